Context: an optimization exercise on an open-source flow, tuned for small area. The choices shown serve that exercise and are no tape-out recipe. In this exercise RTL edits were held to simulation tests only and were not proved equivalent to the original. The runs stand in the order in which they began. Some may have run side by side, so a run need not build on the results above it, and the first need not be the original design. Not every run is shown, and edits may drop behaviour that the tests do not exercise. No driver is modelled on the clock port, so clocking that relies on it looks cheaper here than on a real chip. Power figures rest on the tool's default switching activity, not on a simulated workload.

<file path="flow/design.v">
module debouncer (clk100Mhz, rst, i_sig, o_sig_debounced);
   input clk100Mhz;          
   input rst;      
   input  i_sig;
   output o_sig_debounced;
    reg                isig_rg, isig_sync_rg              ;         
    reg                sig_rg, sig_d_rg, sig_debounced_rg ;         
    reg [3 : 0] counter_rg  ;         
    always @(posedge clk100Mhz)
    begin
       if (rst)
       begin
          sig_rg           <= 0 ;
          sig_d_rg         <= 0 ;
          sig_debounced_rg <= 0 ;
          counter_rg       <=  1;
       end
       else
       begin
          sig_rg   <= isig_sync_rg  ;
          sig_d_rg <= sig_rg        ;
          counter_rg <= (sig_d_rg == sig_rg) ? counter_rg + 1 : 1 ;
          if (counter_rg [3])
          begin
             sig_debounced_rg <= sig_d_rg ;
          end
       end
    end
    always @(posedge clk100Mhz) begin
       if (rst)
       begin
          isig_rg      <= 0 ;
          isig_sync_rg <= 0 ;
       end
       else
       begin
          isig_rg      <= i_sig   ;         
          isig_sync_rg <= isig_rg ;         
       end
    end
    assign o_sig_debounced = sig_debounced_rg ;
endmodule
`timescale 1ns / 1ps
module pulse_generator #(
    parameter CW = 7,            
    parameter WALK_N = 100,      
    parameter JOG_N = 50,        
    parameter RUN_N = 25         
)(
    input [1:0] MODE,
    input START,
    input rst,
    input STOP,
    input clk100Mhz,
    output reg pulse
);
    reg [CW-1:0] count;
    reg generating_checkpoint;
    always@(posedge clk100Mhz) 
    begin
        if(rst) begin
            generating_checkpoint <= 0;
            count <= 0;
            pulse <= 0;
        end
        else 
        begin
            pulse <= 0;
            if(STOP)
                generating_checkpoint <= 0;
            else if(START)
                generating_checkpoint <= 1;
            if(generating_checkpoint) 
            begin
                count <= count + 1;
                case(MODE)
                    2'b00: begin  
                        if(count >= WALK_N) begin
                            count <= 0;
                            pulse <= 1;
                        end
                    end
                    2'b01: begin 
                        if(count >= JOG_N) begin
                            count <= 0;
                            pulse <= 1;
                        end
                    end
                    2'b10: 
                    begin 
                        if(count >= RUN_N) begin
                            count <= 0;
                            pulse <= 1;
                        end
                    end
                    2'b11: 
                    begin  
                        count <= 0;
                        pulse <= 0;
                    end
                endcase
            end
            else 
            begin
                count <= 0;
            end
        end
    end
endmodule
`timescale 1ns / 1ps
`timescale 1ns / 1ps
module fitbitTracker(
input pulseSignal,
input clk100Mhz,
input rst,
output reg [15:0] step,
output reg [15:0] stepdisplay,
output [15:0] distancedisplay,
output reg OFLOW
    );
    always@(posedge clk100Mhz)
        begin
        if(rst) begin
            stepdisplay  <= 0 ;
            stepdisplay <= 0 ;
            OFLOW <= 0 ;
            step<=0;
        end
        else if (pulseSignal) 
        begin
         step <=  step  + 1;
           if(step < 9999)
           begin
            stepdisplay  <=  step;
             end
             else begin
             stepdisplay <= 9999;
             OFLOW  <= 1;
         end
       end
    end
  assign distancedisplay = step >> 11;
    endmodule
module bin2bcd_fsm(clk100Mhz, rst, start, bin, bcd);
    input clk100Mhz, rst, start;
    input [13:0] bin;
    output reg [15:0] bcd;
    reg [13:0] r_bin;  
    reg [15:0] w_bcd;  
    reg [3:0] counter;
    reg [1:0] state;
    localparam START_case = 0, SHIFT = 1, CHECK_ADD = 2, FINISH = 3;
    always @(posedge clk100Mhz)
    begin
        if(rst)
        begin
            counter <= 0;
            state <= START_case;
            bcd <= 0;
            w_bcd <= 0;
			r_bin<=0;
        end
        else
        begin
            case(state)
                START_case:
                begin
                    counter <= 0;
                    if(start)
                    begin
                        state <= SHIFT;
                        w_bcd <= 0;
                        r_bin <= bin;
                    end
                    else
                        state <= START_case;
                end
                SHIFT:
                begin
                    w_bcd <= w_bcd << 1;
                    w_bcd[0] <= r_bin[13];
                    r_bin <= r_bin << 1;
                    counter <= counter + 1;
                    state <= CHECK_ADD;
                end
                CHECK_ADD:
                begin
                    if(w_bcd[3:0] >= 5)
                        w_bcd[3:0] <= w_bcd[3:0] + 3;
                    if(w_bcd[7:4] >= 5)
                        w_bcd[7:4] <= w_bcd[7:4] + 3;
                    if(w_bcd[11:8] >= 5)
                        w_bcd[11:8] <= w_bcd[11:8] + 3;
                    if(w_bcd[15:12] >= 5)
                        w_bcd[15:12] <= w_bcd[15:12] + 3;
                    if(counter < (13))  
                        state <= SHIFT;
                    else
                        state <= FINISH;
                end
                FINISH:
                begin
                    bcd <= {w_bcd[14:0], r_bin[13]};
                    state <= START_case;
                end
            endcase
        end
    end
endmodule
`timescale 1ns / 1ps
module Rotator #(
    parameter CW = 11,           
    parameter PERIOD = 2000      
)(
    input clk100Mhz,          
    input rst,  
    input [15:0] step_count,   
    input [15:0] distance,     
    input [3:0] mode,          
    output reg [15:0] display_value, 
    output reg dp              
);
    parameter STATE_STEPS = 2'b00;
    parameter STATE_DIST = 2'b01;
    parameter STATE_MODE = 2'b10;
    reg [CW-1:0] counter;    
    reg [1:0] display_mode;   
    always @(*)
     begin
        case (display_mode)
            STATE_STEPS:
             begin
                display_value = step_count;  
                dp = 0;              
            end
            STATE_DIST:
             begin
                   display_value = distance;
                dp = 1;              
            end
            STATE_MODE: 
            begin
                   display_value = {12'b0, mode};  
                dp = 0;              
            end
            default: 
            begin
                   display_value = 16'b0;
                dp = 0;
            end
        endcase
    end
    always @(posedge clk100Mhz)
     begin
        if (rst)
         begin
            counter <= 0;
            display_mode <= STATE_STEPS;
        end 
        else 
        begin
            if (counter == PERIOD - 1) 
            begin
               counter <= 0;
                case (display_mode)
                    STATE_STEPS: display_mode <= STATE_DIST;
                    STATE_DIST: display_mode <= STATE_MODE;
                    default: display_mode <= STATE_STEPS;
                endcase
            end 
            else
             begin
                counter <= counter + 1;
            end
        end
    end
endmodule
`timescale 1ns / 1ps
module segment_driver #(
    parameter RW = 7             
)(
    input wire clk100Mhz,           
    input wire rst,               
    input wire [15:0] display_value,    
    input wire display_dp,          
    output reg [7:1] cathodes,      
    output reg [3:0] anodes         
);
    reg [7:0] segment_pattern;  
    reg [RW-1:0] refresh_counter;  
    reg [3:0] digit_to_show;   
    reg decimal_status;   
    wire [1:0] digit_select;
    always @(*) begin
        case (digit_to_show)
            4'h0: segment_pattern[6:0] = 7'b1000000;   
            4'h1: segment_pattern[6:0] = 7'b1111001;   
            4'h2: segment_pattern[6:0] = 7'b0100100;   
            4'h3: segment_pattern[6:0] = 7'b0110000;   
            4'h4: segment_pattern[6:0] = 7'b0011001;   
            4'h5: segment_pattern[6:0] = 7'b0010010;   
            4'h6: segment_pattern[6:0] = 7'b0000010;   
            4'h7: segment_pattern[6:0] = 7'b1111000;   
            4'h8: segment_pattern[6:0] = 7'b0000000;   
            4'h9: segment_pattern[6:0] = 7'b0010000;   
            default: segment_pattern[6:0] = 7'b1111111;
        endcase
        segment_pattern[7] = decimal_status;   
        cathodes = segment_pattern;   
    end
    assign digit_select = refresh_counter[RW-2:RW-3];
    always @(posedge clk100Mhz) begin
        if (rst)
            refresh_counter <= 0;
        else
            refresh_counter <= refresh_counter + 1;
    end
    always @(*) begin
        case (digit_select)
            2'b00: begin   
                anodes = 4'b1110;
                digit_to_show = display_value[3:0];
                decimal_status = 1;   
            end
            2'b01: begin   
                anodes = 4'b1101;
                digit_to_show = display_value[7:4];
                decimal_status = !display_dp;   
            end
            2'b10: begin   
                anodes = 4'b1011;
                digit_to_show = display_value[11:8];
                decimal_status = 1;   
            end
            2'b11: begin   
                anodes = 4'b0111;
                digit_to_show = display_value[15:12];
                decimal_status = 1;   
            end
            default: begin
                anodes = 4'b1111;
                digit_to_show = 4'b0000;
                decimal_status = 1;   
            end
        endcase
    end
endmodule
`timescale 1ns / 1ps
module top(
    input clk100Mhz,
    input [1:0] mode,
    input START,
    input STOP,
    input rst,
    output [7:1] cathode,
    output [3:0] anode,
    output overflow
);
wire start_db, stop_db;
wire pulse;
wire [15:0] step, stepdisplay, distancedisplay;
wire [15:0] bcd_step, bcd_distance;
wire [15:0] display_value;
wire dp;
debouncer db_start (.clk100Mhz(clk100Mhz), .rst(rst), .i_sig(START), .o_sig_debounced(start_db));
debouncer db_stop  (.clk100Mhz(clk100Mhz), .rst(rst), .i_sig(STOP),  .o_sig_debounced(stop_db));
pulse_generator pg (
    .MODE(mode),
    .START(start_db),
    .rst(rst),
    .STOP(stop_db),
    .clk100Mhz(clk100Mhz),
    .pulse(pulse)
);
fitbitTracker tracker (
    .pulseSignal(pulse),
    .clk100Mhz(clk100Mhz),
    .rst(rst),
    .step(step),
    .stepdisplay(stepdisplay),
    .distancedisplay(distancedisplay),
    .OFLOW(overflow)
);
bin2bcd_fsm bin2bcd_step (
    .clk100Mhz(clk100Mhz),
    .rst(rst),
    .start(1'b1),  
    .bin(stepdisplay[13:0]),
    .bcd(bcd_step)
);
bin2bcd_fsm bin2bcd_dist (
    .clk100Mhz(clk100Mhz),
    .rst(rst),
    .start(1'b1),
    .bin(distancedisplay[13:0]),
    .bcd(bcd_distance)
);
Rotator rotator (
    .clk100Mhz(clk100Mhz),
    .rst(rst),
    .step_count(bcd_step),
    .distance(bcd_distance),
    .mode({2'b00, mode}),  
    .display_value(display_value),
    .dp(dp)
);
segment_driver seg_driver (
    .clk100Mhz(clk100Mhz),
    .rst(rst),
    .display_value(display_value),
    .display_dp(dp),
    .cathodes(cathode),
    .anodes(anode)
);
endmodule
</file>
<file path="flow/run.sh">
#!/bin/bash
# synth_recipe.tcl (not shown) runs the flow's synth.tcl, then flattens the netlist and writes it again
# the make line also repeats each setting of config.mk as NAME=value (left out here)
make -C /OpenROAD-flow-scripts/flow DESIGN_CONFIG=/design/flow/config.mk WORK_HOME=/design/flow/orfs CLKGATE_MAP_FILE= SYNTH_SCRIPT=/design/flow/synth_recipe.tcl finish
</file>
<file path="flow/constraint.sdc">
create_clock -name core_clock -period 10.0 [get_ports {clk100Mhz}]
set_input_delay 2.0000 -clock core_clock [delete_from_list [all_inputs] [get_ports {clk100Mhz}]]
set_output_delay 2.0000 -clock core_clock [all_outputs]
set_load 0.01 [all_outputs]
</file>
<file path="flow/config.mk">
export PLATFORM = sky130hd
export DESIGN_NAME = top
export DESIGN_NICKNAME = top
export VERILOG_FILES = /design/flow/design.v
export SDC_FILE = /design/flow/constraint.sdc
export NUM_CORES = 4
export LEC_CHECK = 0
export CAP_MARGIN = 20
export CORE_MARGIN = 2
export CORE_UTILIZATION = 40
export SLEW_MARGIN = 20
</file>
==> results.cfg, run 1 <==
[clock_network]
clkLatencyLatePin_ps = 420
cts_root_buffer = clkbuf_16
cts-resized-gates = 0
cts_hold_buf = 0
numCtsBuffers = 17
cts_tree = built
postCtsSetupBuffers = 0
clockBufferDepth = 2
cts_max_level = 4
cts_sinks = 181
clk_pin_slew_ps = 60

[final_layout]
fin_area_um2 = 9618
drive_gt1_share_pct = 5.545
antenna_cells = 0
nets = 1042
area_growth_pct = 10.60

[global_route]
grt_max_degree = 62
antenna_found_initial = 0
globalRouteOverflowTotal = 0
first_global_vias = 5995
grt_usage_pct = 15.06
grt_first_pass_wirelength_mm = 28.17

[synthesis]
synth_enable_flop_cells = 0
ys_ff_latch = 181
synthCells = 1013
ys_seq_area_share_pct = 41.67
synth_area_leaders = dfxtp_1 42%, mux2i_1 8.7%, nor2_1 6.8%
yosys.area.top_type = dfxtp_1
syn_nets = 1058
yosys_warnings = 6
ys.flop_type = dfxtp_1
synth.avg_cell_area_um2 = 8.584
yosys.area.top_type_share_pct = 41.67
synth_cell_types = 67
synthArstFlopShare_pct = 0
netlist_area_um2 = 8696

[timing]
worstMarginPinSlew_ps = 1002
setup_violations = 0
fin_crit_ps = 6484
period_share_pct = 64.84
fin_ws_ps = 3516
slew_headroom_pct = 33.19
timing.fmax_ghz = 0.1542
hold_ws_ps = 397.9
totalNegativeSetupSlack_ps = 0
skew_ps = 9.329
slew_violations = 0
rsz0062_at_grt = false
hold_viol = 0

[floorplanning]
rows = 53
coreArea_um2 = 21150
dieWidth_um = 151.4
dieArea_um2 = 22940
pin_count = 18
die_h_um = 151.4
start_util_pct = 41.11

[flow_run]
drv_cap = 0

[power]
powerDensity_nw_per_um2 = 163.1
p_leak_nw = 3.421
vdd_ir_drop_max_uv = 120.0

[drt]
dr_total_vias = 6529
first_pass_iters = 4
drtIter0Drc = 323
routed_wl_mm = 16.46
avgRoutedWirePerCell_um = 12.81
avgViaCountPerCell = 5.081
drtAntennaViolNets = 0
route.detailed.drc = 0

[setup_path]
rr_worst_depth = 6
crit_family = buffers and inverters
regToRegSetupSlack_ps = 7530
r2r-end = bin2bcd_step.w_bcd[0]
cpMostUsedCell = clkdlybuf4s50_1
critPathLaunchType = primary input
crit_path_top_delay_cell = clkdlybuf4s50_1
max_stage_delay_ps = 530
cp_num_buf_inv = 3
crit_fanout = 7
cp_cell_sequence = clkdlybuf4s50_1 > o2bb2ai_1 > a211oi_2 > inv_1 > ha_1 > a221o_1 > clkdlybuf4s50_1
end_kind = output port
critPathArrivalTime_ps = 4480
critPathKind = primary input to output port
crit_required_ps = 8000
reg2reg_from = bin2bcd_step.state[1]

[placement]
portBuffers = 17
dp_hpwl_mm = 10.75
preCtsSetupSlack_ps = 3512
placed_area_um2 = 8989
routabilityCongestion = 0.7658

[hold_path]
min_to = db_start.counter_rg[0]
hold_path.class = flop to flop
min_delay_path_depth = 1
min-delay-start = db_start.counter_rg[0]

[outcome]
status = finished clean
==> flip-flops by register name, summed over array words and instances, names as in the netlist, 4 cells and up <==
name,flops
bin2bcd_dist.r_bin,14
bin2bcd_step.counter,4
pg.count,7
bin2bcd_step.w_bcd,16
bin2bcd_dist.bcd,16
rotator.counter,11
bin2bcd_dist.w_bcd,16
seg_driver.refresh_counter,6
bin2bcd_step.bcd,16
bin2bcd_dist.counter,4
db_start.counter_rg,4
tracker.stepdisplay,14
bin2bcd_step.r_bin,14
tracker.step,16
db_stop.counter_rg,4
==> power breakdown <==
| part | total, mW | leakage, nW | internal [mW] | switching [mW] |
|---|---|---|---|---|
| Clock | 0.708 | 0.308 | 0.433 | 0.275 |
| Sequential | 0.741 | 1.46 | 0.732 | 0.00955 |
| Combinational | 0.119 | 1.65 | 0.0410 | 0.0777 |
==> cells by family after synthesis <==
group / share of synthesized area (%)
and+or+nand+nor: 21.12
buffers and inverters: 5.324
muxes: 8.748
DFF: 41.67
AOI/OAI and AO/OA: 12.49
xor gates and xnor gates: 5.036
adders and majority gates: 5.612
==> Yosys cell counts (all sizes together), types with 2 or more instances <==
cell type / count
a31oi: 9
nor2b: 20
a31o: 4
xnor2: 28
or2: 6
nor3: 14
o32ai: 2
ha: 39
clkbuf: 39
inv: 55
nor3b: 10
mux2i: 76
a211oi: 8
nand4: 12
a32o: 4
xor2: 22
nand2b: 38
a21oi: 78
nor4: 2
o21ai: 43
or3: 2
nand3b: 5
and2: 4
nand2: 46
a22o: 4
nor2: 159
a21boi: 2
nand3: 47
and3: 7
o22ai: 2
a22oi: 2
and4: 2
a311oi: 3
dfxtp: 181
a221o: 2
o2bb2ai: 2
buf: 18
==> layout by cell type, fill, tap and decap left out, types with 5 or more instances in the layout <==
cell,instances
buf_4,6
ha_1,39
nor2b_1,20
dfxtp_1,181
a31oi_1,9
inv_1,54
nand2_1,46
nor2_1,158
a21oi_1,76
a211oi_1,6
o21ai_0,41
and3_1,7
clkdlybuf4s50_1,16
nand2b_1,38
nor3b_1,10
nand3_1,47
xnor2_1,28
xor2_1,22
nor3_1,12
or2_2,5
nand3b_1,5
nand4_1,12
clkbuf_16,17
mux2i_1,76
==> metal layers <==
metal / GRT usage (%) / vias to the layer above / wire length (µm)
met1: 19.95 / 3098 / 8281
met5: 0 / - / 0
met3: 3.795 / 7 / 418
met4: 3.505 / 0 / 106
li1: - / 3389 / -
met2: 24.68 / 35 / 7654
==> stage by stage <==
step | total power, mW | std cells | utilization, %
after detailed placement | 0.8776 | 1253 | 42.49
after global placement | 0.8762 | 1253 | 42.49
final | 1.568 | 1285 | 45.47
after CTS | 1.595 | 1285 | 45.47
after global routing | 1.641 | 1285 | 45.47
after floorplan | 0.8500 | 1013 | -
==> area by class of cell <==
class	instances	area (µm²)
clock inverters	11	168.9
flip-flops and latches	181	3623
inverters	55	206.4
clock buffers	21	460.4
fillers	2072	11540
well taps	275	344.1
repair buffers	22	205.2
multi-input cells	720	4609
==> how the worst max path moves through the flow <==
| stage | from | end | slack, ps | depth (start not counted) |
|---|---|---|---|---|
| after detailed placement | mode[1] | cathode[4] | 3510 | 7 |
| final | mode[1] | cathode[4] | 3520 | 7 |
| after floorplan | mode[1] | cathode[4] | 4740 | 5 |
| after global placement | mode[1] | cathode[4] | 3530 | 7 |
| after CTS | mode[1] | cathode[4] | 3500 | 7 |
| after global routing | mode[1] | cathode[4] | 3370 | 7 |
==> run 2: changes to the inputs <==
==> flow/design.v (replaced) <==
module debouncer (clk100Mhz, rst, i_sig, o_sig_debounced);
   input  clk100Mhz;
   input  rst;
   input  i_sig;
   output o_sig_debounced;
   reg       s1, s2, s3, s4, db;
   reg [2:0] cnt;
   always @(posedge clk100Mhz) begin
      if (rst) begin
         s1 <= 0; s2 <= 0; s3 <= 0; s4 <= 0; db <= 0;
         cnt <= 0;
      end else begin
         s1 <= i_sig;
         s2 <= s1;
         s3 <= s2;
         s4 <= s3;
         if (s3 != s4)
            cnt <= 0;
         else if (cnt != 3'd7)
            cnt <= cnt + 1'b1;
         if (cnt == 3'd7)
            db <= s4;
      end
   end
   assign o_sig_debounced = db;
endmodule
module pulse_generator (
    input [1:0] MODE,
    input START,
    input rst,
    input STOP,
    input clk100Mhz,
    output reg pulse
);
    reg [6:0] count;
    reg gen;
    wire ge100 = count[6] & count[5] & count[2];
    wire ge50  = count[6] | (count[5] & count[4] & (count[3] | count[2] | count[1]));
    wire ge25  = count[6] | count[5] | (count[4] & count[3] & (count[2] | count[1] | count[0]));
    wire hit   = (MODE == 2'b00) ? ge100 : (MODE == 2'b01) ? ge50 : ge25;
    always @(posedge clk100Mhz) begin
        if (rst) begin
            gen   <= 0;
            count <= 0;
            pulse <= 0;
        end else begin
            if (STOP)
                gen <= 0;
            else if (START)
                gen <= 1;
            pulse <= gen & (MODE != 2'b11) & hit;
            if (!gen || MODE == 2'b11 || hit)
                count <= 0;
            else
                count <= count + 1'b1;
        end
    end
endmodule
module fitbitTracker (
    input clk100Mhz,
    input rst,
    input pulseSignal,
    input samp,
    input fin,
    output reg [15:0] P,
    output [4:0] dval,
    output reg OFLOW
);
    reg [15:0] s;
    reg [1:0] a, b;
    wire [2:0] pend = a + b;
    wire [2:0] low  = s[1:0] + pend;
    wire at9999 = (s[15:2] == 14'd2499) & (low == 3'd3);
    wire [15:0] sn = s + b;
    wire [4:0] d0 = P[3:0] + b;
    wire c0 = (d0 >= 5'd10);
    wire [3:0] n0 = c0 ? d0 - 5'd10 : d0[3:0];
    wire c1 = c0 & (P[7:4] == 4'd9);
    wire [3:0] n1 = c0 ? (c1 ? 4'd0 : P[7:4] + 1'b1) : P[7:4];
    wire c2 = c1 & (P[11:8] == 4'd9);
    wire [3:0] n2 = c1 ? (c2 ? 4'd0 : P[11:8] + 1'b1) : P[11:8];
    wire c3 = c2 & (P[15:12] == 4'd9);
    wire [3:0] n3 = c2 ? (c3 ? 4'd0 : P[15:12] + 1'b1) : P[15:12];
    wire [15:0] pinc = c3 ? 16'h9999 : {n3, n2, n1, n0};
    wire sn_low = (sn[15:2] == 14'd0) & (sn[1] ^ sn[0]);    
    wire [15:0] pnext = sn_low ? {15'd0, sn[1]} : pinc;
    always @(posedge clk100Mhz) begin
        if (rst) begin
            s <= 0; a <= 0; b <= 0; P <= 0; OFLOW <= 0;
        end else begin
            if (pulseSignal & at9999)
                OFLOW <= 1'b1;
            if (samp) begin
                b <= a;
                a <= {1'b0, pulseSignal};
            end else begin
                a <= a + pulseSignal;
                if (fin) begin
                    b <= 0;
                    if (b != 2'd0) begin
                        s <= sn;
                        P <= pnext;
                    end
                end
            end
        end
    end
    assign dval = s[15:11];
endmodule
module bin2bcd_fsm (bin, tens, ones);
    input [4:0] bin;
    output [1:0] tens;
    output [3:0] ones;
    assign tens = (bin >= 5'd30) ? 2'd3 : (bin >= 5'd20) ? 2'd2 : (bin >= 5'd10) ? 2'd1 : 2'd0;
    assign ones = bin - tens * 4'd10;
endmodule
module Rotator (
    input clk100Mhz,
    input rst,
    output reg [1:0] screen,
    output reg [1:0] sel,
    output samp,             
    output fin               
);
    reg [3:0] c16;
    reg [6:0] q;
    reg [2:0] m7;
    always @(posedge clk100Mhz) begin
        if (rst) begin
            c16 <= 0; q <= 0; screen <= 0; sel <= 0; m7 <= 0;
        end else begin
            c16 <= c16 + 1'b1;
            if (c16 == 4'd15) begin
                sel <= sel + 1'b1;
                if (q == 7'd124) begin
                    q <= 0;
                    screen <= (screen == 2'd2) ? 2'd0 : screen + 1'b1;
                end else
                    q <= q + 1'b1;
            end
            if (c16[1:0] == 2'd3)
                m7 <= (m7 == 3'd6) ? 3'd0 : m7 + 1'b1;
        end
    end
    assign samp = (c16[1:0] == 2'd0) & (m7 == 3'd0);
    assign fin  = (c16[1:0] == 2'd3) & (m7 == 3'd6);
endmodule
module segment_driver (
    input [1:0] screen,
    input [1:0] sel,
    input [15:0] P,
    input [1:0] dtens,
    input [3:0] dones,
    input [1:0] mode,
    output reg [7:1] cathodes,
    output reg [3:0] anodes
);
    reg [3:0] digit;
    always @(*) begin
        case (sel)
            2'd0: anodes = 4'b1110;
            2'd1: anodes = 4'b1101;
            2'd2: anodes = 4'b1011;
            default: anodes = 4'b0111;
        endcase
        case (screen)
            2'd0: digit = P[sel*4 +: 4];
            2'd1: digit = (sel == 2'd0) ? dones : (sel == 2'd1) ? {2'b00, dtens} : 4'd0;
            2'd2: digit = (sel == 2'd0) ? {2'b00, mode} : 4'd0;
            default: digit = 4'd0;
        endcase
        case (digit)
            4'h0: cathodes = 7'b1000000;
            4'h1: cathodes = 7'b1111001;
            4'h2: cathodes = 7'b0100100;
            4'h3: cathodes = 7'b0110000;
            4'h4: cathodes = 7'b0011001;
            4'h5: cathodes = 7'b0010010;
            4'h6: cathodes = 7'b0000010;
            4'h7: cathodes = 7'b1111000;
            4'h8: cathodes = 7'b0000000;
            4'h9: cathodes = 7'b0010000;
            default: cathodes = 7'b1111111;
        endcase
    end
endmodule
module top(
    input clk100Mhz,
    input [1:0] mode,
    input START,
    input STOP,
    input rst,
    output [7:1] cathode,
    output [3:0] anode,
    output overflow
);
    wire start_db, stop_db, pulse, samp, fin;
    wire [1:0] screen, sel;
    wire [15:0] P;
    wire [4:0] dval;
    wire [1:0] dtens;
    wire [3:0] dones;
    debouncer db_start (.clk100Mhz(clk100Mhz), .rst(rst), .i_sig(START), .o_sig_debounced(start_db));
    debouncer db_stop  (.clk100Mhz(clk100Mhz), .rst(rst), .i_sig(STOP),  .o_sig_debounced(stop_db));
    pulse_generator pg (.MODE(mode), .START(start_db), .rst(rst), .STOP(stop_db),
                        .clk100Mhz(clk100Mhz), .pulse(pulse));
    Rotator tb_i (.clk100Mhz(clk100Mhz), .rst(rst), .screen(screen), .sel(sel),
                  .samp(samp), .fin(fin));
    fitbitTracker tracker (.clk100Mhz(clk100Mhz), .rst(rst), .pulseSignal(pulse),
                           .samp(samp), .fin(fin), .P(P), .dval(dval), .OFLOW(overflow));
    bin2bcd_fsm dist_bcd (.bin(dval), .tens(dtens), .ones(dones));
    segment_driver seg_driver (.screen(screen), .sel(sel), .P(P), .dtens(dtens), .dones(dones),
                               .mode(mode), .cathodes(cathode), .anodes(anode));
endmodule
==> results.cfg, run 2 <==
[outcome]
status = finished clean

[clock_network]
cts_hold_buf = 0
postCtsSetupBuffers = 0
cts_max_level = 3
cts_sinks = 80
numCtsBuffers = 9
clkLatencyLatePin_ps = 340
clk_pin_slew_ps = 60
cts_root_buffer = clkbuf_16
clockBufferDepth = 2
cts-resized-gates = 0
cts_tree = built

[timing]
slew_headroom_pct = 44.28
worstMarginPinSlew_ps = 824.2
timing.fmax_ghz = 0.1627
skew_ps = 5.423
totalNegativeSetupSlack_ps = 0
fin_crit_ps = 6145
fin_ws_ps = 3855
hold_ws_ps = 437.5
rsz0062_at_grt = false
period_share_pct = 61.45
setup_violations = 0
hold_viol = 0
slew_violations = 0

[synthesis]
synthArstFlopShare_pct = 0
yosys.area.top_type = dfxtp_1
yosys_warnings = 5
yosys.area.top_type_share_pct = 33.62
synth_area_leaders = dfxtp_1 34%, ha_1 8.7%, nor2_1 6.8%
ys_seq_area_share_pct = 33.62
synth_enable_flop_cells = 0
synth.most_common_cell = nor2_1
netlist_area_um2 = 4763
syn_nets = 611
ys_ff_latch = 80
ys.flop_type = dfxtp_1
synthCells = 567
synthTopCellsByCount = 86 x nor2_1, 80 x dfxtp_1, 35 x nand2_1
synth_cell_types = 62
synth.avg_cell_area_um2 = 8.401

[drt]
dr_total_vias = 3799
first_pass_iters = 15
avgViaCountPerCell = 5.351
routed_wl_mm = 9.867
drtIter0Drc = 185
route.detailed.drc = 0
drtAntennaViolNets = 0
avgRoutedWirePerCell_um = 13.90

[floorplanning]
rows = 39
dieWidth_um = 113.1
coreArea_um2 = 11520
pin_count = 18
start_util_pct = 41.36
die_h_um = 113.1
dieArea_um2 = 12800

[final_layout]
reg_top3 = tracker.P x16, tracker.s x16
drive_gt1_share_pct = 7.231
fin_area_um2 = 5315
multi_input_comb_area_um2 = 2892
fill_cells = 1116
mostFrequentLayoutCell = nor2_1
antenna_cells = 0
area_growth_pct = 11.58
nets = 606
final_cell_mix = 86 x nor2_1, 80 x dfxtp_1, 35 x nand2_1
final-seq-area_um2 = 1602

[placement]
portBuffers = 17
placed_area_um2 = 4976
dp_hpwl_mm = 7.012
preCtsSetupSlack_ps = 3837
routabilityCongestion = 0.8371

[setup_path]
critPathKind = primary input to output port
critPathLaunchType = primary input
regToRegSetupSlack_ps = 6800
max_stage_delay_ps = 570
crit_required_ps = 8000
critPathArrivalTime_ps = 4140
end_kind = output port
crit_fanout = 5
crit_path_top_delay_cell = clkdlybuf4s50_1
cp_cell_sequence = clkdlybuf4s50_1 > nand2_1 > a211o_1 > ha_1 > mux2i_1 > mux2i_1 > clkdlybuf4s50_1

[global_route]
globalRouteOverflowTotal = 0
grt_usage_pct = 16.49
first_global_vias = 3701
grt_max_degree = 65
grt_first_pass_wirelength_mm = 17.34
antenna_found_initial = 0

[flow_run]
drv_cap = 0

[power]
vdd_ir_drop_max_uv = 67.71
p_leak_nw = 2.001
powerDensity_nw_per_um2 = 136.0
power_mw = 0.7227

[hold_path]
hold_path.class = flop to flop
==> run 2: cell types whose count changed in the layout (fill, tap and decap cells not counted), moves of 20 or more <==
cell and delta:
nor2_1 -72, nand2b_1 -30, mux2i_1 -58, o21ai_0 -32, nand3_1 -20, inv_1 -21
dfxtp_1 -101, a21oi_1 -53
==> run 2: through the flow <==
step | std cells | utilization (%)
6_report | 710 | 46.15
5_1_grt | 710 | 46.15
4_1_cts | 710 | 46.15
3_5_place_dp | 694 | 43.21
3_3_place_gp | 694 | 43.21
2_1_floorplan | 567 | -
==> run 2: cell families (layout without fill, tap and decap cells) <==
logic type	Yosys count	in the layout	synth area share (%)
multiplexers	26	26	6.619
adder cells (fa/ha/maj)	40	40	11.19
AO/OA/AOI/OAI	80	80	11.32
flip-flops	80	80	33.62
XOR/XNOR	43	43	7.906
AND/OR/NAND/NOR	230	230	23.67
buffers and inverters	68	68	5.674
==> run 2: layout make-up <==
| class | count | share of cell area, % |
|---|---|---|
| clock buffers | 9 | 4.237 |
| clock inverters | 7 | 2.142 |
| inverters | 33 | 2.331 |
| multi-input cells | 419 | 54.40 |
| flip-flops and latches | 80 | 30.13 |
| well taps | 143 | 3.366 |
| repair buffers | 19 | 3.390 |
==> run 2: layer usage <==
| metal | up-vias | part of all wire [%] | GRT usage, % | wire length, µm |
|---|---|---|---|---|
| li1 | 1936 | - | - | - |
| met1 | 1790 | 50 | 21.90 | 4909 |
| met2 | 59 | 46 | 26.71 | 4547 |
| met3 | 14 | 2.7 | 3.696 | 266 |
| met4 | 0 | 1.5 | 5.285 | 144 |
| met5 | - | 0 | 0 | 0 |
==> run 2: final timing paths <==
kind / to / cells past startpoint / start
setup / recovery: cathode[4] / 7 / mode[0]
hold / removal: pg.gen / 1 / db_stop.db
setup reg to reg: tracker.P[15] / 9 / tracker.b[0]
hold reg to reg: pg.gen / 1 / db_stop.db
==> run 2: worst max-delay path: cells and delay by family <==
| family | cells | cell delay [ps] |
|---|---|---|
| buffers and inverters | 2 | 1120 |
| AOI/OAI and AO/OA | 1 | 370 |
| adders and majority gates | 1 | 330 |
| muxes | 2 | 260 |
| and+or+nand+nor | 1 | 70 |
==> run 2: power breakdown <==
group	switching [mW]	internal, mW
clock	0.145	0.224
combinational	0.0127	0.0103
sequential	0.00538	0.325
==> run 3: changes to the inputs <==
--- a/flow/design.v
+++ b/flow/design.v
@@ -62,31 +62,40 @@
     input pulseSignal,
     input samp,
     input fin,
-    output reg [15:0] P,
+    output reg [15:0] Q,
+    output reg bin,
     output [4:0] dval,
     output reg OFLOW
 );
-    reg [15:0] s;
     reg [1:0] a, b;
+    wire [1:0] bb = fin ? b : 2'd0;
+    wire [4:0] x0 = Q[3:0] + bb;
+    wire dec0 = ~bin & (x0 >= 5'd10);
+    wire c0 = x0[4] | dec0;
+    wire [3:0] r0 = dec0 ? x0[3:0] + 4'd6 : x0[3:0];
+    wire n1_9 = (Q[7:4] == 4'd9), n1_f = (Q[7:4] == 4'd15);
+    wire c1 = c0 & (bin ? n1_f : n1_9);
+    wire [3:0] r1 = (c0 & ~bin & n1_9) ? 4'd0 : Q[7:4] + c0;
+    wire n2_9 = (Q[11:8] == 4'd9), n2_f = (Q[11:8] == 4'd15);
+    wire c2 = c1 & (bin ? n2_f : n2_9);
+    wire [3:0] r2 = (c1 & ~bin & n2_9) ? 4'd0 : Q[11:8] + c1;
+    wire n3_9 = (Q[15:12] == 4'd9), n3_f = (Q[15:12] == 4'd15);
+    wire c3 = c2 & (bin ? n3_f : n3_9);
+    wire [3:0] r3 = (c2 & ~bin & n3_9) ? 4'd0 : Q[15:12] + c2;
+    wire [15:0] r = {r3, r2, r1, r0};
+    wire low12 = (r[15:2] == 14'd0) & (r[1] ^ r[0]);
+    wire [3:0] T = Q[15:12], H = Q[11:8], X = Q[7:4], U = Q[3:0];
+    wire ge2047 = (T > 2) | ((T == 2) & ((H > 0) | (X > 4) | ((X == 4) & (U >= 7))));
+    wire ge4095 = (T > 4) | ((T == 4) & ((H > 0) | ((X == 9) & (U >= 5))));
+    wire ge6143 = (T > 6) | ((T == 6) & ((H > 1) | ((H == 1) & ((X > 4) | ((X == 4) & (U >= 3))))));
+    wire ge8191 = (T > 8) | ((T == 8) & ((H > 1) | ((H == 1) & (X == 9) & (U >= 1))));
+    wire [4:0] dbcd = {2'b00, ge8191, ge4095 & ~ge8191, (ge2047 & ~ge4095) | (ge6143 & ~ge8191)};
+    assign dval = bin ? Q[15:11] : dbcd;
     wire [2:0] pend = a + b;
-    wire [2:0] low  = s[1:0] + pend;
-    wire at9999 = (s[15:2] == 14'd2499) & (low == 3'd3);
-    wire [15:0] sn = s + b;
-    wire [4:0] d0 = P[3:0] + b;
-    wire c0 = (d0 >= 5'd10);
-    wire [3:0] n0 = c0 ? d0 - 5'd10 : d0[3:0];
-    wire c1 = c0 & (P[7:4] == 4'd9);
-    wire [3:0] n1 = c0 ? (c1 ? 4'd0 : P[7:4] + 1'b1) : P[7:4];
-    wire c2 = c1 & (P[11:8] == 4'd9);
-    wire [3:0] n2 = c1 ? (c2 ? 4'd0 : P[11:8] + 1'b1) : P[11:8];
-    wire c3 = c2 & (P[15:12] == 4'd9);
-    wire [3:0] n3 = c2 ? (c3 ? 4'd0 : P[15:12] + 1'b1) : P[15:12];
-    wire [15:0] pinc = c3 ? 16'h9999 : {n3, n2, n1, n0};
-    wire sn_low = (sn[15:2] == 14'd0) & (sn[1] ^ sn[0]);    
-    wire [15:0] pnext = sn_low ? {15'd0, sn[1]} : pinc;
+    wire at9999 = ~bin & (Q[15:4] == 12'h999) & (Q[3:0] + pend == 4'd8);
     always @(posedge clk100Mhz) begin
         if (rst) begin
-            s <= 0; a <= 0; b <= 0; P <= 0; OFLOW <= 0;
+            Q <= 0; bin <= 1'b1; a <= 0; OFLOW <= 0;
         end else begin
             if (pulseSignal & at9999)
                 OFLOW <= 1'b1;
@@ -95,17 +104,24 @@
                 a <= {1'b0, pulseSignal};
             end else begin
                 a <= a + pulseSignal;
-                if (fin) begin
+                if (fin)
                     b <= 0;
-                    if (b != 2'd0) begin
-                        s <= sn;
-                        P <= pnext;
-                    end
-                end
+            end
+            if (bin) begin
+                if (low12) begin
+                    bin <= 1'b0;
+                    Q <= {15'd0, r[1]};
+                end else
+                    Q <= r;
+            end else begin
+                if (c3) begin
+                    bin <= 1'b1;
+                    Q <= {14'h09C4, r[0], ~r[0]};
+                end else
+                    Q <= r;
             end
         end
     end
-    assign dval = s[15:11];
 endmodule
 module bin2bcd_fsm (bin, tens, ones);
     input [4:0] bin;
@@ -149,6 +165,8 @@
     input [1:0] screen,
     input [1:0] sel,
     input [15:0] P,
+    input bin,
+    input oflow,
     input [1:0] dtens,
     input [3:0] dones,
     input [1:0] mode,
@@ -164,7 +182,7 @@
             default: anodes = 4'b0111;
         endcase
         case (screen)
-            2'd0: digit = P[sel*4 +: 4];
+            2'd0: digit = bin ? {oflow, 2'b00, oflow} : P[sel*4 +: 4];
             2'd1: digit = (sel == 2'd0) ? dones : (sel == 2'd1) ? {2'b00, dtens} : 4'd0;
             2'd2: digit = (sel == 2'd0) ? {2'b00, mode} : 4'd0;
             default: digit = 4'd0;
@@ -197,6 +215,7 @@
     wire start_db, stop_db, pulse, samp, fin;
     wire [1:0] screen, sel;
     wire [15:0] P;
+    wire bin;
     wire [4:0] dval;
     wire [1:0] dtens;
     wire [3:0] dones;
@@ -207,8 +226,8 @@
     Rotator tb_i (.clk100Mhz(clk100Mhz), .rst(rst), .screen(screen), .sel(sel),
                   .samp(samp), .fin(fin));
     fitbitTracker tracker (.clk100Mhz(clk100Mhz), .rst(rst), .pulseSignal(pulse),
-                           .samp(samp), .fin(fin), .P(P), .dval(dval), .OFLOW(overflow));
+                           .samp(samp), .fin(fin), .Q(P), .bin(bin), .dval(dval), .OFLOW(overflow));
     bin2bcd_fsm dist_bcd (.bin(dval), .tens(dtens), .ones(dones));
-    segment_driver seg_driver (.screen(screen), .sel(sel), .P(P), .dtens(dtens), .dones(dones),
+    segment_driver seg_driver (.screen(screen), .sel(sel), .P(P), .bin(bin), .oflow(overflow), .dtens(dtens), .dones(dones),
                                .mode(mode), .cathodes(cathode), .anodes(anode));
 endmodule
==> results.cfg, run 3 <==
[synthesis]
synth_enable_flop_cells = 2
netlist_area_um2 = 4352
synthCells = 499
synthTopCellsByCount = 66 x nor2_1, 63 x dfxtp_1, 41 x nand2_1
synth.most_common_cell = nor2_1
synth_compound_area_share_pct = 14.35
ys.flop_type = dfxtp_1
synth.avg_cell_area_um2 = 8.721
synthArstFlopShare_pct = 0
yosys_warnings = 5
syn_nets = 542
yosys.area.top_type_share_pct = 28.98
ys_ff_latch = 65
synth.area.mux_share_pct = 5.405
synth-adder-area-share_pct = 11.50
ys_seq_area_share_pct = 30.36
synth_area_leaders = dfxtp_1 29%, ha_1 9.2%, nor2_1 5.7%
synth_top_family_by_area = simple AND/OR/NAND/NOR gates
synth_simple_gate_area_share_pct = 25.36
synth_cell_types = 74
synthXorXnorAreaFrac_pct = 5.635
yosys.area.top_type = dfxtp_1

[final_layout]
final_cell_mix = 66 x nor2_1, 63 x dfxtp_1, 41 x nand2_1
antenna_cells = 0
mostFrequentLayoutCell = nor2_1
reg_top3 = tracker.Q x16, pg.count x7, tb_i.q x7
drive_gt1_share_pct = 7.874
fill_cells = 1083
nets = 547
largest_register_ffs = 16
fin_area_um2 = 4720
area_growth_pct = 8.453
layout.cells.non_filler = 648
regMostFlops = tracker.Q
utilization_pct = 43.92

[global_route]
antenna_found_initial = 0
first_global_vias = 3357
grt_usage_pct = 16.22
grt_first_pass_wirelength_mm = 15.43
grt_max_degree = 37
globalRouteOverflowTotal = 0

[setup_path]
crit_fanout = 5
rr_worst_depth = 22
crit_required_ps = 8000
critPathKind = primary input to output port
end_kind = output port
critPathArrivalTime_ps = 4510
critPathLaunchType = primary input

[power]
power_mw = 0.5412
powerDensity_nw_per_um2 = 114.7
vdd_ir_drop_max_uv = 79.39
p_leak_nw = 1.861

[placement]
portBuffers = 17
dp_hpwl_mm = 6.425
place_inst = 633
placed_area_um2 = 4492
routabilityCongestion = 0.8328

[clock_network]
cts_max_level = 3
cts_sinks = 65
cts_root_buffer = clkbuf_8
numCtsBuffers = 9
clockBufferDepth = 2
cts-resized-gates = 0
cts_tree = built
cts_hold_buf = 0
clkLatencyLatePin_ps = 330
clk_pin_slew_ps = 70
postCtsSetupBuffers = 0

[timing]
hold_viol = 0
fin_crit_ps = 6509
rsz0062_at_grt = false
slew_headroom_pct = 39.54
worstMarginPinSlew_ps = 895.6
timing.fmax_ghz = 0.1536
slew_violations = 0
period_share_pct = 65.09
setup_violations = 0
skew_ps = 5.903
totalNegativeSetupSlack_ps = 0

[floorplanning]
rows = 38
die_h_um = 108.3
pin_count = 18
start_util_pct = 40.50
coreArea_um2 = 10750
dieArea_um2 = 11730
dieWidth_um = 108.3

[drt]
wl_met1_mm = 4.174
avgViaCountPerCell = 5.400
top_layer = met4
route.detailed.drc = 0
drtAntennaViolNets = 0
dr_total_vias = 3499
routed_wl_mm = 8.918
wl_met3_um = 393
first_pass_iters = 5
wl_met2_mm = 4.265
drtIter0Drc = 295
avgRoutedWirePerCell_um = 13.76

[hold_path]
hold_path.class = flop to flop
min_delay_path_depth = 1

[outcome]
status = finished clean

[flow_run]
drv_cap = 0
-- run 3: cell count changes after synthesis, moves of 5 or more --
cell	previous run	this run
a21oi_1	23	28
clkbuf_1	24	10
nor2b_1	16	11
mux2i_1	18	13
nor2_1	86	66
nand3_1	27	16
nand2_1	35	41
xnor2_1	23	12
dfxtp_1	80	63
inv_1	33	27
and3_1	4	9
buf_2	6	1
buf_6	0	7
clkbuf_8	0	5
-- run 3: layer usage --
layer	vias to the layer above	track usage, %
met2	97	28.03
met1	1633	20.44
met5	-	0
met4	0	3.755
met3	8	3.918
li1	1761	-
-- run 3: area by class of cell --
cell class	count	area [µm²]	area share [%]
Multi-Input combinational cell	382	2709	57.40
Tap cell	140	175.2	3.712
Clock buffer	11	151.4	3.208
Sequential cell	65	1321	28.00
Timing Repair Buffer	19	185.2	3.924
Inverter	27	101.3	2.147
Clock inverter	4	76.32	1.617
-- run 3: report_power, final --
part / leakage (nW) / switching (mW) / internal (mW)
clock network: 0.112 / 0.101 / 0.153
logic: 1.22 / 0.0103 / 0.00871
registers: 0.530 / 0.00317 / 0.265
total: 1.86 / 0.114 / 0.427
-- run 3: kinds of logic after synthesis --
kind of cell | after synthesis
DFF | 65
muxes | 18
xor gates and xnor gates | 28
adders and majority gates | 37
AOI/OAI and AO/OA | 88
and+or+nand+nor | 211
buffers and inverters | 52
-- run 3: worst paths after layout --
check              start  slack (ps)      endpoint
min reg2reg  db_start.s2         440   db_start.s3
min          db_start.s2         440   db_start.s3
max reg2reg  tb_i.c16[0]        4730  tracker.Q[0]
max              mode[1]        3490    cathode[4]
-- run 3: per-stage QoR --
stage | hold slack [ps] | worst slack [ps]
final | 440.5 | 3491
after global routing | 467.7 | 3188
after CTS | 441.6 | 3483
after detailed placement | 424.2 | 3490
after global placement | 416.1 | 3558
after floorplan | 399.3 | 4736
-- run 3: worst max-delay path, cell delays in order --
cell and delay [ps]:
clkdlybuf4s50_1 550, nand2_1 80, o2bb2ai_1 150, nand2_1 60, o311ai_0 240, inv_1 200, ha_1 320, nand2_1 90
o21ai_0 100, a21oi_1 170, clkdlybuf4s50_1 550
==> run 4: changes to the inputs <==
--- a/flow/config.mk
+++ b/flow/config.mk
@@ -8,4 +8,7 @@
 export CAP_MARGIN = 20
 export CORE_MARGIN = 2
 export CORE_UTILIZATION = 40
+export CTS_BUF_LIST = sky130_fd_sc_hd__clkbuf_8
+export CTS_CLUSTER_DIAMETER = 500
+export CTS_CLUSTER_SIZE = 100
 export SLEW_MARGIN = 20
==> results.cfg, run 4 <==
[power]
powerDensity_nw_per_um2 = 114.7
vdd_ir_drop_max_uv = 79.39
clockPowerShare_pct = 46.9
seqPwrFrac_pct = 49.6
p_comb_share_pct = 3.5
power_switching_mw = 0.1142
sw_frac_of_total_pct = 21.11
p_leak_nw = 1.861
p_int_mw = 0.4270

[placement]
dp_hpwl_mm = 6.425
place_inst = 633
portBuffers = 17
routabilityCongestion = 0.8328

[global_route]
grt_max_degree = 37
grt_first_pass_wirelength_mm = 15.43
globalRouteOverflowTotal = 0
first_global_vias = 3357
antenna_found_initial = 0
grt_usage_pct = 16.22

[setup_path]
crit_family = buffers and inverters
path_depth = 11
end_kind = output port
r2r-end = tracker.Q[0]
critPathArrivalTime_ps = 4510
regToRegSetupSlack_ps = 4730
critPathKind = primary input to output port
crit_required_ps = 8000
cp_cell_sequence = clkdlybuf4s50_1 > nand2_1 > o2bb2ai_1 > nand2_1 > o311ai_0 > inv_1 > ha_1 > nand2_1 > o21ai_0 > a21oi_1 > clkdlybuf4s50_1
rr_worst_depth = 22
critPathLaunchType = primary input
cp_num_buf_inv = 3
reg2reg_from = tb_i.c16[0]
cpMostUsedCell = nand2_1
crit_fanout = 5
crit_path_top_delay_cell = clkdlybuf4s50_1
max_stage_delay_ps = 550

[drt]
first_pass_iters = 5
avgRoutedWirePerCell_um = 13.76
route.detailed.drc = 0
routed_wl_mm = 8.918
avgViaCountPerCell = 5.400
drtIter0Drc = 295
dr_total_vias = 3499
drtAntennaViolNets = 0

[final_layout]
nets = 547
layout.cells.non_filler = 648
largest_register_ffs = 16
fill_cells = 1083
area_growth_pct = 8.453
final_cell_mix = 66 x nor2_1, 63 x dfxtp_1, 41 x nand2_1
regMostFlops = tracker.Q
reg_top3 = tracker.Q x16, pg.count x7, tb_i.q x7
antenna_cells = 0
drive_gt1_share_pct = 7.874
mostFrequentLayoutCell = nor2_1

[synthesis]
synthCells = 499
synth_enable_flop_cells = 2
synthTopCellsByCount = 66 x nor2_1, 63 x dfxtp_1, 41 x nand2_1
ys.flop_type = dfxtp_1
synth-adder-area-share_pct = 11.50
synth_simple_gate_area_share_pct = 25.36
yosys_warnings = 5
synth_cell_types = 74
ys_ff_latch = 65
syn_nets = 542
synthXorXnorAreaFrac_pct = 5.635
synth.area.mux_share_pct = 5.405
synth.avg_cell_area_um2 = 8.721
yosys.area.top_type = dfxtp_1
synthArstFlopShare_pct = 0
yosys.area.top_type_share_pct = 28.98
synth_compound_area_share_pct = 14.35
synth_area_leaders = dfxtp_1 29%, ha_1 9.2%, nor2_1 5.7%
synth.most_common_cell = nor2_1
netlist_area_um2 = 4352
ys_seq_area_share_pct = 30.36
synth_top_family_by_area = simple AND/OR/NAND/NOR gates

[clock_network]
cts_sinks = 65
numCtsBuffers = 9
clk_pin_slew_ps = 70
cts-resized-gates = 0
clkLatencyLatePin_ps = 330
cts_hold_buf = 0
cts_max_level = 3
postCtsSetupBuffers = 0
clockBufferDepth = 2
cts_tree = built
cts_root_buffer = clkbuf_8

[hold_path]
min_to = db_start.s3
min_delay_path_depth = 1
min-delay-start = db_start.s2
hold_path.class = flop to flop

[floorplanning]
pin_count = 18
die_h_um = 108.3
dieArea_um2 = 11730
coreArea_um2 = 10750
dieWidth_um = 108.3
start_util_pct = 40.50
rows = 38

[timing]
skew_ps = 5.903
totalNegativeSetupSlack_ps = 0
period_share_pct = 65.09
worstMarginPinSlew_ps = 895.6
fin_crit_ps = 6509
timing.fmax_ghz = 0.1536
setup_violations = 0
slew_headroom_pct = 39.54
rsz0062_at_grt = false
slew_violations = 0
hold_viol = 0

[flow_run]
drv_cap = 0

[outcome]
status = finished clean
[run 4: layout make-up]
class	count	area, µm²	area share, %
Tap cell	140	175.2	3.712
Inverter	27	101.3	2.147
Sequential cell	65	1321	28.00
Timing Repair Buffer	19	185.2	3.924
Clock inverter	4	76.32	1.617
Multi-Input combinational cell	382	2709	57.40
Clock buffer	11	151.4	3.208
[run 4: cells by family after synthesis]
group,count (synthesis)
compound gates,88
mux,18
fa+ha+maj,37
buf+inv,52
flops,65
xor+xnor,28
simple gates,211
[run 4: how the worst max path moves through the flow]
stage | slack, ps | end | start
3_5_place_dp | 3490 | cathode[4] | mode[1]
5_1_grt | 3190 | cathode[3] | tracker.Q[1]
6_report | 3490 | cathode[4] | mode[1]
2_1_floorplan | 4740 | cathode[4] | mode[1]
4_1_cts | 3480 | cathode[4] | mode[1]
3_3_place_gp | 3560 | cathode[4] | mode[1]
[run 4: power by group through the flow]
stage	Combinational (mW)	Clock [mW]	Sequential [mW]
2_1_floorplan	0.0137	0	0.274
3_3_place_gp	0.0184	0	0.274
3_5_place_dp	0.0195	0	0.274
4_1_cts	0.0195	0.261	0.268
5_1_grt	0.0224	0.271	0.269
6_report	0.0190	0.254	0.268
[run 4: layer usage]
layer / vias to the layer above / track usage [%] / share of wire (%)
li1: 1761 / - / -
met1: 1633 / 20.44 / 47
met2: 97 / 28.03 / 48
met3: 8 / 3.918 / 4.4
met4: 0 / 3.755 / 0.94
met5: - / 0 / 0
[run 4: per-stage QoR]
step                utilization, %  total power [mW]  area, µm²  hold slack [ps]  setup WS, ps
finish                       43.92            0.5412       4720            440.5          3491
global route                 43.92            0.5620       4720            467.7          3188
CTS                          43.92            0.5486       4720            441.6          3483
detailed placement           41.80            0.2939       4492            424.2          3490
global placement             41.80            0.2924       4492            416.1          3558
floorplan                        -            0.2873       4352            399.3          4736
==> run 5: changes to the inputs <==
==> flow/config.mk (replaced) <==
export PLATFORM = sky130hd
export DESIGN_NAME = top
export DESIGN_NICKNAME = top
export VERILOG_FILES = /design/flow/design.v
export SDC_FILE = /design/flow/constraint.sdc
export NUM_CORES = 4
export LEC_CHECK = 0
export CAP_MARGIN = 20
export CORE_MARGIN = 2
export CORE_UTILIZATION = 70
export CTS_BUF_LIST = sky130_fd_sc_hd__clkbuf_4 sky130_fd_sc_hd__clkbuf_8
export CTS_CLUSTER_DIAMETER = 200
export CTS_CLUSTER_SIZE = 50
export SLEW_MARGIN = 20
==> results.cfg, run 5 <==
[outcome]
status = finished clean

[synthesis]
synth_cell_types = 74
ys_ff_latch = 65
yosys.area.top_type = dfxtp_1
synth.avg_cell_area_um2 = 8.721
yosys.area.top_type_share_pct = 28.98
netlist_area_um2 = 4352
synthCells = 499
synthTopCellsByCount = 66 x nor2_1, 63 x dfxtp_1, 41 x nand2_1
synth_area_leaders = dfxtp_1 29%, ha_1 9.2%, nor2_1 5.7%
ys.flop_type = dfxtp_1
synthArstFlopShare_pct = 0
synth.most_common_cell = nor2_1
syn_nets = 542
yosys_warnings = 5
synth_enable_flop_cells = 2
ys_seq_area_share_pct = 30.36

[setup_path]
cpMostUsedCell = nand2_1
max_stage_delay_ps = 570
critPathLaunchType = primary input
crit_fanout = 5
crit_path_top_delay_cell = clkdlybuf4s50_1
crit_required_ps = 8000
crit_family = buffers and inverters
critPathKind = primary input to output port
critPathArrivalTime_ps = 4600
cp_cell_sequence = clkdlybuf4s50_1 > nand2_1 > o2bb2ai_1 > nand2_1 > o311ai_0 > inv_1 > ha_1 > nand2_1 > o21ai_0 > a21oi_1 > clkdlybuf4s50_1
cp_num_buf_inv = 3
end_kind = output port

[timing]
skew_ps = 7.009
hold_viol = 0
rsz0062_at_grt = false
fin_crit_ps = 6600
timing.fmax_ghz = 0.1515
period_share_pct = 66.00
slew_headroom_pct = 40.27
hold_ws_ps = 431.0
worstMarginPinSlew_ps = 884.8
setup_violations = 0
totalNegativeSetupSlack_ps = 0
slew_violations = 0

[clock_network]
numCtsBuffers = 9
postCtsSetupBuffers = 0
cts_sinks = 65
clkLatencyLatePin_ps = 330
cts_root_buffer = clkbuf_8
cts-resized-gates = 0
cts_hold_buf = 0
cts_tree = built
clockBufferDepth = 2
clk_pin_slew_ps = 70
cts_max_level = 3

[floorplanning]
coreArea_um2 = 5956
dieArea_um2 = 6863
start_util_pct = 73.07
pin_count = 18
dieWidth_um = 82.85
die_h_um = 82.85
rows = 28

[final_layout]
multi_input_comb_area_um2 = 2709
drive_gt1_share_pct = 8.055
final_cell_mix = 66 x nor2_1, 63 x dfxtp_1, 41 x nand2_1
largest_register_ffs = 16
fill_cells = 440
mostFrequentLayoutCell = nor2_1
final-seq-area_um2 = 1321
nets = 547
reg_top3 = tracker.Q x16, pg.count x7, tb_i.q x7
area_growth_pct = 6.210
antenna_cells = 0
layout.cells.non_filler = 584
regMostFlops = tracker.Q

[flow_run]
drv_cap = 0

[global_route]
grt_first_pass_wirelength_mm = 15.33
use_met3_pct = 4.274
grt_usage_pct = 26.83
use_met2_pct = 46.85
first_global_vias = 3379
globalRouteOverflowTotal = 0
grt_max_degree = 36
grt_busiest_layer = met2
antenna_found_initial = 0
gr-usage-met1_pct = 33.42

[power]
powerDensity_nw_per_um2 = 112.4
p_leak_nw = 1.859
vdd_ir_drop_max_uv = 125.9

[drt]
drtAntennaViolNets = 0
routed_wl_mm = 8.999
drtIter0Drc = 260
first_pass_iters = 4
avgRoutedWirePerCell_um = 15.41
route.detailed.drc = 0
dr_total_vias = 3606
avgViaCountPerCell = 6.175

[placement]
dp_hpwl_mm = 6.472
routabilityCongestion = 0.9609
place_inst = 568
portBuffers = 17

[hold_path]
hold_path.class = flop to flop
==> run 5: cell counts after synthesis <==
No cell type changed its count.
==> run 5: where the power goes <==
part | switching (mW) | internal (mW) | total (mW) | leakage [nW]
Combinational | 0.0107 | 0.00878 | 0.0195 | 1.22
Clock | 0.0996 | 0.132 | 0.232 | 0.110
Sequential | 0.00331 | 0.265 | 0.269 | 0.530
==> run 5: area by class of cell <==
type                            count  share of cell area [%]
Timing Repair Buffer               19                   4.007
Clock inverter                      4                   1.137
Inverter                           27                   2.193
Multi-Input combinational cell    382                   58.61
Clock buffer                       12                   3.438
Tap cell                           75                   2.030
Sequential cell                    65                   28.59
==> run 5: layer usage <==
layer  vias to the layer above  routed length, µm
li1                       1765                  -
met1                      1720               4084
met2                        98               4351
met3                        23                366
met4                         0                197
met5                         -                  0
==> run 5: final timing paths <==
| kind | slack (ps) | from | end | depth (start not counted) |
|---|---|---|---|---|
| max | 3400 | mode[1] | cathode[4] | 11 |
| min | 430 | db_stop.db | pg.gen | 1 |
| max reg2reg | 4780 | tb_i.c16[0] | tracker.Q[0] | 22 |
| min reg2reg | 430 | db_stop.db | pg.gen | 1 |
==> run 5: per-stage QoR <==
step	cell area, µm²	total power [mW]	utilization [%]	setup WS [ps]
after floorplan	4352	0.2873	-	4736
after global placement	4410	0.2923	74.05	3593
after detailed placement	4410	0.2939	74.05	3429
after CTS	4622	0.5236	77.61	3381
after global routing	4622	0.5372	77.61	3171
final	4622	0.5197	77.61	3400
==> run 5: cell families after synthesis <==
| logic type | synth area share, % |
|---|---|
| AND/OR/NAND/NOR | 25.36 |
| AO/OA/AOI/OAI | 14.35 |
| flip-flops | 30.36 |
| buffers and inverters | 7.390 |
| adder cells (fa/ha/maj) | 11.50 |
| XOR/XNOR | 5.635 |
| multiplexers | 5.405 |
==> run 6: changes to the inputs <==
==> flow/config.mk (replaced) <==
export PLATFORM = sky130hd
export DESIGN_NAME = top
export DESIGN_NICKNAME = top
export VERILOG_FILES = /design/flow/design.v
export SDC_FILE = /design/flow/constraint.sdc
export NUM_CORES = 4
export LEC_CHECK = 0
export ABC_AREA = 1
export CAP_MARGIN = 20
export CORE_MARGIN = 2
export CORE_UTILIZATION = 40
export SLEW_MARGIN = 20
==> results.cfg, run 6 <==
[outcome]
status = finished clean

[synthesis]
ys_seq_area_share_pct = 31.77
synth_cell_types = 45
synthArstFlopShare_pct = 0
synthCells = 576
yosys_warnings = 5
ys_ff_latch = 65
netlist_area_um2 = 4159
synth.most_common_cell = nand2_1
yosys.area.top_type_share_pct = 30.32
synth_enable_flop_cells = 2
yosys.area.top_type = dfxtp_1
syn_nets = 619
synthTopCellsByCount = 115 x nand2_1, 90 x inv_1, 71 x nor2_1
synth_area_leaders = dfxtp_1 30%, nand2_1 10%, ha_1 9.6%
ys.flop_type = dfxtp_1
synth.avg_cell_area_um2 = 7.220

[power]
vdd_ir_drop_max_uv = 69.71
p_leak_nw = 2.244
powerDensity_nw_per_um2 = 107.3

[timing]
slew_headroom_pct = 50.38
setup_violations = 0
worstMarginPinSlew_ps = 743.5
rsz0062_at_grt = false
timing.fmax_ghz = 0.1597
totalNegativeSetupSlack_ps = 0
hold_viol = 0
skew_ps = 14.95
fin_ws_ps = 3738
fin_crit_ps = 6262
slew_violations = 0
period_share_pct = 62.62

[flow_run]
drv_cap = 0

[final_layout]
final_cell_mix = 115 x nand2_1, 90 x inv_1, 71 x nor2_1
layout.cells.non_filler = 736
drive_gt1_share_pct = 7.500
mostFrequentLayoutCell = nand2_1
nets = 638
fin_area_um2 = 4634
antenna_cells = 0
reg_top3 = tracker.Q x16, pg.count x7, tb_i.q x7
regMostFlops = tracker.Q
utilization_pct = 45.30
largest_register_ffs = 16
multi_input_comb_area_um2 = 2446
final-seq-area_um2 = 1321
fill_cells = 1025
area_growth_pct = 11.43

[global_route]
globalRouteOverflowTotal = 0
grt_max_degree = 28
grt_first_pass_wirelength_mm = 15.75
grt_usage_pct = 17.33
first_global_vias = 3531
antenna_found_initial = 0

[clock_network]
cts_root_buffer = clkbuf_8
clkLatencyLatePin_ps = 350
cts_hold_buf = 0
clk_pin_slew_ps = 80
cts_max_level = 3
numCtsBuffers = 9
clockBufferDepth = 2
cts_sinks = 65
cts-resized-gates = 0
cts_tree = built
postCtsSetupBuffers = 0

[drt]
drtAntennaViolNets = 0
avgRoutedWirePerCell_um = 12.23
dr_total_vias = 3618
routed_wl_mm = 9.004
drtIter0Drc = 209
route.detailed.drc = 0
avgViaCountPerCell = 4.916
first_pass_iters = 5

[setup_path]
r2r-end = tracker.bin
rr_worst_depth = 25
regToRegSetupSlack_ps = 5810
critPathKind = flop to output port
critPathArrivalTime_ps = 4260
reg2reg_from = tb_i.c16[0]
crit_required_ps = 8000
crit_fanout = 17
critPathLaunchType = flop
end_kind = output port

[placement]
portBuffers = 17
routabilityCongestion = 0.8499
dp_hpwl_mm = 6.851
placed_area_um2 = 4457
preCtsSetupSlack_ps = 3853
place_inst = 720

[floorplanning]
dieWidth_um = 106.0
coreArea_um2 = 10230
rows = 37
pin_count = 18
dieArea_um2 = 11230
die_h_um = 106.0
start_util_pct = 40.65

[hold_path]
min_to = db_stop.s3
min_delay_path_depth = 2
min-delay-start = db_stop.s2
hold_path.class = flop to flop
run 6: logic make-up after synthesis:
logic type                 after synthesis  share of synthesized area [%]
xor gates and xnor gates                19                          4.182
DFF                                     65                          31.77
AOI/OAI and AO/OA                       76                          10.41
adders and majority gates               37                          12.03
and+or+nand+nor                        278                          32.19
buffers and inverters                  101                          9.416
run 6: worst max-delay path by stage:
stage | startpoint | end | slack [ps] | depth (start not counted)
2_1_floorplan | mode[0] | cathode[4] | 5000 | 9
6_report | tracker.bin | cathode[3] | 3740 | 15
4_1_cts | tracker.bin | cathode[3] | 3740 | 15
3_5_place_dp | mode[0] | cathode[4] | 3850 | 11
5_1_grt | tracker.bin | cathode[3] | 3380 | 19
3_3_place_gp | mode[0] | cathode[4] | 3890 | 11
run 6: metal layers:
layer  GRT usage [%]  wire, µm  vias up
li1                -         -     1899
met1           22.17      4316     1644
met2           29.22      4176       57
met3           3.188       327       18
met4           6.297       184        0
met5               0         0        -
run 6: where the power goes:
| group | switching, mW | internal, mW |
|---|---|---|
| logic | 0.0131 | 0.00876 |
| registers | 0.00315 | 0.266 |
| clock network | 0.114 | 0.0926 |
| total | 0.130 | 0.367 |
run 6: critical path: stages, from the launching register on:
cell	delay (ps)
dfxtp_1	730
inv_1	520
nor3_1	470
inv_1	160
nand2_4	110
ha_1	130
inv_1	40
fa_1	360
xor2_1	250
inv_1	70
nand3_1	100
nand3_2	130
nand2_2	150
nand2_4	80
o21ai_1	70
clkdlybuf4s50_1	540
run 6: layout make-up:
type	count	area share, %
clock buffer	9	2.673
timing repair buffer	18	3.834
sequential	65	28.51
tap	136	3.672
inverter	91	7.370
multi-input combinational	410	52.78
clock inverter	7	1.161
run 6: stage by stage:
step / hold slack [ps] / power (mW)
global route: 418.8 / 0.5178
finish: 387.8 / 0.4975
global placement: 392.6 / 0.2962
floorplan: 388.3 / 0.2902
CTS: 393.4 / 0.5060
detailed placement: 397.6 / 0.2974
==> run 7: changes to the inputs <==
==> flow/flow/run.sh (new file) <==
#!/bin/bash
# Own layout flow. Steps:
#   1. the standard synthesis, unchanged (standard.sh synth);
#   2. the combinational logic of that netlist re-mapped for area with ABC
#      (registers, their names and cell types are kept as they are);
#   3. the standard floorplan-to-finish on the re-mapped netlist, with a
#      clock tree built from fewer, smaller buffers and plain port buffers.
# Each tool's full output goes to a log file of its own in this folder.
set -euo pipefail
W=$(pwd)
F=$W/flow
P=${FLOW_PLATFORM:-sky130hd}
R=$W/orfs/results/$P/top/base
FH=${FLOW_HOME:-/OpenROAD-flow-scripts/flow}
YOSYS=$FH/../tools/install/yosys/bin/yosys
[ -x "$YOSYS" ] || YOSYS=$(command -v yosys)
export LIB=$FH/platforms/$P/lib/sky130_fd_sc_hd__tt_025C_1v80.lib

bash standard.sh synth > $W/log_1_standard_synth.log 2>&1
cp $R/1_2_yosys.v $W/standard_1_2_yosys.v

export REMAP_IN=$W/standard_1_2_yosys.v
export REMAP_OUT=$W/remapped.v
"$YOSYS" -c $F/remap.tcl > $W/log_2_remap.log 2>&1
"$YOSYS" -c $F/check.tcl > $W/log_2_remap_check.log 2>&1
cp $W/remapped.v $R/1_2_yosys.v
rm -f $R/1_synth.odb $R/1_synth.sdc
bash standard.sh synth > $W/log_3_synth_odb.log 2>&1

export CTS_ARGS="$(cat $F/cts_args.txt)"
export BUFFER_PORTS_ARGS="-buffer_cell sky130_fd_sc_hd__buf_1"
bash standard.sh finish > $W/log_4_layout.log 2>&1
==> flow/flow/check.tcl (new file) <==
# The re-mapped netlist must be complete: every cell a library cell, no undriven or multiply driven net.
yosys read_liberty -lib -ignore_miss_func $::env(LIB)
yosys read_verilog $::env(REMAP_OUT)
yosys hierarchy -check -top top
yosys check -assert
==> flow/flow/cts_args.txt (new file) <==
-sink_clustering_enable -sink_clustering_size 100 -sink_clustering_max_diameter 1000 -buf_list sky130_fd_sc_hd__clkbuf_8 -root_buf sky130_fd_sc_hd__clkbuf_8 -dont_use_dummy_load -repair_clock_nets
==> flow/flow/remap.tcl (new file) <==
# Re-map the combinational logic of the standard synthesis netlist for area.
# Sequential cells and tie cells are black boxes, so every register keeps its
# instance name and cell type; only the gates between them are re-made.
yosys read_liberty -ignore_miss_func $::env(LIB)
yosys blackbox sky130_fd_sc_hd__*df* sky130_fd_sc_hd__*dl* sky130_fd_sc_hd__conb_1
yosys read_verilog $::env(REMAP_IN)
yosys hierarchy -top top
yosys flatten
yosys opt_clean -purge
yosys stat -liberty $::env(LIB)
set dont_use {-dont_use sky130_fd_sc_hd__probe_p_8 -dont_use sky130_fd_sc_hd__probec_p_8 -dont_use sky130_fd_sc_hd__lpflow_*}
yosys abc -liberty $::env(LIB) {*}$dont_use -script "+strash;&get,-n;&deepsyn,-T,60;&put;dch,-f;amap"
yosys opt_clean -purge
yosys hilomap -singleton -hicell sky130_fd_sc_hd__conb_1 HI -locell sky130_fd_sc_hd__conb_1 LO
yosys splitnets
yosys opt_clean -purge
yosys insbuf -buf sky130_fd_sc_hd__buf_4 A X
yosys stat -liberty $::env(LIB)
yosys write_verilog -noattr -noexpr -nohex -nodec $::env(REMAP_OUT)
==> flow/standard.sh (new file) <==
#!/bin/bash
# synth_recipe.tcl (not shown) runs the flow's synth.tcl, then flattens the netlist and writes it again
# the make line also repeats each setting of config.mk as NAME=value (left out here)
make -C /OpenROAD-flow-scripts/flow DESIGN_CONFIG=/design/flow/config.mk WORK_HOME=/design/flow/orfs CLKGATE_MAP_FILE= SYNTH_SCRIPT=/design/flow/synth_recipe.tcl "${@:-finish}"
--- a/flow/config.mk
+++ b/flow/config.mk
@@ -5,7 +5,6 @@
 export SDC_FILE = /design/flow/constraint.sdc
 export NUM_CORES = 4
 export LEC_CHECK = 0
-export ABC_AREA = 1
 export CAP_MARGIN = 20
 export CORE_MARGIN = 2
 export CORE_UTILIZATION = 40
removed: flow/run.sh
==> results.cfg, run 7 <==
[outcome]
status = finished clean

[setup_path]
setup.worst_path.start = mode[1]
crit_fanout = 4
end_kind = output port
crit_path_top_delay_cell = a31oi_1
critPathArrivalTime_ps = 3690
critPathLaunchType = primary input
regToRegSetupSlack_ps = 5380
crit_family = compound AO/OA/AOI/OAI gates
rr_worst_depth = 25
cp_num_buf_inv = 2
critPathKind = primary input to output port
r2r-end = tracker.Q[15]
path_depth = 11
max_stage_delay_ps = 300
reg2reg_from = tb_i.c16[0]
crit_required_ps = 8000
cp_cell_sequence = buf_1 > nand4_1 > o2111ai_1 > a31oi_1 > nand2_1 > o21ai_0 > o21ai_0 > nor2_1 > nor2_1 > a21oi_1 > buf_1
crit_end = cathode[2]

[hold_path]
hold_path.class = flop to flop
min_delay_path_depth = 2

[synthesis]
synth.avg_cell_area_um2 = 7.357
synthCells = 416
syn_nets = 422
yosys_warnings = 5
netlist_area_um2 = 3060

[clock_network]
numCtsBuffers = 9
cts_max_level = 3
cts_root_buffer = clkbuf_8
clk_pin_slew_ps = 60
clockBufferDepth = 2
cts_tree = built
cts_hold_buf = 0
postCtsSetupBuffers = 0
clkLatencyLatePin_ps = 340
cts-resized-gates = 0
cts_sinks = 65

[final_layout]
regMostFlops = tracker.Q
largest_register_ffs = 16
final_cell_mix = 103 x nor2_1, 63 x dfxtp_1, 45 x clkinv_1
fill_cells = 745
mostFrequentLayoutCell = nor2_1
nets = 450
reg_top3 = tracker.Q x16, pg.count x7, tb_i.q x7
drive_gt1_share_pct = 2.262
layout.cells.non_filler = 541
antenna_cells = 0
area_growth_pct = 10.10

[global_route]
gr-usage-met1_pct = 24.43
grt_first_pass_wirelength_mm = 12.17
grt_busiest_layer = met2
antenna_found_initial = 0
globalRouteOverflowTotal = 0
use_met2_pct = 27.63
first_global_vias = 2659
grt_max_degree = 33
grt_usage_pct = 18.36
use_met3_pct = 6.058

[power]
p_comb_share_pct = 10.6
power_switching_mw = 0.1286
clockPowerShare_pct = 33.1
power_mw = 0.4949
p_int_mw = 0.3663
vdd_ir_drop_max_uv = 79.17
p_leak_nw = 1.119
sw_frac_of_total_pct = 25.98
powerDensity_nw_per_um2 = 146.9
seqPwrFrac_pct = 56.2

[floorplanning]
die_h_um = 91.47
dieWidth_um = 91.47
start_util_pct = 41.75
pin_count = 18
coreArea_um2 = 7331
dieArea_um2 = 8367
rows = 31

[timing]
timing.fmax_ghz = 0.1757
fin_ws_ps = 4308
slew_violations = 0
setup_violations = 0
slew_headroom_pct = 58.86
hold_ws_ps = 422.5
fin_crit_ps = 5692
hold_viol = 0
skew_ps = 16.29
period_share_pct = 56.92
worstMarginPinSlew_ps = 609.3
totalNegativeSetupSlack_ps = 0
rsz0062_at_grt = false

[placement]
routabilityCongestion = 0.9185
dp_hpwl_mm = 5.347
place_inst = 532
preCtsSetupSlack_ps = 4351
portBuffers = 17

[drt]
avgRoutedWirePerCell_um = 13.38
first_pass_iters = 4
routed_wl_mm = 7.238
drtAntennaViolNets = 0
drtIter0Drc = 177
avgViaCountPerCell = 5.360
route.detailed.drc = 0
dr_total_vias = 2900

[flow_run]
drv_cap = 0
run 7: how the worst min path moves through the flow:
stage	start	to
2_1_floorplan	db_stop.db	pg.gen
3_3_place_gp	db_stop.s1	db_stop.s2
3_5_place_dp	db_start.s1	db_start.s2
4_1_cts	db_start.s1	db_start.s2
5_1_grt	db_start.s1	db_start.s2
6_report	db_stop.s3	db_stop.s4
run 7: worst min-delay path, cell delays in order, from the launching register on:
cell and delay (ps):
dfxtp_1 310, clkinv_1 50, nor2_1 30
run 7: power by group through the flow:
stage          Sequential [mW]  Combinational, mW  Clock, mW
2_1_floorplan            0.279             0.0384          0
3_3_place_gp             0.284             0.0518          0
3_5_place_dp             0.284             0.0520          0
4_1_cts                  0.278             0.0523      0.171
5_1_grt                  0.279             0.0603      0.183
6_report                 0.278             0.0526      0.164
run 7: cell type report:
type / instances / area (µm²) / area share, %
multi-input cells: 305 / 1560 / 46.31
flip-flops and latches: 65 / 1321 / 39.21
inverters: 45 / 168.9 / 5.013
clock buffers: 9 / 123.9 / 3.676
well taps: 99 / 123.9 / 3.676
repair buffers: 18 / 71.32 / 2.117
run 7: metrics by stage:
stage	area (µm²)	util, %
2_1_floorplan	3060	-
6_report	3369	45.96
4_1_cts	3369	45.96
3_3_place_gp	3246	44.27
3_5_place_dp	3246	44.27
5_1_grt	3369	45.96
run 7: per-layer routing:
layer | wire length, µm | vias to the layer above
li1 | - | 1517
met1 | 3610 | 1302
met2 | 3106 | 75
met3 | 443 | 6
met4 | 78 | 0
met5 | 0 | -
==> run 8: changes to the inputs <==
--- a/flow/design.v
+++ b/flow/design.v
@@ -4,21 +4,23 @@
    input  i_sig;
    output o_sig_debounced;
    reg       s1, s2, s3, s4, db;
-   reg [2:0] cnt;
+   reg [2:0] k;
+   wire f = (~k[2] & k[1]) | (k[2] & ~k[1] & k[0]);
+   wire stable = (k == 3'b000);
    always @(posedge clk100Mhz) begin
       if (rst) begin
          s1 <= 0; s2 <= 0; s3 <= 0; s4 <= 0; db <= 0;
-         cnt <= 0;
+         k <= 3'b001;
       end else begin
          s1 <= i_sig;
          s2 <= s1;
          s3 <= s2;
          s4 <= s3;
          if (s3 != s4)
-            cnt <= 0;
-         else if (cnt != 3'd7)
-            cnt <= cnt + 1'b1;
-         if (cnt == 3'd7)
+            k <= 3'b001;
+         else
+            k <= {k[1], k[0], f};
+         if (stable)
             db <= s4;
       end
    end
@@ -41,7 +43,6 @@
     always @(posedge clk100Mhz) begin
         if (rst) begin
             gen   <= 0;
-            count <= 0;
             pulse <= 0;
         end else begin
             if (STOP)
@@ -49,11 +50,11 @@
             else if (START)
                 gen <= 1;
             pulse <= gen & (MODE != 2'b11) & hit;
-            if (!gen || MODE == 2'b11 || hit)
-                count <= 0;
-            else
-                count <= count + 1'b1;
         end
+        if (!gen || MODE == 2'b11 || hit)
+            count <= 0;
+        else
+            count <= count + 1'b1;
     end
 endmodule
 module fitbitTracker (
@@ -94,19 +95,21 @@
     wire [2:0] pend = a + b;
     wire at9999 = ~bin & (Q[15:4] == 12'h999) & (Q[3:0] + pend == 4'd8);
     always @(posedge clk100Mhz) begin
+        if (samp)
+            b <= a;
+        else if (fin)
+            b <= 0;
+    end
+    always @(posedge clk100Mhz) begin
         if (rst) begin
             Q <= 0; bin <= 1'b1; a <= 0; OFLOW <= 0;
         end else begin
             if (pulseSignal & at9999)
                 OFLOW <= 1'b1;
-            if (samp) begin
-                b <= a;
+            if (samp)
                 a <= {1'b0, pulseSignal};
-            end else begin
+            else
                 a <= a + pulseSignal;
-                if (fin)
-                    b <= 0;
-            end
             if (bin) begin
                 if (low12) begin
                     bin <= 1'b0;
==> flow/flow/run.sh (replaced) <==
#!/bin/bash
# Own layout flow. Steps:
#   1. the standard synthesis, unchanged (standard.sh synth);
#   2. the combinational logic of that netlist re-mapped for area with ABC
#      (registers, their names and cell types are kept as they are); four
#      runs with different seeds, the smallest result is kept;
#   3. the standard floorplan-to-finish on the re-mapped netlist, with
#      the clock distributed by four buffers (cts_pre.tcl, run before CTS) and
#      plain port buffers.
# Each tool's full output goes to a log file of its own in this folder.
set -euo pipefail
W=$(pwd)
F=$W/flow
P=${FLOW_PLATFORM:-sky130hd}
R=$W/orfs/results/$P/top/base
FH=${FLOW_HOME:-/OpenROAD-flow-scripts/flow}
YOSYS=$FH/../tools/install/yosys/bin/yosys
[ -x "$YOSYS" ] || YOSYS=$(command -v yosys)
export LIB=$FH/platforms/$P/lib/sky130_fd_sc_hd__tt_025C_1v80.lib

bash standard.sh synth > $W/log_1_standard_synth.log 2>&1
cp $R/1_2_yosys.v $W/standard_1_2_yosys.v

export REMAP_IN=$W/standard_1_2_yosys.v
export REMAP_T=90
pids=""
for s in 1 2 3 4; do
  REMAP_SEED=$s REMAP_OUT=$W/remapped_$s.v "$YOSYS" -c $F/remap.tcl > $W/log_2_remap_$s.log 2>&1 &
  pids="$pids $!"
done
for p in $pids; do wait $p; done
best=""; bestarea=""
for s in 1 2 3 4; do
  a=$(grep "Chip area for module" $W/log_2_remap_$s.log | tail -1 | awk '{print $NF}')
  if [ -z "$best" ] || awk -v a="$a" -v b="$bestarea" 'BEGIN{exit !(a < b)}'; then best=$s; bestarea=$a; fi
done
echo "remap: seed $best, area $bestarea" > $W/log_2_remap_choice.log
cp $W/remapped_$best.v $W/remapped.v
export REMAP_OUT=$W/remapped.v
"$YOSYS" -c $F/check.tcl > $W/log_2_remap_check.log 2>&1
cp $W/remapped.v $R/1_2_yosys.v
rm -f $R/1_synth.odb $R/1_synth.sdc
bash standard.sh synth > $W/log_3_synth_odb.log 2>&1

export PRE_CTS_TCL=$F/cts_pre.tcl
export BUFFER_PORTS_ARGS="-buffer_cell sky130_fd_sc_hd__buf_1"
bash standard.sh finish > $W/log_4_layout.log 2>&1
==> flow/flow/cts_pre.tcl (new file) <==
# Clock distribution: the registers are split into four groups by position
# (halves by x, then each half by y), and each group gets one clock buffer at
# its centre, driven straight from the clock port.
set block [ord::get_db_block]
set dbu [$block getDbUnitsPerMicron]
set clk [$block findNet clk100Mhz]
set sinks {}
foreach it [$clk getITerms] {
  set inst [$it getInst]
  set bb [$inst getBBox]
  lappend sinks [list [expr {([$bb xMin] + [$bb xMax]) / 2}] [expr {([$bb yMin] + [$bb yMax]) / 2}] "[$inst getName]/[[$it getMTerm] getName]"]
}
set sinks [lsort -integer -index 0 $sinks]
set n [llength $sinks]
set h [expr {$n / 2}]
set groups {}
foreach half [list [lrange $sinks 0 [expr {$h - 1}]] [lrange $sinks $h end]] {
  set half [lsort -integer -index 1 $half]
  set m [expr {[llength $half] / 2}]
  lappend groups [lrange $half 0 [expr {$m - 1}]] [lrange $half $m end]
}
set i 0
foreach g $groups {
  set xs 0; set ys 0; set pins {}
  foreach s $g { set xs [expr {$xs + [lindex $s 0]}]; set ys [expr {$ys + [lindex $s 1]}]; lappend pins [get_pins [lindex $s 2]] }
  set k [llength $g]
  set cx [expr {double($xs) / $k / $dbu}]
  set cy [expr {double($ys) / $k / $dbu}]
  insert_buffer -buffer_cell sky130_fd_sc_hd__clkbuf_8 -net clk100Mhz -load_pins $pins -location [list $cx $cy] -buffer_name clkbuf_leaf_$i -net_name clknet_leaf_$i
  incr i
}
set skip {clk100Mhz}
foreach net [$block getNets] { if {[string match clknet_leaf_* [$net getName]]} { lappend skip [$net getName] } }
set_cts_config -skip_nets $skip
--- a/flow/flow/remap.tcl
+++ b/flow/flow/remap.tcl
@@ -9,7 +9,7 @@
 yosys opt_clean -purge
 yosys stat -liberty $::env(LIB)
 set dont_use {-dont_use sky130_fd_sc_hd__probe_p_8 -dont_use sky130_fd_sc_hd__probec_p_8 -dont_use sky130_fd_sc_hd__lpflow_*}
-yosys abc -liberty $::env(LIB) {*}$dont_use -script "+strash;&get,-n;&deepsyn,-T,60;&put;dch,-f;amap"
+yosys abc -liberty $::env(LIB) {*}$dont_use -script "+strash;&get,-n;&deepsyn,-T,$::env(REMAP_T),-S,$::env(REMAP_SEED);&put;dch,-f;amap"
 yosys opt_clean -purge
 yosys hilomap -singleton -hicell sky130_fd_sc_hd__conb_1 HI -locell sky130_fd_sc_hd__conb_1 LO
 yosys splitnets
removed: flow/flow/cts_args.txt
==> results.cfg, run 8 <==
[timing]
rsz0062_at_grt = false
worstMarginPinSlew_ps = 757.0
period_share_pct = 56.95
totalNegativeSetupSlack_ps = 0
fin_ws_ps = 4305
slew_violations = 0
skew_ps = 25.06
timing.fmax_ghz = 0.1756
setup_violations = 0
hold_viol = 0
fin_crit_ps = 5695
hold_ws_ps = 423.0
slew_headroom_pct = 48.23

[global_route]
grt_max_degree = 29
gr-usage-met1_pct = 21.82
use_met3_pct = 1.419
grt_usage_pct = 16.05
antenna_found_initial = 0
use_met2_pct = 28.73
first_global_vias = 2499
globalRouteOverflowTotal = 0
grt_first_pass_wirelength_mm = 11.42
grt_busiest_layer = met2

[final_layout]
regMostFlops = tracker.Q
layout.cells.non_filler = 522
final_cell_mix = 79 x nor2_1, 63 x dfxtp_1, 52 x clkinv_1
antenna_cells = 0
reg_top3 = tracker.Q x16, pg.count x7, tb_i.q x7
mostFrequentLayoutCell = nor2_1
fill_cells = 760
utilization_pct = 44.80
fin_area_um2 = 3267
drive_gt1_share_pct = 1.182
largest_register_ffs = 16
area_growth_pct = 8.295
nets = 431

[synthesis]
syn_nets = 407
yosys_warnings = 5
synthCells = 401
netlist_area_um2 = 3017
synth.avg_cell_area_um2 = 7.523

[setup_path]
max_stage_delay_ps = 270
cpMostUsedCell = nor2_1
end_kind = output port
crit_path_top_delay_cell = nor3_1
regToRegSetupSlack_ps = 4730
critPathKind = primary input to output port
crit_fanout = 4
critPathLaunchType = primary input
critPathArrivalTime_ps = 3690
crit_required_ps = 8000
cp_cell_sequence = buf_1 > clkinv_1 > o32ai_1 > nor3_1 > clkinv_1 > nor2_1 > nor2_1 > a21oi_1 > nor2_1 > a21o_1 > or2_0 > buf_1

[drt]
dr_total_vias = 2809
first_pass_iters = 4
route.detailed.drc = 0
avgRoutedWirePerCell_um = 13.13
avgViaCountPerCell = 5.381
routed_wl_mm = 6.853
drtIter0Drc = 120
drtAntennaViolNets = 0

[clock_network]
postCtsSetupBuffers = 0
cts_hold_buf = 0
clk_pin_slew_ps = 90
clkLatencyLatePin_ps = 170
cts-resized-gates = 0

[power]
powerDensity_nw_per_um2 = 129.4
power_mw = 0.4227
p_leak_nw = 1.031
vdd_ir_drop_max_uv = 92.91

[hold_path]
hold_path.class = flop to flop

[placement]
dp_hpwl_mm = 5.171
preCtsSetupSlack_ps = 4311
place_inst = 518
portBuffers = 17
routabilityCongestion = 0.9123
placed_area_um2 = 3212

[floorplanning]
pin_count = 18
die_h_um = 90.84
start_util_pct = 41.37
dieArea_um2 = 8252
dieWidth_um = 90.84
coreArea_um2 = 7292
rows = 31

[flow_run]
drv_cap = 0

[outcome]
status = finished clean
run 8: power by group:
part	leakage (nW)	switching, mW	internal, mW
sequential	0.533	0.00743	0.269
clock	0.0288	0.0673	0.0372
combinational	0.470	0.0274	0.0148
total	1.03	0.102	0.321
run 8: path summary, 6_finish.rpt:
kind | endpoint | depth (start not counted) | from
max | cathode[5] | 12 | mode[1]
min | pg.count[0] | 1 | pg.count[0]
max reg2reg | tracker.Q[0] | 27 | tb_i.c16[0]
min reg2reg | pg.count[0] | 1 | pg.count[0]
run 8: layout make-up, without the clock buffers:
| class | count | area, µm² | share of cell area, % |
|---|---|---|---|
| Tap cell | 99 | 123.9 | 3.792 |
| Sequential cell | 65 | 1321 | 40.44 |
| Inverter | 52 | 195.2 | 5.975 |
| Timing Repair Buffer | 18 | 71.32 | 2.183 |
| Multi-Input combinational cell | 284 | 1500 | 45.92 |
run 8: critical path: cells and delay by family:
kind | cells | cell delay (ps)
buffers and inverters | 4 | 400
AO/OA/AOI/OAI | 3 | 440
AND/OR/NAND/NOR | 5 | 850
run 8: per-layer routing:
layer,share of wire (%),vias up,wire [µm]
li1,-,1467,-
met1,49,1284,3348
met2,46,50,3185
met3,3.7,8,255
met4,0.92,0,63
met5,0,-,0
==> run 9: changes to the inputs <==
--- a/flow/config.mk
+++ b/flow/config.mk
@@ -7,5 +7,6 @@
 export LEC_CHECK = 0
 export CAP_MARGIN = 20
 export CORE_MARGIN = 2
-export CORE_UTILIZATION = 40
+export CORE_UTILIZATION = 70
+export PLACE_DENSITY = 0.8
 export SLEW_MARGIN = 20
==> results.cfg, run 9 <==
[hold_path]
hold_path.class = flop to flop

[drt]
drtIter0Drc = 239
routed_wl_mm = 6.608
avgViaCountPerCell = 6.121
drtAntennaViolNets = 0
first_pass_iters = 4
avgRoutedWirePerCell_um = 13.97
dr_total_vias = 2895
route.detailed.drc = 0

[timing]
totalNegativeSetupSlack_ps = 0
timing.fmax_ghz = 0.1738
setup_violations = 0
slew_headroom_pct = 37.05
rsz0062_at_grt = false
period_share_pct = 57.55
slew_violations = 0
hold_viol = 0
worstMarginPinSlew_ps = 920.4
skew_ps = 19.84
fin_crit_ps = 5755

[setup_path]
cpMostUsedCell = nor2_1
critPathLaunchType = primary input
max_stage_delay_ps = 260
critPathKind = primary input to output port
crit_path_top_delay_cell = nor2_1
critPathArrivalTime_ps = 3750
cp_cell_sequence = buf_1 > clkinv_1 > o32ai_1 > nor3_1 > clkinv_1 > nor2_1 > nor2_1 > a21oi_1 > nor2_1 > a21o_1 > or2_0 > buf_1
crit_fanout = 4
crit_required_ps = 8000
end_kind = output port

[final_layout]
fin_area_um2 = 3206
utilization_pct = 78.44
antenna_cells = 0
final_cell_mix = 79 x nor2_1, 63 x dfxtp_1, 52 x clkinv_1
drive_gt1_share_pct = 1.182
nets = 431
regMostFlops = tracker.Q
largest_register_ffs = 16
layout.cells.non_filler = 473
area_growth_pct = 6.263
reg_top3 = tracker.Q x16, pg.count x7, tb_i.q x7
mostFrequentLayoutCell = nor2_1
fill_cells = 328

[synthesis]
netlist_area_um2 = 3017
yosys_warnings = 5
synth.avg_cell_area_um2 = 7.523
syn_nets = 407
synthCells = 401

[power]
p_leak_nw = 1.031
vdd_ir_drop_max_uv = 115.3
power_mw = 0.4179
powerDensity_nw_per_um2 = 130.4

[global_route]
antenna_found_initial = 0
grt_usage_pct = 27.33
first_global_vias = 2641
grt_first_pass_wirelength_mm = 11.33
grt_max_degree = 29
globalRouteOverflowTotal = 0

[flow_run]
drv_cap = 0

[placement]
portBuffers = 17
place_inst = 469
placed_area_um2 = 3151
routabilityCongestion = 0.9509
dp_hpwl_mm = 5.174

[clock_network]
cts-resized-gates = 0
cts_hold_buf = 0
postCtsSetupBuffers = 0
clk_pin_slew_ps = 80
clkLatencyLatePin_ps = 160

[outcome]
status = finished clean

[floorplanning]
dieWidth_um = 69.65
rows = 23
coreArea_um2 = 4086
start_util_pct = 73.82
pin_count = 18
die_h_um = 69.65
dieArea_um2 = 4850
run 9: report_power, final:
part           internal (mW)  total (mW)  switching [mW]  leakage (nW)
registers              0.269       0.276         0.00736         0.533
logic                 0.0148      0.0425          0.0277         0.470
clock network         0.0371      0.0996          0.0625        0.0288
total                  0.320       0.418          0.0976          1.03
run 9: area by class of cell, without the clock buffers:
type                       count  area [µm²]  area share [%]
sequential                    65        1321           41.22
timing repair buffer          18       71.32           2.225
multi-input combinational    284        1500           46.80
tap                           50       62.56           1.952
inverter                      52       195.2           6.089
run 9: stage by stage:
step	hold slack [ps]	setup WS, ps
2_1_floorplan	392.0	4664
4_1_cts	411.3	4277
3_5_place_dp	409.6	4297
5_1_grt	428.8	3856
3_3_place_gp	405.9	4457
6_report	421.1	4245
run 9: final timing paths:
| path | from | end | slack (ps) | cells after the start |
|---|---|---|---|---|
| max | mode[1] | cathode[5] | 4250 | 12 |
| min | db_stop.db | pg.gen | 420 | 1 |
| max reg2reg | tb_i.c16[0] | tracker.Q[0] | 4510 | 27 |
| min reg2reg | db_stop.db | pg.gen | 420 | 1 |
run 9: critical path, delay by kind of cell:
kind | cells | cell delay, ps
buffers and inverters | 4 | 390
AND/OR/NAND/NOR | 5 | 870
AO/OA/AOI/OAI | 3 | 480
run 9: routing by layer:
layer	up-vias	wire, µm	track usage, %
met5	-	0	0
met2	110	3219	49.47
met4	0	189	8.120
met3	22	417	1.744
met1	1288	2783	35.02
li1	1475	-	-
==> run 10: changes to the inputs <==
--- a/flow/config.mk
+++ b/flow/config.mk
@@ -7,6 +7,6 @@
 export LEC_CHECK = 0
 export CAP_MARGIN = 20
 export CORE_MARGIN = 2
-export CORE_UTILIZATION = 70
-export PLACE_DENSITY = 0.8
+export CORE_UTILIZATION = 55
+export PLACE_DENSITY = 0.7
 export SLEW_MARGIN = 20
==> results.cfg, run 10 <==
[drt]
avgRoutedWirePerCell_um = 13.31
drtAntennaViolNets = 0
routed_wl_mm = 6.564
route.detailed.drc = 0
first_pass_iters = 4
drtIter0Drc = 192
avgViaCountPerCell = 5.673
dr_total_vias = 2797

[clock_network]
cts-resized-gates = 0
postCtsSetupBuffers = 0
clkLatencyLatePin_ps = 160
clk_pin_slew_ps = 90
cts_hold_buf = 0

[power]
seqPwrFrac_pct = 65.9
sw_frac_of_total_pct = 23.42
clockPowerShare_pct = 24.0
vdd_ir_drop_max_uv = 116.0
power_switching_mw = 0.09797
p_comb_share_pct = 10.1
powerDensity_nw_per_um2 = 129.5
p_int_mw = 0.3204
power_mw = 0.4183
p_leak_nw = 1.031

[floorplanning]
dieWidth_um = 78.06
pin_count = 18
dieArea_um2 = 6093
coreArea_um2 = 5205
rows = 26
start_util_pct = 57.96
die_h_um = 78.06

[timing]
hold_viol = 0
worstMarginPinSlew_ps = 749.2
period_share_pct = 56.31
totalNegativeSetupSlack_ps = 0
fin_crit_ps = 5631
timing.fmax_ghz = 0.1776
slew_headroom_pct = 48.76
slew_violations = 0
rsz0062_at_grt = false
skew_ps = 16.70
setup_violations = 0

[final_layout]
mostFrequentLayoutCell = nor2_1
antenna_cells = 0
reg_top3 = tracker.Q x16, pg.count x7, tb_i.q x7
final_cell_mix = 79 x nor2_1, 63 x dfxtp_1, 52 x clkinv_1
area_growth_pct = 7.093
drive_gt1_share_pct = 1.182
fin_area_um2 = 3231
regMostFlops = tracker.Q
nets = 431
largest_register_ffs = 16

[setup_path]
critPathArrivalTime_ps = 3630
crit_required_ps = 8000
critPathKind = primary input to output port
critPathLaunchType = primary input
end_kind = output port
crit_fanout = 4

[global_route]
globalRouteOverflowTotal = 0
grt_usage_pct = 22.62
antenna_found_initial = 0
grt_first_pass_wirelength_mm = 11.71
first_global_vias = 2598
grt_max_degree = 29

[synthesis]
yosys_warnings = 5
synthCells = 401
synth.avg_cell_area_um2 = 7.523
syn_nets = 407
netlist_area_um2 = 3017

[outcome]
status = finished clean

[hold_path]
hold_path.class = flop to flop

[placement]
dp_hpwl_mm = 5.123
routabilityCongestion = 0.9455
placed_area_um2 = 3176
portBuffers = 17

[flow_run]
drv_cap = 0
run 10: layout make-up, without the clock buffers:
type	count	area, µm²
Fill cell	503	1974
Inverter	52	195.2
Multi-Input combinational cell	284	1500
Sequential cell	65	1321
Tap cell	70	87.58
Timing Repair Buffer	18	71.32
run 10: metrics by stage:
| step | utilization (%) | hold WS [ps] | worst slack, ps | std cells |
|---|---|---|---|---|
| finish | 62.07 | 428.3 | 4369 | 493 |
| global route | 62.07 | 456.5 | 3817 | 493 |
| CTS | 62.07 | 417.4 | 4363 | 493 |
| detailed placement | 61.01 | 417.6 | 4372 | 489 |
| global placement | 61.01 | 405.3 | 4445 | 489 |
| floorplan | - | 392.0 | 4664 | 401 |
run 10: critical path, stage by stage:
cell and delay (ps):
buf_1 70, clkinv_1 80, o32ai_1 90, nor3_1 250, clkinv_1 120, nor2_1 230, nor2_1 60, a21oi_1 160
nor2_1 80, a21o_1 180, or2_0 190, buf_1 120
run 10: power groups by stage:
stage	clock (mW)	sequential, mW	combinational, mW
after global placement	0	0.282	0.0412
after detailed placement	0	0.282	0.0419
after global routing	0.113	0.277	0.0475
after floorplan	0	0.280	0.0301
final	0.101	0.276	0.0421
after CTS	0.0759	0.282	0.0420
run 10: routing by layer:
metal / track usage, % / part of all wire [%] / vias up / wire length (µm)
li1: - / - / 1463 / -
met1: 30.40 / 47 / 1261 / 3053
met2: 40.17 / 48 / 65 / 3118
met3: 1.379 / 4.2 / 8 / 277
met4: 5.088 / 1.8 / 0 / 115
met5: 0 / 0 / - / 0
run 10: final timing paths:
check                                  from           end  slack, ps  depth (start not counted)
worst min-delay path            pg.count[0]   pg.count[0]        430                          1
worst min register to register  pg.count[0]   pg.count[0]        430                          1
worst max-delay path                mode[1]    cathode[5]       4370                         12
worst max register to register  tb_i.c16[0]  tracker.Q[0]       4690                         27
==> run 11: changes to the inputs <==
--- a/flow/design.v
+++ b/flow/design.v
@@ -71,29 +71,42 @@
     reg [1:0] a, b;
     wire [1:0] bb = fin ? b : 2'd0;
     wire [4:0] x0 = Q[3:0] + bb;
-    wire dec0 = ~bin & (x0 >= 5'd10);
-    wire c0 = x0[4] | dec0;
-    wire [3:0] r0 = dec0 ? x0[3:0] + 4'd6 : x0[3:0];
-    wire n1_9 = (Q[7:4] == 4'd9), n1_f = (Q[7:4] == 4'd15);
+    wire dec0 = ~bin & Q[3] & (bb[1] | (Q[0] & bb[0]));
+    wire c0 = bin ? x0[4] : dec0;
+    wire [3:0] r0 = dec0 ? {3'b000, Q[0] & bb[1]} : x0[3:0];
+    wire n1_9 = Q[7] & Q[4], n1_f = (Q[7:4] == 4'd15);
     wire c1 = c0 & (bin ? n1_f : n1_9);
     wire [3:0] r1 = (c0 & ~bin & n1_9) ? 4'd0 : Q[7:4] + c0;
-    wire n2_9 = (Q[11:8] == 4'd9), n2_f = (Q[11:8] == 4'd15);
+    wire n2_9 = Q[11] & Q[8], n2_f = (Q[11:8] == 4'd15);
     wire c2 = c1 & (bin ? n2_f : n2_9);
     wire [3:0] r2 = (c1 & ~bin & n2_9) ? 4'd0 : Q[11:8] + c1;
-    wire n3_9 = (Q[15:12] == 4'd9), n3_f = (Q[15:12] == 4'd15);
+    wire n3_9 = Q[15] & Q[12], n3_f = (Q[15:12] == 4'd15);
     wire c3 = c2 & (bin ? n3_f : n3_9);
     wire [3:0] r3 = (c2 & ~bin & n3_9) ? 4'd0 : Q[15:12] + c2;
     wire [15:0] r = {r3, r2, r1, r0};
     wire low12 = (r[15:2] == 14'd0) & (r[1] ^ r[0]);
     wire [3:0] T = Q[15:12], H = Q[11:8], X = Q[7:4], U = Q[3:0];
-    wire ge2047 = (T > 2) | ((T == 2) & ((H > 0) | (X > 4) | ((X == 4) & (U >= 7))));
-    wire ge4095 = (T > 4) | ((T == 4) & ((H > 0) | ((X == 9) & (U >= 5))));
-    wire ge6143 = (T > 6) | ((T == 6) & ((H > 1) | ((H == 1) & ((X > 4) | ((X == 4) & (U >= 3))))));
-    wire ge8191 = (T > 8) | ((T == 8) & ((H > 1) | ((H == 1) & (X == 9) & (U >= 1))));
+    wire T9 = T[3] & T[0], T8 = T[3] & ~T[0], T_gt8 = T9;
+    wire T_gt2 = T[3] | T[2] | (T[1] & T[0]);
+    wire T_gt4 = T[3] | (T[2] & (T[1] | T[0]));
+    wire T_gt6 = T[3] | (T[2] & T[1] & T[0]);
+    wire T2 = ~T[3] & ~T[2] & T[1] & ~T[0];
+    wire T4 = ~T[3] & T[2] & ~T[1] & ~T[0];
+    wire T6 = T[2] & T[1] & ~T[0];
+    wire H0 = ~H[3] & ~H[2] & ~H[1] & ~H[0];
+    wire H1 = ~H[3] & ~H[2] & ~H[1] & H[0];
+    wire H_gt1 = H[3] | H[2] | H[1];
+    wire X9 = X[3] & X[0];
+    wire X4 = X[2] & ~X[1] & ~X[0];
+    wire X_gt4 = X[3] | (X[2] & (X[1] | X[0]));
+    wire ge2047 = T_gt2 | (T2 & (~H0 | X_gt4 | (X4 & (U[3] | (U[2] & U[1] & U[0])))));
+    wire ge4095 = T_gt4 | (T4 & (~H0 | (X9 & (U[3] | (U[2] & (U[1] | U[0]))))));
+    wire ge6143 = T_gt6 | (T6 & (H_gt1 | (H1 & (X_gt4 | (X4 & (U[3] | U[2] | (U[1] & U[0])))))));
+    wire ge8191 = T_gt8 | (T8 & (H_gt1 | (H1 & X9 & (U[3] | U[2] | U[1] | U[0]))));
     wire [4:0] dbcd = {2'b00, ge8191, ge4095 & ~ge8191, (ge2047 & ~ge4095) | (ge6143 & ~ge8191)};
     assign dval = bin ? Q[15:11] : dbcd;
     wire [2:0] pend = a + b;
-    wire at9999 = ~bin & (Q[15:4] == 12'h999) & (Q[3:0] + pend == 4'd8);
+    wire at9999 = ~bin & Q[15] & Q[12] & Q[11] & Q[8] & Q[7] & Q[4] & (Q[3:0] + pend == 4'd8);
     always @(posedge clk100Mhz) begin
         if (samp)
             b <= a;
@@ -151,18 +164,18 @@
             c16 <= c16 + 1'b1;
             if (c16 == 4'd15) begin
                 sel <= sel + 1'b1;
-                if (q == 7'd124) begin
+                if (q[6] & q[5] & q[4] & q[3] & q[2]) begin    
                     q <= 0;
-                    screen <= (screen == 2'd2) ? 2'd0 : screen + 1'b1;
+                    screen <= {screen[0], ~screen[1] & ~screen[0]};    
                 end else
                     q <= q + 1'b1;
             end
             if (c16[1:0] == 2'd3)
-                m7 <= (m7 == 3'd6) ? 3'd0 : m7 + 1'b1;
+                m7 <= (m7[2] & m7[1]) ? 3'd0 : m7 + 1'b1;    
         end
     end
     assign samp = (c16[1:0] == 2'd0) & (m7 == 3'd0);
-    assign fin  = (c16[1:0] == 2'd3) & (m7 == 3'd6);
+    assign fin  = (c16[1:0] == 2'd3) & m7[2] & m7[1];
 endmodule
 module segment_driver (
     input [1:0] screen,
@@ -177,6 +190,7 @@
     output reg [3:0] anodes
 );
     reg [3:0] digit;
+    wire [3:0] d = digit;
     always @(*) begin
         case (sel)
             2'd0: anodes = 4'b1110;
@@ -190,19 +204,13 @@
             2'd2: digit = (sel == 2'd0) ? {2'b00, mode} : 4'd0;
             default: digit = 4'd0;
         endcase
-        case (digit)
-            4'h0: cathodes = 7'b1000000;
-            4'h1: cathodes = 7'b1111001;
-            4'h2: cathodes = 7'b0100100;
-            4'h3: cathodes = 7'b0110000;
-            4'h4: cathodes = 7'b0011001;
-            4'h5: cathodes = 7'b0010010;
-            4'h6: cathodes = 7'b0000010;
-            4'h7: cathodes = 7'b1111000;
-            4'h8: cathodes = 7'b0000000;
-            4'h9: cathodes = 7'b0010000;
-            default: cathodes = 7'b1111111;
-        endcase
+        cathodes[1] = (d[2] & ~d[1] & ~d[0]) | (~d[3] & ~d[2] & ~d[1] & d[0]);
+        cathodes[2] = (d[2] & ~d[1] & d[0]) | (d[2] & d[1] & ~d[0]);
+        cathodes[3] = ~d[2] & d[1] & ~d[0];
+        cathodes[4] = (d[2] & ~d[1] & ~d[0]) | (d[2] & d[1] & d[0]) | (~d[3] & ~d[2] & ~d[1] & d[0]);
+        cathodes[5] = d[0] | (d[2] & ~d[1]);
+        cathodes[6] = (d[1] & d[0]) | (~d[2] & d[1]) | (~d[3] & ~d[2] & d[0]);
+        cathodes[7] = (d[2] & d[1] & d[0]) | (~d[3] & ~d[2] & ~d[1]);
     end
 endmodule
 module top(
--- a/flow/flow/run.sh
+++ b/flow/flow/run.sh
@@ -2,7 +2,7 @@
 # Own layout flow. Steps:
 #   1. the standard synthesis, unchanged (standard.sh synth);
 #   2. the combinational logic of that netlist re-mapped for area with ABC
-#      (registers, their names and cell types are kept as they are); four
+#      (registers, their names and cell types are kept as they are); eight
 #      runs with different seeds, the smallest result is kept;
 #   3. the standard floorplan-to-finish on the re-mapped netlist, with
 #      the clock distributed by four buffers (cts_pre.tcl, run before CTS) and
@@ -22,15 +22,18 @@
 cp $R/1_2_yosys.v $W/standard_1_2_yosys.v
 
 export REMAP_IN=$W/standard_1_2_yosys.v
-export REMAP_T=90
-pids=""
-for s in 1 2 3 4; do
-  REMAP_SEED=$s REMAP_OUT=$W/remapped_$s.v "$YOSYS" -c $F/remap.tcl > $W/log_2_remap_$s.log 2>&1 &
-  pids="$pids $!"
+export REMAP_T=120
+# eight seeds, four at a time (the layout has four CPUs)
+for batch in "1 2 3 4" "5 6 7 8"; do
+  pids=""
+  for s in $batch; do
+    REMAP_SEED=$s REMAP_OUT=$W/remapped_$s.v "$YOSYS" -c $F/remap.tcl > $W/log_2_remap_$s.log 2>&1 &
+    pids="$pids $!"
+  done
+  for p in $pids; do wait $p; done
 done
-for p in $pids; do wait $p; done
 best=""; bestarea=""
-for s in 1 2 3 4; do
+for s in 1 2 3 4 5 6 7 8; do
   a=$(grep "Chip area for module" $W/log_2_remap_$s.log | tail -1 | awk '{print $NF}')
   if [ -z "$best" ] || awk -v a="$a" -v b="$bestarea" 'BEGIN{exit !(a < b)}'; then best=$s; bestarea=$a; fi
 done
==> results.cfg, run 11 <==
[timing]
worstMarginPinSlew_ps = 529.1
slew_headroom_pct = 63.81
hold_viol = 0
slew_violations = 0
setup_violations = 0
skew_ps = 28.68
totalNegativeSetupSlack_ps = 0
period_share_pct = 57.71
timing.fmax_ghz = 0.1733
fin_crit_ps = 5771
rsz0062_at_grt = false

[drt]
avgViaCountPerCell = 5.595
routed_wl_mm = 6.296
dr_total_vias = 2680
drtAntennaViolNets = 0
route.detailed.drc = 0
drtIter0Drc = 213
first_pass_iters = 4
avgRoutedWirePerCell_um = 13.14

[clock_network]
cts_hold_buf = 0
postCtsSetupBuffers = 0
clkLatencyLatePin_ps = 180
clk_pin_slew_ps = 90
cts-resized-gates = 0

[power]
power_switching_mw = 0.1106
vdd_ir_drop_max_uv = 112.6
sw_frac_of_total_pct = 25.11
p_int_mw = 0.3298
seqPwrFrac_pct = 63.4
p_comb_share_pct = 13.3
powerDensity_nw_per_um2 = 139.5
p_leak_nw = 1.036
clockPowerShare_pct = 23.2

[outcome]
status = finished clean

[placement]
placed_area_um2 = 3102
routabilityCongestion = 0.9440
portBuffers = 17
dp_hpwl_mm = 4.717

[synthesis]
syn_nets = 393
synth.avg_cell_area_um2 = 7.604
synthCells = 387
yosys_warnings = 5
netlist_area_um2 = 2943

[final_layout]
reg_top3 = tracker.Q x16, pg.count x7, tb_i.q x7
regMostFlops = tracker.Q
nets = 417
drive_gt1_share_pct = 1.222
final_cell_mix = 87 x nor2_1, 63 x dfxtp_1, 41 x clkinv_1
mostFrequentLayoutCell = nor2_1
fin_area_um2 = 3157
fill_cells = 503
largest_register_ffs = 16
area_growth_pct = 7.271
antenna_cells = 0

[setup_path]
rr_worst_depth = 23
crit_path_top_delay_cell = nor4_1
critPathLaunchType = primary input
end_kind = output port
setup.worst_path.start = mode[0]
crit_fanout = 4
cp_cell_sequence = buf_1 > clkinv_1 > o21ai_0 > nor4_1 > nor2b_1 > nor2_1 > a21oi_1 > nor2_1 > o21a_1 > or2_0 > buf_1
critPathKind = primary input to output port
crit_family = simple AND/OR/NAND/NOR gates
regToRegSetupSlack_ps = 5460
reg2reg_from = tb_i.c16[0]
cp_num_buf_inv = 3
crit_required_ps = 8000
r2r-end = tracker.Q[0]
max_stage_delay_ps = 330
critPathArrivalTime_ps = 3770

[hold_path]
hold_path.class = flop to flop
min_to = tb_i.c16[0]
min_delay_path_depth = 1
min-delay-start = tb_i.c16[0]

[floorplanning]
start_util_pct = 57.25
pin_count = 18
rows = 26
dieArea_um2 = 5951
dieWidth_um = 77.15
coreArea_um2 = 5140
die_h_um = 77.15

[global_route]
grt_max_degree = 34
globalRouteOverflowTotal = 0
first_global_vias = 2464
grt_first_pass_wirelength_mm = 10.89
grt_usage_pct = 21.41
antenna_found_initial = 0

[flow_run]
drv_cap = 0
==> run 11: cell types whose count changed in the layout (fill, tap and decap cells not counted), sizes merged, moves of 5 or more <==
cell,delta
clkinv,-11
nor2b,+6
nand2,-5
nor2,+8
a21oi,-12
==> run 11: worst max path at each step <==
stage,cells past startpoint,end
CTS,11,cathode[4]
floorplan,9,cathode[4]
finish,11,cathode[4]
global route,11,cathode[4]
global placement,11,cathode[4]
detailed placement,11,cathode[4]
==> run 11: worst register-to-register path: cells and delay by family, from the launching register on <==
kind | cells | cell delay (ps)
AO/OA/AOI/OAI | 8 | 1450
AND/OR/NAND/NOR | 14 | 2520
flip-flops | 1 | 350
buffers and inverters | 1 | 100
==> run 11: final cells by class, without the clock buffers <==
class                   count  area [µm²]  share of cell area [%]
multi-input cells         281        1468                   46.49
inverters                  41       153.9                   4.875
flip-flops and latches     65        1321                   41.85
repair buffers             18       71.32                   2.259
well taps                  70       87.58                   2.774
==> run 11: metrics by stage <==
stage / power, mW / cells / hold WS [ps] / setup WS, ps / utilization (%)
after floorplan: 0.3274 / 387 / 392.0 / 4564 / -
after global placement: 0.3421 / 475 / 412.5 / 4358 / 60.35
after detailed placement: 0.3424 / 475 / 416.8 / 4273 / 60.35
after CTS: 0.4190 / 479 / 416.7 / 4258 / 61.42
after global routing: 0.4625 / 479 / 457.4 / 3930 / 61.42
final: 0.4404 / 479 / 431.9 / 4229 / 61.42
==> run 11: power by group through the flow <==
stage	combinational, mW	sequential, mW	clock (mW)
after floorplan	0.0449	0.283	0
after global routing	0.0661	0.281	0.115
after global placement	0.0572	0.285	0
after detailed placement	0.0572	0.285	0
final	0.0586	0.279	0.102
after CTS	0.0578	0.285	0.0759
==> run 11: layer usage <==
metal	vias up	routed length, µm	global-route usage (%)
li1	1413	-	-
met4	0	104	4.286
met1	1182	3141	30.83
met5	-	0	0
met2	74	2746	35.57
met3	11	303	1.412
==> run 12: changes to the inputs <==
--- a/flow/design.v
+++ b/flow/design.v
@@ -108,10 +108,7 @@
     wire [2:0] pend = a + b;
     wire at9999 = ~bin & Q[15] & Q[12] & Q[11] & Q[8] & Q[7] & Q[4] & (Q[3:0] + pend == 4'd8);
     always @(posedge clk100Mhz) begin
-        if (samp)
-            b <= a;
-        else if (fin)
-            b <= 0;
+        b <= samp ? a : (b & {2{~fin}});
     end
     always @(posedge clk100Mhz) begin
         if (rst) begin
--- a/flow/flow/run.sh
+++ b/flow/flow/run.sh
@@ -5,7 +5,8 @@
 #      (registers, their names and cell types are kept as they are); eight
 #      runs with different seeds, the smallest result is kept;
 #   3. the standard floorplan-to-finish on the re-mapped netlist, with
-#      the clock distributed by four buffers (cts_pre.tcl, run before CTS) and
+#      the clock distributed by four buffers straight from the clock port
+#      (cts_pre.tcl, run before CTS; CTS itself then has no net to build) and
 #      plain port buffers.
 # Each tool's full output goes to a log file of its own in this folder.
 set -euo pipefail
@@ -22,7 +23,7 @@
 cp $R/1_2_yosys.v $W/standard_1_2_yosys.v
 
 export REMAP_IN=$W/standard_1_2_yosys.v
-export REMAP_T=120
+export REMAP_T=180
 # eight seeds, four at a time (the layout has four CPUs)
 for batch in "1 2 3 4" "5 6 7 8"; do
   pids=""
==> flow/flow/cts_pre.tcl (replaced) <==
# Clock distribution: the registers are split into four groups of equal size
# by position (each set is halved along its longer side, twice), and each
# group gets one clock buffer at its centre, driven straight from the clock
# port. A buffer whose estimated output slew is high is made a larger one.
set block [ord::get_db_block]
set dbu [$block getDbUnitsPerMicron]
set clk [$block findNet clk100Mhz]
set sinks {}
foreach it [$clk getITerms] {
  set inst [$it getInst]
  set bb [$inst getBBox]
  lappend sinks [list [expr {([$bb xMin] + [$bb xMax]) / 2}] [expr {([$bb yMin] + [$bb yMax]) / 2}] "[$inst getName]/[[$it getMTerm] getName]"]
}
proc halve {set} {
  set xs [lmap s $set {lindex $s 0}]
  set ys [lmap s $set {lindex $s 1}]
  set w [expr {[tcl::mathfunc::max {*}$xs] - [tcl::mathfunc::min {*}$xs]}]
  set h [expr {[tcl::mathfunc::max {*}$ys] - [tcl::mathfunc::min {*}$ys]}]
  set set [lsort -integer -index [expr {$w >= $h ? 0 : 1}] $set]
  set m [expr {[llength $set] / 2}]
  return [list [lrange $set 0 [expr {$m - 1}]] [lrange $set $m end]]
}
set groups {}
foreach half [halve $sinks] { lappend groups {*}[halve $half] }
set i 0
set bufs {}
foreach g $groups {
  set xs 0; set ys 0; set pins {}
  foreach s $g { set xs [expr {$xs + [lindex $s 0]}]; set ys [expr {$ys + [lindex $s 1]}]; lappend pins [get_pins [lindex $s 2]] }
  set k [llength $g]
  set cx [expr {double($xs) / $k / $dbu}]
  set cy [expr {double($ys) / $k / $dbu}]
  insert_buffer -buffer_cell sky130_fd_sc_hd__clkbuf_8 -net clk100Mhz -load_pins $pins -location [list $cx $cy] -buffer_name clkbuf_leaf_$i -net_name clknet_leaf_$i
  incr i
}
set skip {clk100Mhz}
foreach net [$block getNets] { if {[string match clknet_leaf_* [$net getName]]} { lappend skip [$net getName] } }
set_propagated_clock [all_clocks]
estimate_parasitics -placement
foreach inst [$block getInsts] {
  if {![string match clkbuf_leaf_* [$inst getName]]} { continue }
  set slew [get_property [get_pins [$inst getName]/X] slew_max]
  puts "clock leaf [$inst getName]: estimated slew $slew ns"
  if {$slew > 0.100} {
    replace_cell [$inst getName] sky130_fd_sc_hd__clkbuf_16
    puts "clock leaf [$inst getName]: made clkbuf_16"
  }
}
set_cts_config -skip_nets $skip
==> results.cfg, run 12 <==
[floorplanning]
dieWidth_um = 76.76
rows = 26
die_h_um = 76.76
start_util_pct = 57.01
pin_count = 18
coreArea_um2 = 5107
dieArea_um2 = 5891

[final_layout]
area_growth_pct = 7.735
nets = 419
final_cell_mix = 86 x nor2_1, 65 x dfxtp_1, 45 x clkinv_1
reg_top3 = tracker.Q x16, pg.count x7, tb_i.q x7
utilization_pct = 61.42
drive_gt1_share_pct = 1.217
regMostFlops = tracker.Q
largest_register_ffs = 16
antenna_cells = 0
mostFrequentLayoutCell = nor2_1
fin_area_um2 = 3137

[flow_run]
drv_cap = 0

[clock_network]
clkLatencyLatePin_ps = 150
cts_hold_buf = 0
cts-resized-gates = 0
postCtsSetupBuffers = 0
clk_pin_slew_ps = 90

[power]
powerDensity_nw_per_um2 = 130.3
vdd_ir_drop_max_uv = 109.2
p_leak_nw = 1.033
power_mw = 0.4089

[timing]
setup_violations = 0
fin_ws_ps = 4212
worstMarginPinSlew_ps = 747.2
slew_headroom_pct = 49.73
slew_violations = 0
totalNegativeSetupSlack_ps = 0
fin_crit_ps = 5788
hold_viol = 0
skew_ps = 13.56
timing.fmax_ghz = 0.1728
rsz0062_at_grt = false
period_share_pct = 57.88

[setup_path]
max_stage_delay_ps = 630
crit_fanout = 5
end_kind = output port
crit_end = cathode[1]
critPathKind = primary input to output port
rr_worst_depth = 24
critPathLaunchType = primary input
crit_family = simple AND/OR/NAND/NOR gates
cp_num_buf_inv = 3
reg2reg_from = tb_i.c16[0]
critPathArrivalTime_ps = 3790
crit_required_ps = 8000
cpMostUsedCell = nor2_1
crit_path_top_delay_cell = nor4_1
regToRegSetupSlack_ps = 5460
cp_cell_sequence = buf_1 > clkinv_1 > o221ai_1 > nor4_1 > nor2_1 > a21oi_1 > nor2_1 > nor2_1 > nor2_1 > buf_1
r2r-end = tracker.Q[0]
path_depth = 10
setup.worst_path.start = mode[0]

[global_route]
grt_max_degree = 38
antenna_found_initial = 0
grt_first_pass_wirelength_mm = 11.01
globalRouteOverflowTotal = 0
grt_usage_pct = 21.78
first_global_vias = 2465

[drt]
routed_wl_mm = 6.331
drtAntennaViolNets = 0
route.detailed.drc = 0
dr_total_vias = 2719
avgRoutedWirePerCell_um = 13.16
avgViaCountPerCell = 5.653
drtIter0Drc = 183
first_pass_iters = 5

[hold_path]
min_delay_path_depth = 1
hold_path.class = flop to flop

[synthesis]
netlist_area_um2 = 2912
yosys_warnings = 5
syn_nets = 395
synthCells = 389
synth.avg_cell_area_um2 = 7.485

[placement]
preCtsSetupSlack_ps = 4217
dp_hpwl_mm = 4.750
routabilityCongestion = 0.9999
placed_area_um2 = 3070
portBuffers = 17

[outcome]
status = finished clean
-- run 12: final cells by class, without the clock buffers --
type / instances / area [µm²]
tap: 70 / 87.58
sequential: 65 / 1301
multi-input combinational: 279 / 1441
inverter: 45 / 168.9
timing repair buffer: 18 / 71.32
fill: 487 / 1971
-- run 12: power breakdown --
part,internal [mW],total [mW],switching (mW)
combinational,0.00971,0.0265,0.0168
clock,0.0458,0.109,0.0631
sequential,0.267,0.273,0.00663
total,0.322,0.409,0.0865
-- run 12: through the flow --
stage / cells / hold WS [ps]
4_1_cts: 481 / 443.3
3_3_place_gp: 477 / 403.3
3_5_place_dp: 477 / 419.7
5_1_grt: 481 / 466.9
6_report: 481 / 432.5
2_1_floorplan: 389 / 391.9
-- run 12: how the worst min path moves through the flow --
stage / from / endpoint
after global placement: db_stop.db / pg.gen
after CTS: db_start.s2 / db_start.s3
after detailed placement: db_stop.db / pg.gen
after global routing: db_start.s2 / db_start.s3
final: db_stop.db / pg.gen
after floorplan: db_stop.db / pg.gen
-- run 12: per-layer routing --
layer  up-vias  routed length (µm)  GRT usage [%]
li1       1419                   -              -
met5         -                   0              0
met1      1215                3071          29.96
met4         0                  94          4.545
met2        71                2899          37.28
met3        14                 266          2.118

==> what the ideal ports hide <==
The flow's constraints put no driver on any port. The routed layouts listed below were extracted and timed again, unchanged, in two steps. Step 1 sets driving cells, clkbuf_16 on the clock port and buf_2 on the other inputs (assumed; they add their load-dependent delay and slew). Step 2 adds t to the input delays and takes it off the output delays; t is the mean of the earliest and latest rising clock arrival at the registers after step 1. Input paths then give back, and output paths get back, about the clock's delay inside the block. Three values: ideal ports, drivers, drivers and shift; two values: the first two.
run	shift t [ns]	setup slack, ns	hold WS [ns]	clock arrival spread, ns	worst register clock-pin slew, ns
run 1	0.462	3.516 / 3.484 / 3.484	0.398 / 0.398 / 0.398	0.013 / 0.013	0.07 / 0.07
run 2	0.369	3.855 / 3.826 / 3.826	0.437 / 0.437 / 0.437	0.006 / 0.005	0.07 / 0.07
run 3	0.361	3.491 / 3.468 / 3.468	0.440 / 0.440 / 0.440	0.007 / 0.006	0.07 / 0.07
run 4	0.361	3.491 / 3.468 / 3.468	0.440 / 0.440 / 0.440	0.007 / 0.006	0.07 / 0.07
run 5	0.357	3.400 / 3.376 / 3.376	0.431 / 0.431 / 0.431	0.007 / 0.007	0.07 / 0.07
run 6	0.374	3.738 / 3.706 / 3.820	0.388 / 0.388 / 0.388	0.015 / 0.015	0.08 / 0.08
run 7	0.361	4.308 / 4.284 / 4.284	0.422 / 0.422 / 0.422	0.017 / 0.017	0.07 / 0.07
run 8	0.222	4.305 / 4.286 / 4.286	0.423 / 0.423 / 0.423	0.028 / 0.028	0.12 / 0.12
run 9	0.209	4.245 / 4.223 / 4.223	0.421 / 0.421 / 0.421	0.020 / 0.020	0.11 / 0.11
run 10	0.213	4.369 / 4.349 / 4.349	0.428 / 0.428 / 0.428	0.017 / 0.017	0.11 / 0.11
run 11	0.215	4.229 / 4.207 / 4.207	0.432 / 0.432 / 0.432	0.029 / 0.028	0.12 / 0.12
run 12	0.209	4.212 / 4.190 / 4.190	0.433 / 0.433 / 0.433	0.014 / 0.013	0.09 / 0.09
After both steps every run listed still meets setup and hold. For run 1, which loses most, drivers alone change the setup slack by -0.032 ns; drivers and shift together by -0.032 ns.
